What follows belongs to an exercise in optimizing a design on an open flow for small area, a short achievable clock period and few clock cycles; a production flow would make more cautious choices.
Where RTL was checked, it was by simulation tests only, not by an equivalence proof against the original.
Runs are listed by start time; runs that overlapped did not see each other's results, and the first one shown may already differ from the original design.
Some runs may be left out. An edit can pass the tests and still lose a function that they never use.
The RTL of run 2 was laid out without a check of its function.
Power is estimated from default activity; no workload was simulated.

`flow/run.sh`:
```
#!/bin/bash
# synth_recipe.tcl (not shown) runs the flow's synth.tcl, then flattens the netlist and writes it again
# the make line also repeats each setting of config.mk as NAME=value (left out here)
make -C /OpenROAD-flow-scripts/flow DESIGN_CONFIG=/design/flow/config.mk WORK_HOME=/design/flow/orfs CLKGATE_MAP_FILE= SYNTH_SCRIPT=/design/flow/synth_recipe.tcl finish
```
`flow/config.mk`:
```
export PLATFORM = sky130hd
export DESIGN_NAME = riscx
export DESIGN_NICKNAME = riscx
export VERILOG_FILES = /design/flow/design.v
export SDC_FILE = /design/flow/constraint.sdc
export NUM_CORES = 4
export LEC_CHECK = 0
export CAP_MARGIN = 20
export CORE_MARGIN = 2
export CORE_UTILIZATION = 30
export PLACE_DENSITY = 0.5
export SLEW_MARGIN = 20
```
`flow/constraint.sdc`:
```
create_clock -name core_clock -period 10.0 [get_ports {clk}]
set_input_delay 2.0000 -clock core_clock [delete_from_list [all_inputs] [get_ports {clk}]]
set_output_delay 2.0000 -clock core_clock [all_outputs]
set_load 0.01 [all_outputs]
```
`flow/design.v`:
```
module dff
#(
    parameter DW        = 32,
    parameter RESET_VAL = 0
)
(
    input           clk,
    input           rst_n,
    input           wen,
    input  [DW-1:0] din,
    output [DW-1:0] qout
);
    reg [DW-1:0] qout_r;
    assign qout = qout_r;
    always @(posedge clk or negedge rst_n) begin
        if(~rst_n)
            qout_r <= RESET_VAL;
        else if(wen)
            qout_r <= din;
    end
endmodule
module pc_reg(
    input                  clk,
    input                  rst_n,
    input                  stall_i,
    input                  pipe_flush_i,
    input  [32-1:0] pipe_flush_pc_i,
    input  [32-1:0] pc_next_i,
    output [32-1:0] pc_o
);
    wire [32-1:0] pc_din = pipe_flush_i ? pipe_flush_pc_i : pc_next_i;
    wire wen = pipe_flush_i | ~stall_i;
    dff #(.DW(32), .RESET_VAL(0)) pc_dff(.clk(clk), .rst_n(rst_n), .wen(wen), .din(pc_din), .qout(pc_o));
endmodule
module fetch_mini_dec(
    input [32-1:0]    instr_i,
    output                      dec_bjp_o,  
    output                      dec_bxx_o,
    output                      dec_jal_o,
    output                      dec_jalr_o,
    output [5-1:0] dec_jalr_rs1_idx_o,
    output [32-1:0]          dec_bjp_imm_o
);
    wire [6:0] opcode = instr_i[6:0];
    assign dec_bxx_o  = (opcode == 7'b1100011);
    assign dec_jal_o  = (opcode == 7'b1101111);
    assign dec_jalr_o = (opcode == 7'b1100111);
    assign dec_bjp_o = dec_bxx_o | dec_jal_o | dec_jalr_o;
    assign dec_jalr_rs1_idx_o = instr_i[19:15];
    wire [32-1:0] bjp_imm_bxx  = { {19{instr_i[31]}}, instr_i[31],   instr_i[7],     instr_i[30:25], instr_i[11:8],  1'b0 };
    wire [32-1:0] bjp_imm_jal  = { {11{instr_i[31]}}, instr_i[31],   instr_i[19:12], instr_i[20],    instr_i[30:21], 1'b0};
    wire [32-1:0] bjp_imm_jalr = { {20{instr_i[31]}}, instr_i[31:20]};
    assign dec_bjp_imm_o = ({32{dec_bxx_o}}  & bjp_imm_bxx)
                         | ({32{dec_jal_o}}  & bjp_imm_jal)
                         | ({32{dec_jalr_o}} & bjp_imm_jalr);
endmodule
module ifu(
    input  [32-1:0]    pc_i,
    output [32-1:0]    if_pc_next_o,
    output [32-1:0]    imem_addr_o,
    input  [32-1:0] imem_rdata_i,
    output                    if_prdt_taken_o,
    output [32-1:0] if_instr_o,
    output [32-1:0]    if_pc_o
);
    wire [32-1:0] instr = imem_rdata_i;
    assign imem_addr_o = pc_i;
    assign if_pc_o     = pc_i;
    assign if_instr_o  = instr;
    wire                      dec_bjp;
    wire                      dec_bxx;
    wire                      dec_jal;
    wire                      dec_jalr;
    wire [5-1:0] dec_jalr_rs1_idx;
    wire [32-1:0]          dec_bjp_imm;
    fetch_mini_dec mini_dec_u(
        .instr_i            (instr),
        .dec_bjp_o          (dec_bjp),
        .dec_bxx_o          (dec_bxx),
        .dec_jal_o          (dec_jal),
        .dec_jalr_o         (dec_jalr),
        .dec_jalr_rs1_idx_o (dec_jalr_rs1_idx),
        .dec_bjp_imm_o      (dec_bjp_imm)
    );
    wire   prdt_taken = dec_jal | (dec_bxx & dec_bjp_imm[31]);
    assign if_prdt_taken_o = prdt_taken;
    wire [32-1:0] pc_add_op1 = pc_i;
    wire [32-1:0] pc_add_op2 = prdt_taken ? dec_bjp_imm : 32'd4;
    assign if_pc_next_o = pc_add_op1 + pc_add_op2;
endmodule
module if_id(
    input                     clk,
    input                     rst_n,
    input                     stall_i,  
    input                     flush_i,  
    input [32-1:0]     if_pc_i,
    input [32-1:0]  if_instr_i,
    input                     if_prdt_taken_i,
    output [32-1:0]    if_id_pc_o,
    output [32-1:0] if_id_instr_o,
    output                    if_id_prdt_taken_o
);
    wire wen = flush_i | ~stall_i;
    wire [32-1:0] instr_d      = flush_i ? 32'h00000013 : if_instr_i;
    wire                    prdt_taken_d = flush_i ? 1'b0       : if_prdt_taken_i;
    dff #(.DW(32),    .RESET_VAL(0))          pc_dff        (clk, rst_n, wen, if_pc_i,      if_id_pc_o);
    dff #(.DW(32), .RESET_VAL(32'h00000013)) instr_dff     (clk, rst_n, wen, instr_d,      if_id_instr_o);
    dff #(.DW(1),            .RESET_VAL(0))          prdt_taken_dff(clk, rst_n, wen, prdt_taken_d, if_id_prdt_taken_o);
endmodule
module id(
    input      [32-1:0]      pc_i,
    input      [32-1:0]   instr_i,
    output     [5-1:0] id_rs1_idx_o,
    output     [5-1:0] id_rs2_idx_o,
    output                          id_rs1_en_o,
    output                          id_rs2_en_o,
    input      [32-1:0]          rs1_rdata_i,
    input      [32-1:0]          rs2_rdata_i,
    input [5-1:0]      ex_rd_idx_i,
    input                           ex_rd_en_i,
    input [32-1:0]               ex_rd_wdata_i,
    input                           ex_ld_i,
    input [5-1:0]      ex_mem_ex_rd_idx_i,
    input                           ex_mem_ex_rd_en_i,
    input [32-1:0]               ex_mem_ex_rd_wdata_i,
    input [5-1:0]      mem_rd_idx_i,
    input                           mem_rd_en_i,
    input [32-1:0]               mem_rd_wdata_i,
    output     [32-1:0]          id_rs1_rdata_o,
    output     [32-1:0]          id_rs2_rdata_o,
    output     [32-1:0]          id_imm_o,
    output     [5-1:0] id_rd_idx_o,
    output                          id_rd_en_o,
    output                          id_stall_o
);
    wire [6:0] opcode = instr_i[6:0];
    wire [4:0] rd     = instr_i[11:7];
    wire [2:0] fun3   = instr_i[14:12];
    wire [4:0] rs1    = instr_i[19:15];
    wire [4:0] rs2    = instr_i[24:20];
    wire [6:0] fun7   = instr_i[31:25];
    assign id_rs1_idx_o = rs1;
    assign id_rs2_idx_o = rs2;
    assign id_rd_idx_o  = rd;
    wire rv32_op_imm = (opcode == 7'b00_100_11);
    wire rv32_op     = (opcode == 7'b01_100_11);
    wire rv32_branch = (opcode == 7'b11_000_11);
    wire rv32_jal    = (opcode == 7'b11_011_11);
    wire rv32_jalr   = (opcode == 7'b11_001_11);
    wire rv32_load   = (opcode == 7'b00_000_11);
    wire rv32_store  = (opcode == 7'b01_000_11);
    wire rv32_lui    = (opcode == 7'b01_101_11);
    wire rv32_auipc  = (opcode == 7'b00_101_11);
    wire rv32_system = (opcode == 7'b11_100_11);
    wire rv32_ecall  = rv32_system & (fun3 == 3'b000) & (instr_i[31:20] == 12'b0000_0000_0000);
    wire rv32_ebreak = rv32_system & (fun3 == 3'b000) & (instr_i[31:20] == 12'b0000_0000_0001);
    wire rv32_csrrwi = rv32_system & (fun3 == 3'b101);
    wire rv32_csrrsi = rv32_system & (fun3 == 3'b110);
    wire rv32_csrrci = rv32_system & (fun3 == 3'b111);
    wire rv32_need_rs1 = (~rv32_lui)    & (~rv32_auipc)  & (~rv32_jal)
                       & (~rv32_csrrwi) & (~rv32_csrrsi) & (~rv32_csrrci)
                       & (~rv32_ecall)  & (~rv32_ebreak);
    wire rv32_need_rs2 = rv32_op | rv32_branch | rv32_store;
    wire rv32_need_rd = (~rv32_ecall) & (~rv32_ebreak) & (~rv32_branch) & (~rv32_store);
    assign id_rs1_en_o = rv32_need_rs1;
    assign id_rs2_en_o = rv32_need_rs2;
    assign id_rd_en_o  = rv32_need_rd;
    wire [32-1:0] rv32_i_imm = { {20{instr_i[31]}}, instr_i[31:20] };
    wire [32-1:0] rv32_s_imm = { {20{instr_i[31]}}, instr_i[31:25], instr_i[11:7 ]};
    wire [32-1:0] rv32_b_imm = { {19{instr_i[31]}}, instr_i[31],    instr_i[7],     instr_i[30:25], instr_i[11:8 ], 1'b0 };
    wire [32-1:0] rv32_j_imm = { {11{instr_i[31]}}, instr_i[31],    instr_i[19:12], instr_i[20],    instr_i[30:21], 1'b0};
    wire [32-1:0] rv32_u_imm = { instr_i[31:12],    12'b0 };
    wire rv32_imm_sel_i = rv32_op_imm | rv32_load | rv32_jalr;
    wire rv32_imm_sel_s = rv32_store;
    wire rv32_imm_sel_b = rv32_branch;
    wire rv32_imm_sel_j = rv32_jal;
    wire rv32_imm_sel_u = rv32_lui | rv32_auipc;
    assign id_imm_o = ({32{rv32_imm_sel_i}} & rv32_i_imm)
                    | ({32{rv32_imm_sel_s}} & rv32_s_imm)
                    | ({32{rv32_imm_sel_b}} & rv32_b_imm)
                    | ({32{rv32_imm_sel_j}} & rv32_j_imm)
                    | ({32{rv32_imm_sel_u}} & rv32_u_imm);
    wire rs1_not_x0 = (rs1 != 5'd0);
    wire rs2_not_x0 = (rs2 != 5'd0);
    wire rs1_ex_fwd     = ((ex_rd_en_i        & rv32_need_rs1 & rs1_not_x0) & (rs1 == ex_rd_idx_i));
    wire rs1_mem_ex_fwd = ((ex_mem_ex_rd_en_i & rv32_need_rs1 & rs1_not_x0) & (rs1 == ex_mem_ex_rd_idx_i));
    wire rs1_mem_fwd    = ((mem_rd_en_i       & rv32_need_rs1 & rs1_not_x0) & (rs1 == mem_rd_idx_i));
    assign id_rs1_rdata_o = rs1_ex_fwd     ? ex_rd_wdata_i
                          : rs1_mem_ex_fwd ? ex_mem_ex_rd_wdata_i
                          : rs1_mem_fwd    ? mem_rd_wdata_i
                          : rs1_rdata_i;
    wire rs2_ex_fwd     = ((ex_rd_en_i        & rv32_need_rs2 & rs2_not_x0) & (rs2 == ex_rd_idx_i));
    wire rs2_mem_ex_fwd = ((ex_mem_ex_rd_en_i & rv32_need_rs2 & rs2_not_x0) & (rs2 == ex_mem_ex_rd_idx_i));
    wire rs2_mem_fwd    = ((mem_rd_en_i       & rv32_need_rs2 & rs2_not_x0) & (rs2 == mem_rd_idx_i));
    assign id_rs2_rdata_o = rs2_ex_fwd     ? ex_rd_wdata_i
                          : rs2_mem_ex_fwd ? ex_mem_ex_rd_wdata_i
                          : rs2_mem_fwd    ? mem_rd_wdata_i
                          : rs2_rdata_i;
    wire rs1_ld_use = ex_ld_i & rv32_need_rs1 & rs1_not_x0 & (rs1 == ex_rd_idx_i);
    wire rs2_ld_use = ex_ld_i & rv32_need_rs2 & rs2_not_x0 & (rs2 == ex_rd_idx_i);
    assign id_stall_o = rs1_ld_use | rs2_ld_use;
endmodule
module regfile
#(
    parameter reg_num = 32
)
(
    input                      clk,
    input                      rst_n,
    input                      wb_rd_en_i,
    input [5-1:0] wb_rd_idx_i,
    input [32-1:0]          wb_rd_wdata_i,
    input                      id_rs1_en_i,
    input                      id_rs2_en_i,
    input [5-1:0] id_rs1_idx_i,
    input [5-1:0] id_rs2_idx_i,
    output [32-1:0]         rf_rs1_rdata_o,
    output [32-1:0]         rf_rs2_rdata_o
);
    reg [32-1:0] reg_data [1:reg_num-1];
    integer i;
    always @(posedge clk or negedge rst_n) begin
        if(~rst_n) begin
            for(i = 1; i < reg_num; i = i + 1) begin
                reg_data[i] <= 32'b0;
            end
        end else if(wb_rd_en_i & (wb_rd_idx_i != 5'd0)) begin
            reg_data[wb_rd_idx_i] <= wb_rd_wdata_i;
        end
    end
    assign rf_rs1_rdata_o = ((id_rs1_idx_i == 5'd0) | ~id_rs1_en_i)   ? 32'b0
                          : ((id_rs1_idx_i == wb_rd_idx_i) & wb_rd_en_i) ? wb_rd_wdata_i
                          : reg_data[id_rs1_idx_i];
    assign rf_rs2_rdata_o = ((id_rs2_idx_i == 5'd0) | ~id_rs2_en_i)   ? 32'b0
                          : ((id_rs2_idx_i == wb_rd_idx_i) & wb_rd_en_i) ? wb_rd_wdata_i
                          : reg_data[id_rs2_idx_i];
endmodule
module id_ex(
    input                       clk,
    input                       rst_n,
    input                       flush_i,
    input  [32-1:0]      if_id_pc_i,
    input  [32-1:0]   if_id_instr_i,
    input                       if_id_prdt_taken_i,
    input  [32-1:0]          id_rs1_rdata_i,
    input  [32-1:0]          id_rs2_rdata_i,
    input  [32-1:0]          id_imm_i,
    input  [5-1:0] id_rd_idx_i,
    input                       id_rd_en_i,
    output [32-1:0]      id_ex_pc_o,
    output [32-1:0]   id_ex_instr_o,
    output                      id_ex_prdt_taken_o,
    output [32-1:0]          id_ex_rs1_rdata_o,
    output [32-1:0]          id_ex_rs2_rdata_o,
    output [32-1:0]          id_ex_imm_o,
    output [5-1:0] id_ex_rd_idx_o,
    output                      id_ex_rd_en_o
);
    wire wen = 1'b1;
    wire [32-1:0] instr_d      = flush_i ? 32'h00000013 : if_id_instr_i;
    wire                    prdt_taken_d = flush_i ? 1'b0       : if_id_prdt_taken_i;
    wire                    rd_en_d      = flush_i ? 1'b0       : id_rd_en_i;
    dff #(32     , 0)          pc_dff        (clk, rst_n, wen, if_id_pc_i,     id_ex_pc_o);
    dff #(32  , 32'h00000013) instr_dff     (clk, rst_n, wen, instr_d,        id_ex_instr_o);
    dff #(32         , 0)          alu_op1_dff   (clk, rst_n, wen, id_rs1_rdata_i, id_ex_rs1_rdata_o);
    dff #(32         , 0)          alu_op2_dff   (clk, rst_n, wen, id_rs2_rdata_i, id_ex_rs2_rdata_o);
    dff #(32         , 0)          alu_fun_dff   (clk, rst_n, wen, id_imm_i,       id_ex_imm_o);
    dff #(5, 0)          rd_idx_dff    (clk, rst_n, wen, id_rd_idx_i,    id_ex_rd_idx_o);
    dff #(1             , 0)          rd_en_dff     (clk, rst_n, wen, rd_en_d,        id_ex_rd_en_o);
    dff #(1             , 0)          prdt_taken_dff(clk, rst_n, wen, prdt_taken_d,   id_ex_prdt_taken_o);
endmodule
module ex(
    input  [32-1:0]      pc_i,
    input  [32-1:0]   instr_i,
    input                       prdt_taken,
    input  [5-1:0] rd_idx_i,
    input                       rd_en_i,
    input  [32-1:0]          rs1_rdata_i,
    input  [32-1:0]          rs2_rdata_i,
    input  [32-1:0]          imm_i,
    output [32-1:0]          ex_alu_res_o,  
    output                      ex_pipe_flush_o,
    output [32-1:0]      ex_pipe_flush_pc_o,
    output [5-1:0] ex_rd_idx_o,
    output                      ex_rd_en_o,
    output [32-1:0]          ex_rd_wdata_o,
    output                      ex_ld_o
);
    wire [6:0] opcode = instr_i[6:0];
    wire [4:0] rd     = instr_i[11:7];
    wire [2:0] fun3   = instr_i[14:12];
    wire [6:0] fun7   = instr_i[31:25];
    wire al    = (opcode == 7'b01_100_11);
    wire ali   = (opcode == 7'b00_100_11);
    wire ld    = (opcode == 7'b00_000_11);
    wire st    = (opcode == 7'b01_000_11);
    wire ld_st = ld | st;
    wire bxx   = (opcode == 7'b11_000_11);
    wire jal   = (opcode == 7'b11_011_11);
    wire jalr  = (opcode == 7'b11_001_11);
    wire lui   = (opcode == 7'b01_101_11);
    wire auipc = (opcode == 7'b00_101_11);
    wire al_ali = al | ali;
    assign ex_rd_idx_o   = rd;
    assign ex_rd_en_o    = (al_ali | lui | auipc | jal | jalr);
    assign ex_rd_wdata_o = ex_alu_res_o;
    assign ex_ld_o       = ld;
    wire fun_add     = (fun3 == 3'b000);
    wire fun_sll     = (fun3 == 3'b001);
    wire fun_slt     = (fun3 == 3'b010);
    wire fun_sltu    = (fun3 == 3'b011);
    wire fun_xor     = (fun3 == 3'b100);
    wire fun_srl     = (fun3 == 3'b101 & ~fun7[5]);
    wire fun_sra     = (fun3 == 3'b101 &  fun7[5]);
    wire fun_or      = (fun3 == 3'b110);
    wire fun_and     = (fun3 == 3'b111);
    wire op_sub  = (al      & fun_add & fun7[5]);
    wire op_add  = ((al_ali & fun_add & ~op_sub) | ld_st | lui | auipc | jal | jalr);
    wire op_sll  = (al_ali  & fun_sll);
    wire op_srl  = (al_ali  & fun_srl);
    wire op_sra  = (al_ali  & fun_sra);
    wire op_and  = (al_ali  & fun_and);
    wire op_or   = (al_ali  & fun_or);
    wire op_xor  = (al_ali  & fun_xor);
    wire op_slt  = (al_ali  & fun_slt);
    wire op_sltu = (al_ali  & fun_sltu);
    wire [32-1:0] alu_op1;
    wire [32-1:0] alu_op2;
    assign alu_op1 = lui                  ? 32'b0
                   : (auipc | jal | jalr) ? pc_i
                   : rs1_rdata_i;
    assign alu_op2 = (al | bxx)   ? rs2_rdata_i
                   : (jal | jalr) ? 32'd4
                   : imm_i;
    wire [32-1:0] add_res = alu_op1 + alu_op2;
    wire [32:0]   sub_full = {1'b0, alu_op1} + {1'b0, ~alu_op2} + 1'b1;
    wire [32-1:0] sub_res  = sub_full[32-1:0];
    wire [4:0]       shamt   = alu_op2[4:0];
    wire [32-1:0] sll_res = alu_op1 << shamt;
    wire [32-1:0] srl_res = alu_op1 >> shamt;
    wire [32-1:0] sra_res = $signed(alu_op1) >>> shamt;
    wire [32-1:0] and_res = alu_op1 & alu_op2;
    wire [32-1:0] or_res  = alu_op1 | alu_op2;
    wire [32-1:0] xor_res = alu_op1 ^ alu_op2;
    wire ltu = ~sub_full[32];
    wire lt  = (alu_op1[32-1] ^ alu_op2[32-1]) ? alu_op1[32-1] : sub_res[32-1];
    wire [32-1:0] slt_res  = { {(32-1){1'b0}}, lt  };
    wire [32-1:0] sltu_res = { {(32-1){1'b0}}, ltu };
    assign ex_alu_res_o = ({32{op_add}}  & add_res)
                        | ({32{op_sub}}  & sub_res)
                        | ({32{op_sll}}  & sll_res)
                        | ({32{op_srl}}  & srl_res)
                        | ({32{op_sra}}  & sra_res)
                        | ({32{op_and}}  & and_res)
                        | ({32{op_or}}   & or_res)
                        | ({32{op_xor}}  & xor_res)
                        | ({32{op_slt}}  & slt_res)
                        | ({32{op_sltu}} & sltu_res);
    wire beq  = bxx & (fun3 == 3'b000);
    wire bne  = bxx & (fun3 == 3'b001);
    wire blt  = bxx & (fun3 == 3'b100);
    wire bge  = bxx & (fun3 == 3'b101);
    wire bltu = bxx & (fun3 == 3'b110);
    wire bgeu = bxx & (fun3 == 3'b111);
    wire neq = (|xor_res);
    wire branch_res = (beq  & ~neq)
                    | (bne  &  neq)
                    | (blt  &  lt )
                    | (bge  & ~lt )
                    | (bltu &  ltu)
                    | (bgeu & ~ltu);
    assign ex_pipe_flush_o = (bxx & (branch_res ^ prdt_taken)) | jalr;
    wire [32-1:0] pipe_flush_pc_op1 = jalr ? rs1_rdata_i : pc_i;
    wire [32-1:0] pipe_flush_pc_op2 = jalr ? imm_i
                                           : prdt_taken ? 32'd4 : imm_i;
    wire [32-1:0] pipe_flush_pc_sum = pipe_flush_pc_op1 + pipe_flush_pc_op2;
    assign ex_pipe_flush_pc_o = {pipe_flush_pc_sum[32-1:1], pipe_flush_pc_sum[0] & ~jalr};
endmodule
module ex_mem(
    input                       clk,
    input                       rst_n,
    input  [32-1:0]      id_ex_pc_i,
    input  [32-1:0]   id_ex_instr_i,
    input  [32-1:0]          id_ex_rs2_rdata_i,
    input  [32-1:0]          ex_alu_res_i,
    input  [5-1:0] ex_rd_idx_i,
    input                       ex_rd_en_i,
    input  [32-1:0]          ex_rd_wdata_i,
    output [32-1:0]      ex_mem_pc_o,
    output [32-1:0]   ex_mem_instr_o,
    output [32-1:0]          ex_mem_rs2_rdata_o,
    output [32-1:0]          ex_mem_alu_res_o,
    output [5-1:0] ex_mem_ex_rd_idx_o,
    output                      ex_mem_ex_rd_en_o,
    output [32-1:0]          ex_mem_ex_rd_wdata_o
);
    wire wen = 1'b1;
    dff #(.DW(32),      .RESET_VAL(0))          pc_dff         (clk, rst_n, wen, id_ex_pc_i,        ex_mem_pc_o);
    dff #(.DW(32),   .RESET_VAL(32'h00000013)) instr_dff      (clk, rst_n, wen, id_ex_instr_i,     ex_mem_instr_o);
    dff #(.DW(32),          .RESET_VAL(0))          rs2_rdata_dff  (clk, rst_n, wen, id_ex_rs2_rdata_i, ex_mem_rs2_rdata_o);
    dff #(.DW(32),          .RESET_VAL(0))          alu_res_dff    (clk, rst_n, wen, ex_alu_res_i,      ex_mem_alu_res_o);
    dff #(.DW(5), .RESET_VAL(0))          ex_rd_idx_dff  (clk, rst_n, wen, ex_rd_idx_i,       ex_mem_ex_rd_idx_o);
    dff #(.DW(1),              .RESET_VAL(0))          ex_rd_en_dff   (clk, rst_n, wen, ex_rd_en_i,        ex_mem_ex_rd_en_o);
    dff #(.DW(32),          .RESET_VAL(0))          ex_rd_wdata_dff(clk, rst_n, wen, ex_rd_wdata_i,     ex_mem_ex_rd_wdata_o);
endmodule
module mem(
    input  [32-1:0]   ex_mem_instr_i,
    input  [32-1:0]          ex_mem_rs2_rdata_i,
    input  [32-1:0]          ex_mem_alu_res_i,
    output [32-1:0]          dmem_addr_o,
    output                      dmem_wen_o,
    output [3:0]                dmem_wstrb_o,
    output [32-1:0]          dmem_wdata_o,
    input  [32-1:0]          dmem_rdata_i,
    output [5-1:0] mem_rd_idx_o,
    output                      mem_rd_en_o,
    output [32-1:0]          mem_rd_wdata_o
);
    wire [6:0] opcode = ex_mem_instr_i[6:0];
    wire [2:0] fun3   = ex_mem_instr_i[14:12];
    assign mem_rd_idx_o = ex_mem_instr_i[11:7];
    wire ld = (opcode == 7'b00_000_11);
    wire st = (opcode == 7'b01_000_11);
    assign mem_rd_en_o = ld;
    wire [32-1:0] mem_addr = ex_mem_alu_res_i;
    wire [1:0]       byte_off = mem_addr[1:0];
    assign dmem_addr_o = mem_addr;
    assign dmem_wen_o  = st;
    wire sb = (fun3[1:0] == 2'b00);
    wire sh = (fun3[1:0] == 2'b01);
    assign dmem_wstrb_o = sb ? (4'b0001 << byte_off)
                        : sh ? (byte_off[1] ? 4'b1100 : 4'b0011)
                        : 4'b1111;
    assign dmem_wdata_o = sb ? {4{ex_mem_rs2_rdata_i[7:0]}}
                        : sh ? {2{ex_mem_rs2_rdata_i[15:0]}}
                        : ex_mem_rs2_rdata_i;
    wire [32-1:0] ld_shift = dmem_rdata_i >> {byte_off, 3'b000};
    wire             ld_uns   = fun3[2];
    wire [32-1:0] ld_data = sb ? { {24{~ld_uns & ld_shift[7]}},  ld_shift[7:0] }
                             : sh ? { {16{~ld_uns & ld_shift[15]}}, ld_shift[15:0] }
                             : dmem_rdata_i;
    assign mem_rd_wdata_o = mem_rd_en_o ? ld_data : 32'b0;
endmodule
module mem_wb(
    input                       clk,
    input                       rst_n,
    input [5-1:0]  ex_mem_ex_rd_idx_i,
    input                       ex_mem_ex_rd_en_i,
    input [32-1:0]           ex_mem_ex_rd_wdata_i,
    input [5-1:0]  mem_rd_idx_i,
    input                       mem_rd_en_i,
    input [32-1:0]           mem_rd_wdata_i,
    output [5-1:0] mem_wb_ex_rd_idx_o,
    output                      mem_wb_ex_rd_en_o,
    output [32-1:0]          mem_wb_ex_rd_wdata_o,
    output [5-1:0] mem_wb_mem_rd_idx_o,
    output                      mem_wb_mem_rd_en_o,
    output [32-1:0]          mem_wb_mem_rd_wdata_o
);
    wire wen = 1'b1;
    dff #(.DW(5), .RESET_VAL(0)) ex_rd_idx_dff  (clk, rst_n, wen, ex_mem_ex_rd_idx_i,   mem_wb_ex_rd_idx_o);
    dff #(.DW(1),              .RESET_VAL(0)) ex_rd_en_dff   (clk, rst_n, wen, ex_mem_ex_rd_en_i,    mem_wb_ex_rd_en_o);
    dff #(.DW(32),          .RESET_VAL(0)) ex_rd_wdata_dff(clk, rst_n, wen, ex_mem_ex_rd_wdata_i, mem_wb_ex_rd_wdata_o);
    dff #(.DW(5), .RESET_VAL(0)) mem_rd_idx_dff  (clk, rst_n, wen, mem_rd_idx_i,   mem_wb_mem_rd_idx_o);
    dff #(.DW(1),              .RESET_VAL(0)) mem_rd_en_dff   (clk, rst_n, wen, mem_rd_en_i,    mem_wb_mem_rd_en_o);
    dff #(.DW(32),          .RESET_VAL(0)) mem_rd_wdata_dff(clk, rst_n, wen, mem_rd_wdata_i, mem_wb_mem_rd_wdata_o);
endmodule
module wb(
    input [5-1:0]  mem_wb_ex_rd_idx_i,
    input                       mem_wb_ex_rd_en_i,
    input [32-1:0]           mem_wb_ex_rd_wdata_i,
    input [5-1:0]  mem_wb_mem_rd_idx_i,
    input                       mem_wb_mem_rd_en_i,
    input [32-1:0]           mem_wb_mem_rd_wdata_i,
    output                      wb_rd_en_o,
    output [5-1:0] wb_rd_idx_o,
    output [32-1:0]          wb_rd_wdata_o
);
    assign wb_rd_en_o = mem_wb_ex_rd_en_i | mem_wb_mem_rd_en_i;
    assign wb_rd_idx_o = ({5{mem_wb_ex_rd_en_i}}  & mem_wb_ex_rd_idx_i)
                       | ({5{mem_wb_mem_rd_en_i}} & mem_wb_mem_rd_idx_i);
    assign wb_rd_wdata_o = ({32{mem_wb_ex_rd_en_i}}  & mem_wb_ex_rd_wdata_i)
                         | ({32{mem_wb_mem_rd_en_i}} & mem_wb_mem_rd_wdata_i);
endmodule
module riscx(
    input                      clk,
    input                      rst_n,
    output [32-1:0]     imem_addr,
    input  [32-1:0]  imem_rdata,
    output [32-1:0]         dmem_addr,
    output                     dmem_wen,
    output [3:0]               dmem_wstrb,
    output [32-1:0]         dmem_wdata,
    input  [32-1:0]         dmem_rdata
);
    wire [32-1:0]    if_pc_next;
    wire [32-1:0]    pr_pc;
    wire [32-1:0]    if_pc;
    wire [32-1:0] if_instr;
    wire                    if_prdt_taken;
    wire [32-1:0]    if_id_pc;
    wire [32-1:0] if_id_instr;
    wire                    if_id_prdt_taken;
    wire                      id_rs1_en;
    wire                      id_rs2_en;
    wire [5-1:0] id_rs1_idx;
    wire [5-1:0] id_rs2_idx;
    wire [32-1:0]          rf_rs1_rdata;
    wire [32-1:0]          rf_rs2_rdata;
    wire [32-1:0]          id_rs1_rdata;
    wire [32-1:0]          id_rs2_rdata;
    wire [32-1:0]          id_imm;
    wire [5-1:0] id_rd_idx;
    wire                      id_rd_en;
    wire                      id_stall;
    wire [32-1:0]      id_ex_pc;
    wire [32-1:0]   id_ex_instr;
    wire                      id_ex_prdt_taken;
    wire [32-1:0]          id_ex_rs1_rdata;
    wire [32-1:0]          id_ex_rs2_rdata;
    wire [32-1:0]          id_ex_imm;
    wire [5-1:0] id_ex_rd_idx;
    wire                      id_ex_rd_en;
    wire                      ex_pipe_flush;
    wire [32-1:0]      ex_pipe_flush_pc;
    wire [32-1:0]          ex_alu_res;
    wire [5-1:0] ex_rd_idx;
    wire                      ex_rd_en;
    wire [32-1:0]          ex_rd_wdata;
    wire                      ex_ld;
    wire [32-1:0]      ex_mem_pc;
    wire [32-1:0]   ex_mem_instr;
    wire [32-1:0]          ex_mem_rs2_rdata;
    wire [32-1:0]          ex_mem_alu_res;
    wire [5-1:0] ex_mem_ex_rd_idx;
    wire                      ex_mem_ex_rd_en;
    wire [32-1:0]          ex_mem_ex_rd_wdata;
    wire [5-1:0] mem_rd_idx;
    wire                      mem_rd_en;
    wire [32-1:0]          mem_rd_wdata;
    wire [5-1:0] mem_wb_ex_rd_idx;
    wire                      mem_wb_ex_rd_en;
    wire [32-1:0]          mem_wb_ex_rd_wdata;
    wire [5-1:0] mem_wb_mem_rd_idx;
    wire                      mem_wb_mem_rd_en;
    wire [32-1:0]          mem_wb_mem_rd_wdata;
    wire [5-1:0] wb_rd_idx;
    wire                      wb_rd_en;
    wire [32-1:0]          wb_rd_wdata;
    pc_reg pc_reg_u(
        .clk             (clk),
        .rst_n           (rst_n),
        .stall_i         (id_stall),
        .pipe_flush_i    (ex_pipe_flush),
        .pipe_flush_pc_i (ex_pipe_flush_pc),
        .pc_next_i       (if_pc_next),
        .pc_o            (pr_pc)
    );
    ifu if_u(
        .pc_i               (pr_pc),
        .if_pc_next_o       (if_pc_next),
        .imem_addr_o        (imem_addr),
        .imem_rdata_i       (imem_rdata),
        .if_prdt_taken_o    (if_prdt_taken),
        .if_instr_o         (if_instr),
        .if_pc_o            (if_pc)
    );
    if_id if_id_u(
        .clk                (clk),
        .rst_n              (rst_n),
        .stall_i            (id_stall),
        .flush_i            (ex_pipe_flush),
        .if_pc_i            (if_pc),
        .if_instr_i         (if_instr),
        .if_prdt_taken_i    (if_prdt_taken),
        .if_id_pc_o         (if_id_pc),
        .if_id_instr_o      (if_id_instr),
        .if_id_prdt_taken_o (if_id_prdt_taken)
    );
    id id_u(
        .pc_i                 (if_id_pc),
        .instr_i              (if_id_instr),
        .id_rs1_idx_o         (id_rs1_idx),
        .id_rs2_idx_o         (id_rs2_idx),
        .id_rs1_en_o          (id_rs1_en),
        .id_rs2_en_o          (id_rs2_en),
        .rs1_rdata_i          (rf_rs1_rdata),
        .rs2_rdata_i          (rf_rs2_rdata),
        .ex_rd_idx_i          (ex_rd_idx),
        .ex_rd_en_i           (ex_rd_en),
        .ex_rd_wdata_i        (ex_rd_wdata),
        .ex_ld_i              (ex_ld),
        .ex_mem_ex_rd_idx_i   (ex_mem_ex_rd_idx),
        .ex_mem_ex_rd_en_i    (ex_mem_ex_rd_en),
        .ex_mem_ex_rd_wdata_i (ex_mem_ex_rd_wdata),
        .mem_rd_idx_i         (mem_rd_idx),
        .mem_rd_en_i          (mem_rd_en),
        .mem_rd_wdata_i       (mem_rd_wdata),
        .id_rs1_rdata_o       (id_rs1_rdata),
        .id_rs2_rdata_o       (id_rs2_rdata),
        .id_imm_o             (id_imm),
        .id_rd_idx_o          (id_rd_idx),
        .id_rd_en_o           (id_rd_en),
        .id_stall_o           (id_stall)
    );
    regfile regfile_u(
        .clk               (clk),
        .rst_n             (rst_n),
        .wb_rd_en_i        (wb_rd_en),
        .wb_rd_idx_i       (wb_rd_idx),
        .wb_rd_wdata_i     (wb_rd_wdata),
        .id_rs1_en_i       (id_rs1_en),
        .id_rs2_en_i       (id_rs2_en),
        .id_rs1_idx_i      (id_rs1_idx),
        .id_rs2_idx_i      (id_rs2_idx),
        .rf_rs1_rdata_o    (rf_rs1_rdata),
        .rf_rs2_rdata_o    (rf_rs2_rdata)
    );
    id_ex id_ex_u(
        .clk                (clk),
        .rst_n              (rst_n),
        .flush_i            (ex_pipe_flush | id_stall),
        .if_id_pc_i         (if_id_pc),
        .if_id_instr_i      (if_id_instr),
        .if_id_prdt_taken_i (if_id_prdt_taken),
        .id_rs1_rdata_i     (id_rs1_rdata),
        .id_rs2_rdata_i     (id_rs2_rdata),
        .id_imm_i           (id_imm),
        .id_rd_idx_i        (id_rd_idx),
        .id_rd_en_i         (id_rd_en),
        .id_ex_pc_o         (id_ex_pc),
        .id_ex_instr_o      (id_ex_instr),
        .id_ex_prdt_taken_o (id_ex_prdt_taken),
        .id_ex_rs1_rdata_o  (id_ex_rs1_rdata),
        .id_ex_rs2_rdata_o  (id_ex_rs2_rdata),
        .id_ex_imm_o        (id_ex_imm),
        .id_ex_rd_idx_o     (id_ex_rd_idx),
        .id_ex_rd_en_o      (id_ex_rd_en)
    );
    ex ex_u(
        .pc_i               (id_ex_pc),
        .instr_i            (id_ex_instr),
        .prdt_taken         (id_ex_prdt_taken),
        .rd_idx_i           (id_ex_rd_idx),
        .rd_en_i            (id_ex_rd_en),
        .rs1_rdata_i        (id_ex_rs1_rdata),
        .rs2_rdata_i        (id_ex_rs2_rdata),
        .imm_i              (id_ex_imm),
        .ex_alu_res_o       (ex_alu_res),
        .ex_pipe_flush_o    (ex_pipe_flush),
        .ex_pipe_flush_pc_o (ex_pipe_flush_pc),
        .ex_rd_idx_o        (ex_rd_idx),
        .ex_rd_en_o         (ex_rd_en),
        .ex_rd_wdata_o      (ex_rd_wdata),
        .ex_ld_o            (ex_ld)
    );
    ex_mem ex_mem_u(
        .clk                  (clk),
        .rst_n                (rst_n),
        .id_ex_pc_i           (id_ex_pc),
        .id_ex_instr_i        (id_ex_instr),
        .id_ex_rs2_rdata_i    (id_ex_rs2_rdata),
        .ex_alu_res_i         (ex_alu_res),
        .ex_rd_idx_i          (ex_rd_idx),
        .ex_rd_en_i           (ex_rd_en),
        .ex_rd_wdata_i        (ex_rd_wdata),
        .ex_mem_pc_o          (ex_mem_pc),
        .ex_mem_instr_o       (ex_mem_instr),
        .ex_mem_rs2_rdata_o   (ex_mem_rs2_rdata),
        .ex_mem_alu_res_o     (ex_mem_alu_res),
        .ex_mem_ex_rd_idx_o   (ex_mem_ex_rd_idx),
        .ex_mem_ex_rd_en_o    (ex_mem_ex_rd_en),
        .ex_mem_ex_rd_wdata_o (ex_mem_ex_rd_wdata)
    );
    mem mem_u(
        .ex_mem_instr_i     (ex_mem_instr),
        .ex_mem_rs2_rdata_i (ex_mem_rs2_rdata),
        .ex_mem_alu_res_i   (ex_mem_alu_res),
        .dmem_addr_o        (dmem_addr),
        .dmem_wen_o         (dmem_wen),
        .dmem_wstrb_o       (dmem_wstrb),
        .dmem_wdata_o       (dmem_wdata),
        .dmem_rdata_i       (dmem_rdata),
        .mem_rd_idx_o       (mem_rd_idx),
        .mem_rd_en_o        (mem_rd_en),
        .mem_rd_wdata_o     (mem_rd_wdata)
    );
    mem_wb mem_wb_u(
        .clk                   (clk),
        .rst_n                 (rst_n),
        .ex_mem_ex_rd_idx_i    (ex_mem_ex_rd_idx),
        .ex_mem_ex_rd_en_i     (ex_mem_ex_rd_en),
        .ex_mem_ex_rd_wdata_i  (ex_mem_ex_rd_wdata),
        .mem_rd_idx_i          (mem_rd_idx),
        .mem_rd_en_i           (mem_rd_en),
        .mem_rd_wdata_i        (mem_rd_wdata),
        .mem_wb_ex_rd_idx_o    (mem_wb_ex_rd_idx),
        .mem_wb_ex_rd_en_o     (mem_wb_ex_rd_en),
        .mem_wb_ex_rd_wdata_o  (mem_wb_ex_rd_wdata),
        .mem_wb_mem_rd_idx_o   (mem_wb_mem_rd_idx),
        .mem_wb_mem_rd_en_o    (mem_wb_mem_rd_en),
        .mem_wb_mem_rd_wdata_o (mem_wb_mem_rd_wdata)
    );
    wb wb_u(
        .mem_wb_ex_rd_idx_i    (mem_wb_ex_rd_idx),
        .mem_wb_ex_rd_en_i     (mem_wb_ex_rd_en),
        .mem_wb_ex_rd_wdata_i  (mem_wb_ex_rd_wdata),
        .mem_wb_mem_rd_idx_i   (mem_wb_mem_rd_idx),
        .mem_wb_mem_rd_en_i    (mem_wb_mem_rd_en),
        .mem_wb_mem_rd_wdata_i (mem_wb_mem_rd_wdata),
        .wb_rd_en_o            (wb_rd_en),
        .wb_rd_idx_o           (wb_rd_idx),
        .wb_rd_wdata_o         (wb_rd_wdata)
    );
endmodule
```
==> flow_summary_export.csv, run 1 <==
group,metric,value,unit
timing,tightestPinTransition,1380,ps
drt,dr.first_iter.drc_count,14081,
floorplan,ioPinCount,167,
drt,routedWlPerCell,36.9,um
worst_setup_path,cp_top_family,"compound AO/OA/AOI/OAI gates",
drt,drc,0,
grt,grt_pass1_vias,74019,
worst_setup_path,cp_num_cells,26,
drt,vias_per_cell,6.37,
clock_tree,clock_path_buffers,3,
yosys,ys_ff_latch,1417,
floorplan,die_h,512,um
grt,grt_antenna_before_repair,51,
yosys,async_flop_share,97.7,%
run,cap_violations,0,
floorplan,core-area,257000,um^2
worst_setup_path,slowest_delay,750,ps
worst_setup_path,crit_arrival,9270,ps
drt,wirelength,457000,um
power,peakVddDrop,0.212,mV
drt,vias,79010,
yosys,synth_area_leaders,"dfrtp_1, a22oi_1, a21oi_1, nand2_1, nor2_1",
worst_hold_path,hold_depth,0,
power,leakagePower,40.0,nW
clock_tree,h-tree-depth,4,
worst_setup_path,cpMaxStageDelayCell,"a2111oi_0",
cells_and_area,area_growth,15.5,%
grt,grt_usage,33.7,%
timing,period_share,85.2,%
timing,relSlewSlack,8.12,%
clock_tree,clock-root-buffer,"clkbuf_16",
timing,setup_viol,0,
cells_and_area,drive_gt1_share,8.84,%
cells_and_area,multi_input_area,39300,um^2
cells_and_area,fillers,26505,
placement,dp.cells,12062,
yosys,synth_area_per_cell,8.62,um^2
power,power.density,181,nW/um^2
worst_setup_path,worstSetupStartpointType,"flop",
yosys,synthCells,8983,
worst_setup_path,ff2ff_path_depth,26,
worst_setup_path,cp_data_required_time,10760,ps
worst_hold_path,hold_class,"flop to flop",
timing,rsz0062_at_grt,"no",
clock_tree,ctsResizeCount,0,
status,status,"timing/DRC/antenna clean",
yosys,syn_area,77500,um^2
placement,numPortBuffers,166,
worst_setup_path,crit_path_max_fanout,29,
cells_and_area,fin_util,34.8,%
floorplan,placement_rows,186,
grt,grt_pass1_wl,621000,um
placement,hpwlAfterDp,294000,um
cells_and_area,instances_no_fill,12402,
grt,grt_overflow,0,
timing,skew,63.0,ps
clock_tree,postCtsSetupBuffers,0,
timing,final_max_slew_viol_count,0,
floorplan,dieArea,262000,um^2
worst_setup_path,cp-end-kind,"flop",
timing,layout_min_cycle_time,8520,ps
cells_and_area,finalNetCount,9072,
cells_and_area,seq_area,35600,um^2
yosys,synth_area_leader_cell,"dfrtp_1",
yosys,synth_edf_count,32,
yosys,synth_top_flop_cell,"dfrtp_1",
clock_tree,cts_hold_buffers,0,
worst_setup_path,critPathBufInv,2,
timing,tns,0,ps
worst_setup_path,critical_path_class,"flop to flop",
timing,finalHoldViolCount,0,
yosys,yosysSeqAreaShare,46.0,%
timing,setup_ws,1480,ps
drt,ant_nets,0,
yosys,yosysWarnings,6,
placement,place_ws,1830,ps
floorplan,fp.dieW,512,um
grt,grt_max_degree,158,
placement,place_congestion,1.02,
yosys,yosysUniqueCellTypes,100,
yosys,synth_top_area_share,44.5,%
clock_tree,cts_made_buffers,161,
drt,drtPass1Iterations,9,
clock_tree,clk_pin_slew,60,ps
timing,timing.fmax,0.117,GHz
clock_tree,cts_num_sinks,1417,
clock_tree,cts_tree,"built",
floorplan,initial_utilization,30.1,%
clock_tree,insertion_delay,860,ps
[cells in the final DEF, fill, tap and decap left out, types with 47 or more instances in the layout]
cell / n
ha_1: 159
nor3_1: 111
nand4_1: 85
dfrtp_1: 1372
xnor2_1: 55
nor2_4: 83
nand3_1: 86
nor2b_1: 48
a221oi_1: 54
nor4_1: 59
clkbuf_16: 167
o221ai_1: 61
buf_4: 253
a22o_1: 47
o21ai_0: 594
a211oi_1: 66
a21oi_1: 1088
nand2_1: 1140
nor2_1: 983
a22oi_1: 890
inv_1: 194
and2_1: 65
o211ai_1: 89
and3_1: 60
clkdlybuf4s50_1: 165
mux2i_1: 79
a21o_1: 93
[logic make-up after synthesis]
family | synth area share (%)
other | 0.00484
and+or+nand+nor | 15.7
muxes | 1.91
buffers and inverters | 4.79
DFF | 46.0
xor gates and xnor gates | 1.14
adders and majority gates | 2.70
AOI/OAI and AO/OA | 27.8
[power breakdown]
group	switching, W	leakage [nW]	internal (W)
registers	0.000732	19.0	0.00623
logic	0.00177	18.1	0.000934
clock network	0.00270	2.81	0.00383
[registers in the layout (all words and copies together) (netlist names)]
register,flops
id_ex_u.alu_op2_dff.qout_r,32
mem_wb_u.ex_rd_en_dff.qout_r,1
id_ex_u.pc_dff.qout_r,32
mem_wb_u.mem_rd_wdata_dff.qout_r,32
mem_wb_u.ex_rd_idx_dff.qout_r,5
id_ex_u.alu_fun_dff.qout_r,32
mem_wb_u.ex_rd_wdata_dff.qout_r,32
id_ex_u.instr_dff.qout_r,16
if_id_u.prdt_taken_dff.qout_r,1
pc_reg_u.pc_dff.qout_r,32
ex_mem_u.rs2_rdata_dff.qout_r,32
id_ex_u.prdt_taken_dff.qout_r,1
ex_mem_u.ex_rd_wdata_dff.qout_r,32
id_ex_u.alu_op1_dff.qout_r,32
mem_wb_u.mem_rd_en_dff.qout_r,1
if_id_u.instr_dff.qout_r,32
ex_mem_u.ex_rd_en_dff.qout_r,1
ex_mem_u.instr_dff.qout_r,15
if_id_u.pc_dff.qout_r,32
regfile_u.reg_data,1024
[through the flow]
step / hold slack, ps / power [W] / instance area, um^2
floorplan: 349 / 0.00811 / 77600
global placement: 361 / 0.00963 / 83600
detailed placement: 362 / 0.00964 / 83600
CTS: 376 / 0.0161 / 89400
global route: 392 / 0.0167 / 89400
finish: 375 / 0.0162 / 89500
[cells in the mapped netlist (all sizes together), types with 23 or more instances]
library cell,count
nand4,85
a21o,93
buf,94
a22oi,924
edfxtp,32
nor3,113
clkbuf,669
and2,68
o21bai,30
nand2,1151
ha,159
nor4,63
o221ai,61
o21a,32
a22o,47
dfrtp,1376
nand2b,31
a221o,23
xnor2,55
o22ai,30
a211oi,69
inv,197
nor2b,48
a21oi,1092
a222oi,41
and3,61
a221oi,55
nand3,90
a31oi,24
xor2,46
nor2,1069
mux2i,80
mux2,42
o21ai,612
o211ai,89
[area by class of cell]
class                   instances  area share (%)
diodes                         39           0.109
flip-flops and latches       1417            39.8
repair buffers                427            4.18
inverters                     197           0.829
well taps                    3384            4.73
multi-input cells            6638            43.9
clock buffers                 234            5.32
clock inverters                66            1.13
[per-layer routing]
layer | vias to the layer above | wire length (um) | GRT usage [%]
li1 | 32220 | - | -
met1 | 39261 | 187000 | 46.0
met2 | 6056 | 182000 | 46.2
met3 | 1435 | 57100 | 10.9
met4 | 38 | 30300 | 19.5
met5 | - | 303 | 0.183
[path summary, 6_finish.rpt]
| kind | start | to | slack (ps) |
|---|---|---|---|
| min in group asynchronous | rst_n | regfile_u.reg_data[10][30] | 1030 |
| max in group asynchronous | rst_n | mem_wb_u.ex_rd_wdata_dff.qout_r[18] | 6600 |
| setup / recovery | id_ex_u.instr_dff.qout_r[4] | pc_reg_u.pc_dff.qout_r[24] | 1480 |
| setup reg to reg | id_ex_u.instr_dff.qout_r[4] | pc_reg_u.pc_dff.qout_r[24] | 1480 |
| hold / removal | if_id_u.pc_dff.qout_r[29] | id_ex_u.pc_dff.qout_r[29] | 370 |
| hold reg to reg | if_id_u.pc_dff.qout_r[29] | id_ex_u.pc_dff.qout_r[29] | 370 |
[worst register-to-register path, stage by stage (launching register included)]
cell	delay, ps
dfstp_2	610
nor2b_1	510
nand2_1	190
o21ai_2	460
buf_4	440
a22o_1	330
ha_1	440
a21o_1	250
a21o_1	180
a21oi_1	230
nor3_1	80
a2111oi_0	750
o31ai_1	240
a21o_1	270
a21oi_1	170
o21bai_1	80
a21oi_1	150
o21bai_1	100
fa_1	600
o21ai_0	280
o21ai_0	120
nor3_1	390
buf_4	230
xnor2_1	290
a21o_1	520
mux2_2	390
a21oi_1	140
==> run 2, diff against run 1 <==
==> flow/design.v (replaced) <==
module regfile(
    input             clk,
    input             we,
    input      [4:0]  waddr,
    input      [31:0] wdata,
    input      [4:0]  raddr1,
    input      [4:0]  raddr2,
    output     [31:0] rdata1,
    output     [31:0] rdata2
);
    reg [31:0] rf [1:31];
    always @(posedge clk)
        if (we && waddr != 5'd0)
            rf[waddr] <= wdata;
    assign rdata1 = (raddr1 == 5'd0) ? 32'd0 : rf[raddr1];
    assign rdata2 = (raddr2 == 5'd0) ? 32'd0 : rf[raddr2];
endmodule
module riscx(
    input                      clk,
    input                      rst_n,
    output [32-1:0]     imem_addr,
    input  [32-1:0]  imem_rdata,
    output [32-1:0]         dmem_addr,
    output                     dmem_wen,
    output [3:0]               dmem_wstrb,
    output [32-1:0]         dmem_wdata,
    input  [32-1:0]         dmem_rdata
);
    reg  [31:2] pc_f;
    reg         v_d;
    reg  [31:0] ir_d;
    reg  [31:2] pc_d;
    reg  [31:0] a_e, b_e, s_e;
    reg  [31:2] t_e;
    reg  [4:0]  rd_e;
    reg  [2:0]  f3_e, mf_e;
    reg         we_e, ld_e, st_e, br_e, jalr_e, alu_e, sub_e, sra_e;
    reg  [31:0] res_m, wdata_m;
    reg  [3:0]  wstrb_m;
    reg  [4:0]  rd_m;
    reg  [2:0]  f3_m;
    reg         we_m, ld_m, wen_m;
    assign dmem_addr  = res_m;
    assign dmem_wen   = wen_m;
    assign dmem_wstrb = wstrb_m;
    assign dmem_wdata = wdata_m;
    wire [15:0] ld_h = res_m[1] ? dmem_rdata[31:16] : dmem_rdata[15:0];
    wire [7:0]  ld_b = res_m[0] ? ld_h[15:8] : ld_h[7:0];
    wire [31:0] ld_val = (f3_m[1:0] == 2'b00) ? {{24{~f3_m[2] & ld_b[7]}}, ld_b}
                       : (f3_m[1:0] == 2'b01) ? {{16{~f3_m[2] & ld_h[15]}}, ld_h}
                       : dmem_rdata;
    wire [31:0] wb_m = ld_m ? ld_val : res_m;
    wire [31:0] b_inv = sub_e ? ~b_e : b_e;
    wire [32:0] sum_c = {1'b0, a_e} + {1'b0, b_inv} + {32'd0, sub_e};
    wire [31:0] sum   = sum_c[31:0];
    wire        ltu   = ~sum_c[32];
    wire        lt    = (a_e[31] ^ b_e[31]) ? a_e[31] : sum[31];
    wire        eq    = (a_e == b_e);
    wire        sh_left = ~f3_e[2];
    reg  [31:0] a_rev;
    integer k;
    always @(*) for (k = 0; k < 32; k = k + 1) a_rev[k] = a_e[31-k];
    wire [31:0] sh_in  = sh_left ? a_rev : a_e;
    wire [32:0] sh_ext = {sra_e & a_e[31], sh_in};
    wire [32:0] sh_out = $signed(sh_ext) >>> b_e[4:0];
    reg  [31:0] sh_rev;
    always @(*) for (k = 0; k < 32; k = k + 1) sh_rev[k] = sh_out[31-k];
    wire [31:0] sh_res = sh_left ? sh_rev : sh_out[31:0];
    reg  [31:0] alu_res;
    always @(*) begin
        case (f3_e)
            3'b000: alu_res = sum;
            3'b001: alu_res = sh_res;
            3'b010: alu_res = {31'd0, lt};
            3'b011: alu_res = {31'd0, ltu};
            3'b100: alu_res = a_e ^ b_e;
            3'b101: alu_res = sh_res;
            3'b110: alu_res = a_e | b_e;
            default: alu_res = a_e & b_e;
        endcase
    end
    wire [31:0] res_e = jalr_e ? {t_e, 2'b00} : alu_res;
    reg br_cond;
    always @(*) begin
        case (f3_e[2:1])
            2'b00:   br_cond = eq  ^ f3_e[0];
            2'b10:   br_cond = lt  ^ f3_e[0];
            2'b11:   br_cond = ltu ^ f3_e[0];
            default: br_cond = 1'b0;
        endcase
    end
    wire        redir_e = (br_e & br_cond) | jalr_e;
    wire [31:2] tgt_e   = jalr_e ? sum[31:2] : t_e;
    wire [31:0] st_data = (mf_e[1:0] == 2'b00) ? {4{s_e[7:0]}}
                        : (mf_e[1:0] == 2'b01) ? {2{s_e[15:0]}}
                        : s_e;
    wire [3:0]  st_strb = (mf_e[1:0] == 2'b00) ? (4'b0001 << sum[1:0])
                        : (mf_e[1:0] == 2'b01) ? (sum[1] ? 4'b1100 : 4'b0011)
                        : 4'b1111;
    wire [4:0] op  = ir_d[6:2];
    wire [4:0] rd  = ir_d[11:7];
    wire [2:0] f3  = ir_d[14:12];
    wire [4:0] rs1 = ir_d[19:15];
    wire [4:0] rs2 = ir_d[24:20];
    wire d_lui   = (op == 5'b01101);
    wire d_auipc = (op == 5'b00101);
    wire d_jal   = (op == 5'b11011);
    wire d_jalr  = (op == 5'b11001);
    wire d_br    = (op == 5'b11000);
    wire d_ld    = (op == 5'b00000);
    wire d_st    = (op == 5'b01000);
    wire d_opi   = (op == 5'b00100);
    wire d_op    = (op == 5'b01100);
    wire use1 = d_jalr | d_br | d_ld | d_st | d_opi | d_op;
    wire use2 = d_br | d_st | d_op;
    wire d_we = (d_lui | d_auipc | d_jal | d_jalr | d_ld | d_opi | d_op) & (rd != 5'd0);
    wire [31:0] imm_i = {{20{ir_d[31]}}, ir_d[31:20]};
    wire [31:0] imm_s = {{20{ir_d[31]}}, ir_d[31:25], ir_d[11:7]};
    wire [31:0] imm_b = {{19{ir_d[31]}}, ir_d[31], ir_d[7], ir_d[30:25], ir_d[11:8], 1'b0};
    wire [31:0] imm_j = {{11{ir_d[31]}}, ir_d[31], ir_d[19:12], ir_d[20], ir_d[30:21], 1'b0};
    wire [31:0] imm_u = {ir_d[31:12], 12'd0};
    wire [31:0] rf1, rf2;
    regfile rf_u(
        .clk    (clk),
        .we     (we_m),
        .waddr  (rd_m),
        .wdata  (wb_m),
        .raddr1 (rs1),
        .raddr2 (rs2),
        .rdata1 (rf1),
        .rdata2 (rf2)
    );
    wire fe1 = we_e & (rd_e == rs1);
    wire fe2 = we_e & (rd_e == rs2);
    wire fm1 = we_m & (rd_m == rs1);
    wire fm2 = we_m & (rd_m == rs2);
    wire [31:0] r1_mr = fm1 ? wb_m : rf1;
    wire [31:0] r2_mr = fm2 ? wb_m : rf2;
    wire stall = v_d & ld_e & ((use1 & fe1) | (use2 & fe2));
    wire        a_is_r = ~(d_lui | d_auipc | d_jal);
    wire [31:0] a_nf   = d_lui ? 32'd0 : (d_auipc | d_jal) ? {pc_d, 2'b00} : r1_mr;
    wire [31:0] a_d    = (a_is_r & fe1) ? res_e : a_nf;
    wire        b_is_r = d_op | d_br;
    wire [31:0] b_imm  = d_st ? imm_s : (d_lui | d_auipc) ? imm_u : d_jal ? 32'd4 : imm_i;
    wire [31:0] b_nf   = b_is_r ? r2_mr : b_imm;
    wire [31:0] b_d    = (b_is_r & fe2) ? res_e : b_nf;
    wire [31:0] s_d    = fe2 ? res_e : r2_mr;
    wire [31:0] t_off  = d_jal ? imm_j : d_br ? imm_b : 32'd4;
    wire [31:2] t_d    = pc_d + t_off[31:2];
    wire redir_d = v_d & d_jal;
    wire [31:2] pc_next = redir_e ? tgt_e
                        : redir_d ? t_d
                        : stall   ? pc_f
                        : pc_f + 30'd1;
    assign imem_addr = {pc_f, 2'b00};
    wire kill_d = redir_e | ~v_d;           
    wire go_e   = ~kill_d & ~stall;
    always @(posedge clk or negedge rst_n) begin
        if (~rst_n) begin
            pc_f   <= 30'd0;
            v_d    <= 1'b0;
            we_e   <= 1'b0;
            ld_e   <= 1'b0;
            st_e   <= 1'b0;
            br_e   <= 1'b0;
            jalr_e <= 1'b0;
            we_m   <= 1'b0;
            wen_m  <= 1'b0;
        end else begin
            pc_f   <= pc_next;
            if (~stall)
                v_d <= ~(redir_e | redir_d);
            we_e   <= go_e & d_we;
            ld_e   <= go_e & d_ld;
            st_e   <= go_e & d_st;
            br_e   <= go_e & d_br;
            jalr_e <= go_e & d_jalr;
            we_m   <= we_e;
            wen_m  <= st_e;
        end
    end
    always @(posedge clk) begin
        if (~stall) begin
            ir_d <= imem_rdata;
            pc_d <= pc_f;
        end
        a_e    <= a_d;
        b_e    <= b_d;
        s_e    <= s_d;
        t_e    <= t_d;
        rd_e   <= rd;
        f3_e   <= (d_op | d_opi | d_br) ? f3 : 3'b000;
        mf_e   <= f3;
        alu_e  <= d_op | d_opi;
        sub_e  <= (d_op & f3 == 3'b000 & ir_d[30]) | d_br | ((d_op | d_opi) & f3[2:1] == 2'b01);
        sra_e  <= ir_d[30];
        res_m   <= res_e;
        wdata_m <= st_data;
        wstrb_m <= st_strb;
        rd_m    <= rd_e;
        f3_m    <= mf_e;
        ld_m    <= ld_e;
    end
endmodule
==> flow_summary_export.csv, run 2 <==
group,metric,value,unit
grt,grt_pass1_vias,44682,
timing,rsz0062_at_grt,"no",
timing,timing.fmax,0.173,GHz
yosys,synth_top_area_share,46.7,%
placement,hpwlAfterDp,173000,um
power,p_seq_share,46.1,%
floorplan,initial_utilization,30.2,%
clock_tree,cts_num_sinks,1316,
yosys,yosysSeqAreaShare,54.8,%
yosys,ys_ff_latch,1316,
floorplan,fp.dieW,479,um
floorplan,core-area,224000,um^2
placement,place_area,73000,um^2
power,power.density,216,nW/um^2
clock_tree,cts_hold_buffers,0,
yosys,synth_edf_count,1052,
drt,routedWlPerCell,33.8,um
yosys,async_flop_share,2.89,%
run,cap_violations,0,
worst_setup_path,cp_data_required_time,10680,ps
cells_and_area,multi_input_area,29100,um^2
grt,grt_pass1_wl,366000,um
cells_and_area,area_growth,14.5,%
power,comb_power_share,22.9,%
yosys,syn_area,67700,um^2
yosys,synthCells,4672,
yosys,synth_area_per_cell,14.5,um^2
yosys,synth_most_common_cell,"edfxtp_1",
cells_and_area,layout_commonest_cell,"edfxtp_1",
worst_setup_path,cp_cell_sequence,"and3b_1 > and3_1 > o21ai_0 > inv_1 > ha_1 > a21o_1 > a21oi_1 > nand2_1 > nor4b_1 > nor2_1 > o311ai_0 > o21ai_0 > xor2_1 > o21ai_0 > o221ai_1",
timing,tns,0,ps
worst_hold_path,hold_class,"flop to flop",
clock_tree,insertion_delay,800,ps
grt,grt_overflow,0,
drt,vias,45570,
clock_tree,clock_path_buffers,3,
yosys,synthTopCellsByCount,"edfxtp_1, mux4_2, a21oi_1",
floorplan,die_h,479,um
clock_tree,postCtsSetupBuffers,0,
placement,dp.cells,7593,
drt,drc,0,
cells_and_area,drive_gt1_share,22.1,%
grt,grt_usage,22.7,%
yosys,synth_area_leaders,"edfxtp_1, mux4_2, dfxtp_1, mux2i_1, a21oi_1",
drt,ant_nets,0,
cells_and_area,largest_register,"rf_u.rf",
yosys,synth_top_flop_cell,"edfxtp_1",
grt,grt_max_degree,115,
clock_tree,ctsResizeCount,0,
power,leakagePower,26.3,nW
clock_tree,cts_tree,"built",
clock_tree,clock-root-buffer,"clkbuf_16",
drt,dr.first_iter.drc_count,5574,
drt,drtPass1Iterations,6,
grt,grt_antenna_before_repair,17,
timing,final_max_slew_viol_count,0,
placement,place_congestion,0.995,
timing,relSlewSlack,14.0,%
clock_tree,h-tree-depth,4,
worst_setup_path,critical_path_class,"flop to flop",
clock_tree,clk_pin_slew,60,ps
status,status,"timing/DRC/antenna clean",
drt,wirelength,265000,um
cells_and_area,finalNetCount,4938,
cells_and_area,stdcell_area,77500,um^2
drt,met2_length,119000,um
worst_setup_path,ff2ff_path_depth,15,
worst_setup_path,slowest_delay,700,ps
drt,wl_met1,109000,um
floorplan,ioPinCount,167,
timing,layout_min_cycle_time,5760,ps
clock_tree,cts_made_buffers,142,
worst_setup_path,r2r_slack,4240,ps
placement,numPortBuffers,162,
cells_and_area,instances_no_fill,7850,
yosys,synth_area_leader_cell,"edfxtp_1",
floorplan,placement_rows,174,
power,pwr-share-clk,31.0,%
power,power_switching,0.00568,W
worst_hold_path,hp-start,"mf_e[2]",
worst_hold_path,holdPathEnd,"f3_m[2]",
worst_setup_path,worstReg2RegEnd,"pc_f[29]",
power,p_int,0.0111,W
worst_hold_path,hold_depth,0,
worst_setup_path,worstSetupStartpointType,"flop",
worst_setup_path,cpMaxStageDelayCell,"o21ai_0",
drt,highest_layer,"met5",
worst_setup_path,cpMostUsedCell,"o21ai_0",
drt,dr_wl_met3,21500,um
yosys,yosysWarnings,2,
worst_setup_path,crit_path_max_fanout,11,
timing,skew,68.0,ps
timing,setup_viol,0,
cells_and_area,largest_register_ffs,992,
power,peakVddDrop,0.139,mV
worst_setup_path,cp-end-kind,"flop",
worst_setup_path,r2r_start,"ir_d[5]",
timing,tightestPinTransition,1290,ps
timing,finalHoldViolCount,0,
drt,vias_per_cell,5.81,
worst_setup_path,crit_arrival,6450,ps
cells_and_area,fillers,21564,
cells_and_area,final_cell_mix,"edfxtp_1, mux4_2, a21oi_1, nand2_1, nor2_1",
floorplan,dieArea,229000,um^2
cells_and_area,seq_area,37100,um^2
power,switching_share,33.9,%
timing,period_share,57.6,%
yosys,yosysUniqueCellTypes,92,
## run 2: final cells by class
| cell class | count | area share, % |
|---|---|---|
| antenna | 7 | 0.0226 |
| clock buffer | 179 | 4.97 |
| clock inverter | 71 | 0.883 |
| inverter | 143 | 0.694 |
| multi-input combinational | 2866 | 37.5 |
| sequential | 1316 | 47.9 |
| tap | 2992 | 4.83 |
| timing repair buffer | 276 | 3.25 |
## run 2: power by group through the flow
stage / Sequential [W] / Clock, W / Combinational [W]
floorplan: 0.00728 / 0 / 0.00211
global placement: 0.00781 / 0 / 0.00374
detailed placement: 0.00779 / 0 / 0.00377
CTS: 0.00769 / 0.00529 / 0.00379
global route: 0.00771 / 0.00550 / 0.00408
finish: 0.00772 / 0.00519 / 0.00384
## run 2: kinds of logic after synthesis
kind of cell / Yosys count / share of synthesized area [%]
DFF: 1316 / 54.8
AOI/OAI and AO/OA: 979 / 9.38
muxes: 844 / 23.7
and+or+nand+nor: 790 / 5.30
buffers and inverters: 491 / 2.90
adders and majority gates: 127 / 2.37
xor gates and xnor gates: 124 / 1.60
other: 1 / 0.00554
## run 2: how the worst max path moves through the flow
| stage | from | end | cells after the start |
|---|---|---|---|
| 2_1_floorplan | dmem_rdata[31] | a_e[22] | 10 |
| 3_3_place_gp | dmem_rdata[31] | rf_u.rf[26][20] | 9 |
| 3_5_place_dp | dmem_rdata[31] | rf_u.rf[25][20] | 9 |
| 4_1_cts | ir_d[5] | pc_f[29] | 15 |
| 5_1_grt | ir_d[5] | pc_f[29] | 15 |
| 6_report | ir_d[5] | pc_f[29] | 15 |
## run 2: worst max-delay path: cells and delay by family, from the launching register on
kind                       cells  cell delay [ps]
xor gates and xnor gates       1              410
adders and majority gates      1              480
AOI/OAI and AO/OA              7             2420
and+or+nand+nor                5             1360
DFF                            1              540
buffers and inverters          1              440
## run 2: through the flow
step	hold slack [ps]	total power [W]	utilization [%]	setup WS, ps
floorplan	310	0.00938	-	5310
global placement	316	0.0115	32.5	3970
detailed placement	313	0.0116	32.5	3900
CTS	330	0.0168	34.5	4240
global route	340	0.0173	34.5	3550
finish	331	0.0168	34.5	4240
## run 2: metal layers
layer | global-route usage [%] | up-vias
met3 | 4.90 | 478
met5 | 0 | -
li1 | - | 18868
met2 | 34.6 | 2197
met1 | 30.5 | 24009
met4 | 11.5 | 18
==> run 3, diff against run 2 <==
==> flow/design.v (replaced) <==
module regfile(
    input             clk,
    input             we,
    input      [4:0]  waddr,
    input      [31:0] wdata,
    input      [4:0]  raddr1,
    input      [4:0]  raddr2,
    output reg [31:0] rdata1,
    output reg [31:0] rdata2
);
    reg [31:0] rf [1:31];
    always @(posedge clk)
        if (we && waddr != 5'd0)
            rf[waddr] <= wdata;
    integer i;
    always @(*) begin
        rdata1 = 32'd0;
        rdata2 = 32'd0;
        for (i = 1; i < 32; i = i + 1) begin
            rdata1 = rdata1 | (rf[i] & {32{raddr1 == i}});
            rdata2 = rdata2 | (rf[i] & {32{raddr2 == i}});
        end
    end
endmodule
module riscx(
    input                      clk,
    input                      rst_n,
    output [32-1:0]     imem_addr,
    input  [32-1:0]  imem_rdata,
    output [32-1:0]         dmem_addr,
    output                     dmem_wen,
    output [3:0]               dmem_wstrb,
    output [32-1:0]         dmem_wdata,
    input  [32-1:0]         dmem_rdata
);
    reg  [31:2] pc_f;
    reg         v_d;
    reg  [31:0] ir_d;
    reg  [31:0] a_e, b_e;
    reg  [31:0] t_e;    
    reg  [4:0]  rd_e;
    reg  [2:0]  f3_e, mf_e;
    reg         we_e, ld_e, st_e, br_e, jalr_e, link_e, alu_e, sub_e, sra_e;
    reg         dead_e, sgn_e, is_sum_e;
    reg  [4:0]  sh_e;
    reg  [31:0] res_m, wdata_m;
    reg  [3:0]  wstrb_m;
    reg  [4:0]  rd_m;
    reg  [2:0]  f3_m;
    reg         we_m, ld_m, wen_m;
    assign dmem_addr  = res_m;
    assign dmem_wen   = wen_m;
    assign dmem_wstrb = wstrb_m;
    assign dmem_wdata = wdata_m;
    wire [15:0] ld_h = res_m[1] ? dmem_rdata[31:16] : dmem_rdata[15:0];
    wire [7:0]  ld_b = res_m[0] ? ld_h[15:8] : ld_h[7:0];
    wire [31:0] ld_val = (f3_m[1:0] == 2'b00) ? {{24{~f3_m[2] & ld_b[7]}}, ld_b}
                       : (f3_m[1:0] == 2'b01) ? {{16{~f3_m[2] & ld_h[15]}}, ld_h}
                       : dmem_rdata;
    wire [31:0] wb_m = ld_m ? ld_val : res_m;
    wire        ok_e  = ~dead_e;
    wire [31:0] b_inv = sub_e ? ~b_e : b_e;
    wire [31:0] sum   = a_e + b_inv + {31'd0, sub_e};
    wire        ltx   = {a_e[31] ^ sgn_e, a_e[30:0]} < {b_e[31] ^ sgn_e, b_e[30:0]};
    wire        eq    = (a_e == b_e);
    wire        sh_left = ~f3_e[2];
    reg  [31:0] a_rev;
    integer k;
    always @(*) for (k = 0; k < 32; k = k + 1) a_rev[k] = a_e[31-k];
    wire [31:0] sh_in  = sh_left ? a_rev : a_e;
    wire [32:0] sh_ext = {sra_e & a_e[31], sh_in};
    wire [32:0] sh_out = $signed(sh_ext) >>> sh_e;
    reg  [31:0] sh_rev;
    always @(*) for (k = 0; k < 32; k = k + 1) sh_rev[k] = sh_out[31-k];
    wire [31:0] sh_res = sh_left ? sh_rev : sh_out[31:0];
    reg  [31:0] oth_res;
    always @(*) begin
        case (f3_e)
            3'b001: oth_res = sh_res;
            3'b010: oth_res = {31'd0, ltx};
            3'b011: oth_res = {31'd0, ltx};
            3'b100: oth_res = a_e ^ b_e;
            3'b101: oth_res = sh_res;
            3'b110: oth_res = a_e | b_e;
            3'b111: oth_res = a_e & b_e;
            default: oth_res = t_e;
        endcase
    end
    wire [31:0] res_e = is_sum_e ? sum : oth_res;
    wire br_cond = (f3_e[2] ? ltx : eq) ^ f3_e[0];
    wire redir_e = ok_e & ((br_e & br_cond) | jalr_e);
    wire [31:2] tgt_e   = jalr_e ? sum[31:2] : t_e[31:2];
    wire [31:0] st_data = (mf_e[1:0] == 2'b00) ? {4{t_e[7:0]}}
                        : (mf_e[1:0] == 2'b01) ? {2{t_e[15:0]}}
                        : t_e;
    wire [3:0]  st_strb = (mf_e[1:0] == 2'b00) ? (4'b0001 << sum[1:0])
                        : (mf_e[1:0] == 2'b01) ? (sum[1] ? 4'b1100 : 4'b0011)
                        : 4'b1111;
    wire [4:0] op  = ir_d[6:2];
    wire [4:0] rd  = ir_d[11:7];
    wire [2:0] f3  = ir_d[14:12];
    wire [4:0] rs1 = ir_d[19:15];
    wire [4:0] rs2 = ir_d[24:20];
    wire d_lui   = (op == 5'b01101);
    wire d_auipc = (op == 5'b00101);
    wire d_jal   = (op == 5'b11011);
    wire d_jalr  = (op == 5'b11001);
    wire d_br    = (op == 5'b11000);
    wire d_ld    = (op == 5'b00000);
    wire d_st    = (op == 5'b01000);
    wire d_opi   = (op == 5'b00100);
    wire d_op    = (op == 5'b01100);
    wire use1 = d_jalr | d_br | d_ld | d_st | d_opi | d_op;
    wire use2 = d_br | d_st | d_op;
    wire d_we = (d_lui | d_auipc | d_jal | d_jalr | d_ld | d_opi | d_op) & (rd != 5'd0);
    wire [31:0] imm_i = {{20{ir_d[31]}}, ir_d[31:20]};
    wire [31:0] imm_s = {{20{ir_d[31]}}, ir_d[31:25], ir_d[11:7]};
    wire [31:0] imm_b = {{19{ir_d[31]}}, ir_d[31], ir_d[7], ir_d[30:25], ir_d[11:8], 1'b0};
    wire [31:0] imm_j = {{11{ir_d[31]}}, ir_d[31], ir_d[19:12], ir_d[20], ir_d[30:21], 1'b0};
    wire [31:0] imm_u = {ir_d[31:12], 12'd0};
    wire [19:0] imm_u_hi_m1 = ir_d[31:12] - 20'd1;
    wire [31:0] imm_u_m4 = {imm_u_hi_m1, 12'hffc};
    wire [31:0] rf1, rf2;
    regfile rf_u(
        .clk    (clk),
        .we     (we_m),
        .waddr  (rd_m),
        .wdata  (wb_m),
        .raddr1 (rs1),
        .raddr2 (rs2),
        .rdata1 (rf1),
        .rdata2 (rf2)
    );
    wire fe1 = we_e & ok_e & (rd_e == rs1);
    wire fe2 = we_e & ok_e & (rd_e == rs2);
    wire fm1 = we_m & (rd_m == rs1);
    wire fm2 = we_m & (rd_m == rs2);
    wire [31:0] r1_mr = fm1 ? wb_m : rf1;
    wire [31:0] r2_mr = fm2 ? wb_m : rf2;
    wire stall = v_d & ld_e & ((use1 & fe1) | (use2 & fe2));
    wire        a_is_r = ~(d_lui | d_auipc);
    wire [31:0] a_nf   = d_lui ? 32'd0 : d_auipc ? {pc_f, 2'b00} : r1_mr;
    wire [31:0] a_d    = (a_is_r & fe1) ? res_e : a_nf;
    wire        b_is_r = d_op | d_br;
    wire [31:0] b_imm  = d_st ? imm_s : d_lui ? imm_u : d_auipc ? imm_u_m4 : imm_i;
    wire [31:0] b_nf   = b_is_r ? r2_mr : b_imm;
    wire [31:0] b_d    = (b_is_r & fe2) ? res_e : b_nf;
    wire [31:0] s_d    = fe2 ? res_e : r2_mr;
    wire [31:0] t_off  = ir_d[3] ? imm_j : imm_b;
    wire [31:2] t_s    = ~(pc_f ^ t_off[31:2]);
    wire [31:2] t_c    = pc_f | t_off[31:2];
    wire [31:2] t_d    = t_s + {t_c[30:2], 1'b0};
    wire [31:0] t_de   = d_st ? s_d : d_br ? {t_d, 2'b00} : {pc_f, 2'b00};
    wire redir_d = v_d & d_jal;
    wire [31:2] pc_next = redir_e ? tgt_e
                        : redir_d ? t_d
                        : stall   ? pc_f
                        : pc_f + 30'd1;
    assign imem_addr = {pc_f, 2'b00};
    wire go_e   = v_d & ~stall;
    always @(posedge clk or negedge rst_n) begin
        if (~rst_n) begin
            pc_f   <= 30'd0;
            v_d    <= 1'b0;
            we_e   <= 1'b0;
            ld_e   <= 1'b0;
            st_e   <= 1'b0;
            br_e   <= 1'b0;
            jalr_e <= 1'b0;
            dead_e <= 1'b0;
            we_m   <= 1'b0;
            wen_m  <= 1'b0;
        end else begin
            pc_f   <= pc_next;
            if (~stall)
                v_d <= ~(redir_e | redir_d);
            we_e   <= go_e & d_we;
            ld_e   <= go_e & d_ld;
            st_e   <= go_e & d_st;
            br_e   <= go_e & d_br;
            jalr_e <= go_e & d_jalr;
            dead_e <= redir_e;
            we_m   <= we_e & ok_e;
            wen_m  <= st_e & ok_e;
        end
    end
    always @(posedge clk) begin
        if (~stall) begin
            ir_d <= imem_rdata;
        end
        a_e    <= a_d;
        b_e    <= b_d;
        t_e    <= t_de;
        rd_e   <= rd;
        f3_e   <= (d_op | d_opi | d_br) ? f3 : 3'b000;
        sgn_e  <= d_br ? ~f3[1] : ~f3[0];
        is_sum_e <= ~(d_op | d_opi | d_jal | d_jalr) | ((d_op | d_opi) & f3 == 3'b000);
        sh_e   <= b_d[4:0];
        mf_e   <= f3;
        alu_e  <= d_op | d_opi;
        sub_e  <= d_op & f3 == 3'b000 & ir_d[30];
        sra_e  <= ir_d[30];
        link_e <= d_jal | d_jalr;
        res_m   <= res_e;
        wdata_m <= st_data;
        wstrb_m <= st_strb;
        rd_m    <= rd_e;
        f3_m    <= mf_e;
        ld_m    <= ld_e;
    end
endmodule
--- a/flow/config.mk
+++ b/flow/config.mk
@@ -7,6 +7,7 @@
 export LEC_CHECK = 0
 export CAP_MARGIN = 20
 export CORE_MARGIN = 2
-export CORE_UTILIZATION = 30
-export PLACE_DENSITY = 0.5
+export CORE_UTILIZATION = 40
+export PLACE_DENSITY = 0.6
+export SETUP_SLACK_MARGIN = 5
 export SLEW_MARGIN = 20
==> flow_summary_export.csv, run 3 <==
group,metric,value,unit
power,peakVddDrop,0.233,mV
power,switching_share,36.6,%
worst_setup_path,cpMostUsedCell,"nand2_1",
timing,skew,77.4,ps
worst_setup_path,r2r_slack,4740,ps
cells_and_area,layout_commonest_cell,"edfxtp_1",
yosys,synth_area_leaders,"edfxtp_1, a22oi_1, dfxtp_1, ha_1, nand2_1",
power,leakagePower,26.2,nW
power,pwr-share-clk,29.5,%
yosys,synthSimpleGateAreaFrac,10.1,%
timing,rsz0062_at_grt,"yes",
drt,dr.first_iter.drc_count,13352,
yosys,yosysSeqAreaShare,55.4,%
clock_tree,h-tree-depth,4,
clock_tree,cts_num_sinks,1249,
timing,period_share,52.6,%
cells_and_area,largest_register,"rf_u.rf",
drt,vias_per_cell,7.40,
timing,timing.fmax,0.190,GHz
yosys,synth-compound-area-share,21.7,%
grt,grt_usage,40.2,%
yosys,synth_top_area_share,48.0,%
yosys,synth_top_flop_cell,"edfxtp_1",
drt,wirelength,339000,um
worst_setup_path,cp_cell_sequence,"nand2_1 > nor2_4 > buf_4 > a22oi_1 > nand2_1 > nor4_1 > a31oi_1 > o21ai_0 > o211a_1 > a221oi_1",
grt,grt_antenna_before_repair,21,
floorplan,core-area,159000,um^2
timing,final_max_slew_viol_count,0,
power,power_switching,0.00637,W
power,power.density,236,nW/um^2
drt,drtPass1Iterations,9,
cells_and_area,largest_register_ffs,992,
worst_setup_path,critical_path_class,"flop to flop",
yosys,synthCells,5699,
timing,relSlewSlack,12.1,%
timing,tightestPinTransition,1320,ps
yosys,yosysUniqueCellTypes,91,
worst_hold_path,hold_class,"flop to flop",
timing,setup_viol,0,
floorplan,ioPinCount,167,
worst_hold_path,hold_depth,0,
placement,hpwlAfterDp,201000,um
floorplan,dieArea,163000,um^2
clock_tree,clock_path_buffers,3,
grt,grt_overflow,0,
drt,vias,59208,
cells_and_area,fin_util,46.4,%
clock_tree,insertion_delay,830,ps
clock_tree,clock-root-buffer,"clkbuf_16",
power,comb_power_share,28.9,%
cells_and_area,area_growth,15.1,%
cells_and_area,fillers,14492,
cells_and_area,drive_gt1_share,11.6,%
grt,grt_pass1_vias,53963,
worst_setup_path,crit_arrival,5930,ps
worst_setup_path,crit_path_max_fanout,23,
yosys,synth_edf_count,1022,
timing,layout_min_cycle_time,5260,ps
yosys,synth_area_leader_cell,"edfxtp_1",
cells_and_area,finalNetCount,6062,
floorplan,fp.dieW,404,um
floorplan,die_h,404,um
yosys,yosysWarnings,2,
cells_and_area,final_cell_mix,"edfxtp_1, a22oi_1, nand2_1, nor2_1, o21ai_0",
grt,grt_pass1_wl,451000,um
drt,routedWlPerCell,42.4,um
worst_setup_path,ff2ff_path_depth,10,
grt,grt_max_degree,72,
worst_setup_path,cpMaxStageDelayCell,"edfxtp_1",
worst_setup_path,worstSetupStartpointType,"flop",
clock_tree,cts_tree,"built",
yosys,synth_fa_ha_area_share,3.68,%
power,p_int,0.0110,W
yosys,synthMuxAreaShare,3.66,%
clock_tree,clk_pin_slew,60,ps
yosys,async_flop_share,3.12,%
timing,tns,0,ps
placement,place_congestion,1.03,
yosys,syn_area,64000,um^2
yosys,synthTopCellsByCount,"edfxtp_1, a22oi_1, nand2_1",
clock_tree,cts_made_buffers,133,
worst_setup_path,slowest_delay,890,ps
worst_setup_path,cp_data_required_time,10670,ps
run,cap_violations,0,
floorplan,initial_utilization,40.3,%
timing,finalHoldViolCount,0,
worst_setup_path,cp-end-kind,"flop",
yosys,synth_area_per_cell,11.2,um^2
power,total_power,0.0174,W
drt,ant_nets,0,
placement,numPortBuffers,162,
drt,drc,0,
yosys,synth_top_family_by_area,"compound AO/OA/AOI/OAI gates",
yosys,ys_ff_latch,1249,
floorplan,placement_rows,146,
status,status,"timing/DRC/antenna clean",
yosys,synth_most_common_cell,"edfxtp_1",
clock_tree,cts_hold_buffers,0,
power,p_seq_share,41.6,%
yosys,synth-xor-area-share,1.56,%
[run 3: layout make-up]
class | instances | area [um^2] | share of cell area (%)
Sequential cell | 1249 | 35400 | 48.1
Multi-Input combinational cell | 3815 | 26900 | 36.6
Clock buffer | 162 | 3510 | 4.77
Timing Repair Buffer | 378 | 3290 | 4.47
Tap cell | 2072 | 2590 | 3.52
Clock inverter | 83 | 925 | 1.26
Inverter | 230 | 875 | 1.19
Antenna cell | 7 | 17.5 | 0.0238
Timing Repair inverter | 2 | 10.0 | 0.0136
[run 3: path summary, 6_finish.rpt]
path                          start  endpoint
hold / removal              mf_e[2]   f3_m[2]
max in group asynchronous     rst_n  pc_f[29]
setup reg to reg           ir_d[20]   t_e[21]
min in group asynchronous     rst_n  pc_f[17]
hold reg to reg             mf_e[2]   f3_m[2]
setup / recovery           ir_d[20]   t_e[21]
[run 3: logic make-up after synthesis]
group                      count (synthesis)
adders and majority gates                187
AOI/OAI and AO/OA                       1951
other                                      1
xor gates and xnor gates                 114
and+or+nand+nor                         1401
DFF                                     1249
buffers and inverters                    636
muxes                                    160
[run 3: critical path, delay by kind of cell (launching register included)]
kind / cells / cell delay [ps]
compound gates: 5 / 1770
flops: 1 / 890
simple gates: 4 / 1690
buf+inv: 1 / 750
[run 3: power groups by stage]
stage | Clock (W) | Combinational [W] | Sequential, W
final | 0.00512 | 0.00503 | 0.00724
after detailed placement | 0 | 0.00471 | 0.00729
after floorplan | 0 | 0.00258 | 0.00693
after CTS | 0.00509 | 0.00474 | 0.00718
after global placement | 0 | 0.00467 | 0.00729
after global routing | 0.00531 | 0.00524 | 0.00720
[run 3: metrics by stage]
step | area [um^2] | setup slack [ps] | hold WS [ps] | cells
after global placement | 68800 | 3950 | 312 | 7724
after CTS | 73300 | 5030 | 360 | 7969
after floorplan | 64000 | 5270 | 310 | 5700
final | 73600 | 4740 | 355 | 7998
after global routing | 73600 | 5000 | 358 | 7991
after detailed placement | 68800 | 3970 | 327 | 7724
[run 3: routing by layer]
layer / share of wire [%] / wire (um) / track usage (%)
met1: 33 / 112000 / 48.5
met2: 41 / 138000 / 57.4
met3: 17 / 57800 / 17.4
met4: 9.2 / 31100 / 28.4
met5: 0.067 / 226 / 0.0892
[run 3: repair_timing]
| item | CTS | global route |
|---|---|---|
| setup endpoints to repair | 4 | 61 |
| pin swaps | 0 | 5 |
| cloned | 0 | 2 |
| resized for setup | 2 | 13 |
| setup buffers | 0 | 16 |
Testbench counts for the RTL of run 3, summed over its fixed seeds: cycles 158,247.
==> run 4, diff against run 3 <==
--- a/flow/design.v
+++ b/flow/design.v
@@ -42,7 +42,7 @@
     reg  [2:0]  f3_e, mf_e;
     reg         we_e, ld_e, st_e, br_e, jalr_e, link_e, alu_e, sub_e, sra_e;
     reg         dead_e, sgn_e, is_sum_e;
-    reg  [4:0]  sh_e;
+    reg  [4:0]  shl_e, shr_e;
     reg  [31:0] res_m, wdata_m;
     reg  [3:0]  wstrb_m;
     reg  [4:0]  rd_m;
@@ -63,24 +63,18 @@
     wire [31:0] sum   = a_e + b_inv + {31'd0, sub_e};
     wire        ltx   = {a_e[31] ^ sgn_e, a_e[30:0]} < {b_e[31] ^ sgn_e, b_e[30:0]};
     wire        eq    = (a_e == b_e);
-    wire        sh_left = ~f3_e[2];
-    reg  [31:0] a_rev;
-    integer k;
-    always @(*) for (k = 0; k < 32; k = k + 1) a_rev[k] = a_e[31-k];
-    wire [31:0] sh_in  = sh_left ? a_rev : a_e;
-    wire [32:0] sh_ext = {sra_e & a_e[31], sh_in};
-    wire [32:0] sh_out = $signed(sh_ext) >>> sh_e;
-    reg  [31:0] sh_rev;
-    always @(*) for (k = 0; k < 32; k = k + 1) sh_rev[k] = sh_out[31-k];
-    wire [31:0] sh_res = sh_left ? sh_rev : sh_out[31:0];
+    wire [31:0] sll_res = a_e << shl_e;
+    wire [32:0] sr_ext  = {sra_e & a_e[31], a_e};
+    wire [32:0] sr_out  = $signed(sr_ext) >>> shr_e;
+    wire [31:0] sr_res  = sr_out[31:0];
     reg  [31:0] oth_res;
     always @(*) begin
         case (f3_e)
-            3'b001: oth_res = sh_res;
+            3'b001: oth_res = sll_res;
             3'b010: oth_res = {31'd0, ltx};
             3'b011: oth_res = {31'd0, ltx};
             3'b100: oth_res = a_e ^ b_e;
-            3'b101: oth_res = sh_res;
+            3'b101: oth_res = sr_res;
             3'b110: oth_res = a_e | b_e;
             3'b111: oth_res = a_e & b_e;
             default: oth_res = t_e;
@@ -146,16 +140,18 @@
     wire [31:0] b_nf   = b_is_r ? r2_mr : b_imm;
     wire [31:0] b_d    = (b_is_r & fe2) ? res_e : b_nf;
     wire [31:0] s_d    = fe2 ? res_e : r2_mr;
-    wire [31:0] t_off  = ir_d[3] ? imm_j : imm_b;
-    wire [31:2] t_s    = ~(pc_f ^ t_off[31:2]);
-    wire [31:2] t_c    = pc_f | t_off[31:2];
-    wire [31:2] t_d    = t_s + {t_c[30:2], 1'b0};
-    wire [31:0] t_de   = d_st ? s_d : d_br ? {t_d, 2'b00} : {pc_f, 2'b00};
+    wire [31:2] tj_s   = ~(pc_f ^ imm_j[31:2]);
+    wire [31:2] tj_c   = pc_f | imm_j[31:2];
+    wire [31:2] t_j    = tj_s + {tj_c[30:2], 1'b0};
+    wire [31:2] tb_s   = ~(pc_f ^ imm_b[31:2]);
+    wire [31:2] tb_c   = pc_f | imm_b[31:2];
+    wire [31:2] t_b    = tb_s + {tb_c[30:2], 1'b0};
+    wire [31:0] t_oth  = d_st ? s_d : {pc_f, 2'b00};
+    wire [31:0] t_de   = d_br ? {t_b, 2'b00} : t_oth;
     wire redir_d = v_d & d_jal;
-    wire [31:2] pc_next = redir_e ? tgt_e
-                        : redir_d ? t_d
-                        : stall   ? pc_f
-                        : pc_f + 30'd1;
+    wire [31:2] pc_seq  = stall ? pc_f : pc_f + 30'd1;
+    wire [31:2] pc_nd   = redir_d ? t_j : pc_seq;
+    wire [31:2] pc_next = redir_e ? tgt_e : pc_nd;
     assign imem_addr = {pc_f, 2'b00};
     wire go_e   = v_d & ~stall;
     always @(posedge clk or negedge rst_n) begin
@@ -195,7 +191,8 @@
         f3_e   <= (d_op | d_opi | d_br) ? f3 : 3'b000;
         sgn_e  <= d_br ? ~f3[1] : ~f3[0];
         is_sum_e <= ~(d_op | d_opi | d_jal | d_jalr) | ((d_op | d_opi) & f3 == 3'b000);
-        sh_e   <= b_d[4:0];
+        shl_e  <= b_d[4:0];
+        shr_e  <= b_d[4:0];
         mf_e   <= f3;
         alu_e  <= d_op | d_opi;
         sub_e  <= d_op & f3 == 3'b000 & ir_d[30];
==> flow/flow/run.sh (new file) <==
#!/bin/bash
set -euo pipefail
bash standard.sh SETUP_SLACK_MARGIN=6.5 "BUFFER_PORTS_ARGS=-buffer_cell sky130_fd_sc_hd__buf_4" finish > standard_flow.log 2>&1
==> flow/standard.sh (new file) <==
#!/bin/bash
# synth_recipe.tcl (not shown) runs the flow's synth.tcl, then flattens the netlist and writes it again
# the make line also repeats each setting of config.mk as NAME=value (left out here)
make -C /OpenROAD-flow-scripts/flow DESIGN_CONFIG=/design/flow/config.mk WORK_HOME=/design/flow/orfs CLKGATE_MAP_FILE= SYNTH_SCRIPT=/design/flow/synth_recipe.tcl "${@:-finish}"
--- a/flow/config.mk
+++ b/flow/config.mk
@@ -7,7 +7,6 @@
 export LEC_CHECK = 0
 export CAP_MARGIN = 20
 export CORE_MARGIN = 2
-export CORE_UTILIZATION = 40
-export PLACE_DENSITY = 0.6
-export SETUP_SLACK_MARGIN = 5
+export CORE_UTILIZATION = 30
+export PLACE_DENSITY = 0.5
 export SLEW_MARGIN = 20
removed: flow/run.sh
==> flow_summary_export.csv, run 4 <==
group,metric,value,unit
clock_tree,insertion_delay,830,ps
drt,vias,61771,
drt,ant_nets,0,
worst_hold_path,hold_class,"flop to flop",
placement,numPortBuffers,162,
timing,skew,66.4,ps
floorplan,ioPinCount,167,
worst_setup_path,cp_data_required_time,10510,ps
floorplan,initial_utilization,30.1,%
yosys,synth_top_flop_cell,"edfxtp_1",
clock_tree,clk_pin_slew,80,ps
clock_tree,cts_num_sinks,1249,
floorplan,dieArea,219000,um^2
yosys,yosysUniqueCellTypes,103,
grt,grt_max_degree,72,
yosys,synth_most_common_cell,"edfxtp_1",
cells_and_area,area_growth,26.1,%
cells_and_area,drive_gt1_share,25.6,%
power,power_switching,0.00762,W
timing,rsz0062_at_grt,"yes",
cells_and_area,largest_register,"rf_u.rf",
timing,layout_min_cycle_time,3730,ps
cells_and_area,instances_no_fill,9070,
power,comb_power_share,36.8,%
yosys,synth_top_area_share,47.5,%
timing,relSlewSlack,6.83,%
floorplan,core-area,214000,um^2
timing,hold_ws,298,ps
timing,timing.fmax,0.268,GHz
yosys,syn_area,64600,um^2
clock_tree,clock-root-buffer,"clkbuf_16",
drt,drtPass1Iterations,11,
yosys,synth_edf_count,1022,
grt,grt_overflow,0,
cells_and_area,fin_util,38.0,%
power,power.density,243,nW/um^2
yosys,yosysSeqAreaShare,54.8,%
drt,vias_per_cell,6.81,
grt,grt_pass1_wl,503000,um
power,p_int,0.0122,W
floorplan,fp.dieW,468,um
power,peakVddDrop,0.128,mV
power,total_power,0.0198,W
floorplan,placement_rows,170,
run,cap_violations,0,
yosys,synth_area_per_cell,11.5,um^2
worst_setup_path,r2r_slack,6310,ps
cells_and_area,layout_commonest_cell,"edfxtp_1",
yosys,synth_area_leader_cell,"edfxtp_1",
placement,place_congestion,0.983,
power,switching_share,38.5,%
yosys,ys_ff_latch,1249,
floorplan,die_h,468,um
yosys,yosysWarnings,2,
worst_setup_path,crit_arrival,4240,ps
timing,finalHoldViolCount,0,
yosys,async_flop_share,3.12,%
placement,hpwlAfterDp,225000,um
drt,routedWlPerCell,42.3,um
clock_tree,cts_hold_buffers,0,
yosys,synthTopCellsByCount,"edfxtp_1, a22oi_1, nor2_1",
grt,grt_antenna_before_repair,20,
power,leakagePower,29.0,nW
drt,drc,0,
yosys,synth_area_leaders,"edfxtp_1, a22oi_1, dfxtp_1, ha_1, a221oi_1",
worst_setup_path,critical_path_class,"input pin to flop",
timing,tns,0,ps
worst_setup_path,cp-end-kind,"flop",
grt,grt_pass1_vias,56711,
power,p_seq_share,36.9,%
clock_tree,clock_path_buffers,3,
power,pwr-share-clk,26.3,%
timing,period_share,37.3,%
timing,tightestPinTransition,1390,ps
cells_and_area,largest_register_ffs,992,
cells_and_area,finalNetCount,6389,
grt,grt_usage,33.6,%
status,status,"timing/DRC/antenna clean",
placement,dp.cells,8453,
clock_tree,h-tree-depth,4,
clock_tree,cts_made_buffers,135,
timing,final_max_slew_viol_count,0,
cells_and_area,fillers,20713,
timing,setup_viol,0,
drt,dr.first_iter.drc_count,13205,
clock_tree,cts_tree,"built",
yosys,synthCells,5637,
drt,wirelength,383000,um
cells_and_area,final_cell_mix,"edfxtp_1, buf_4, a22oi_1, nand2_1, nor2_1",
worst_setup_path,crit_path_max_fanout,16,
worst_setup_path,worstSetupStartpointType,"input pin",
==> run 4: cell types whose count changed in the layout (fill, tap and decap cells not counted), sizes merged, moves of 40 or more <==
cell / delta
nand2: -130
nor2: +42
a22oi: -278
inv: +45
clkdlybuf4s50: -161
buf: +478
a221oi: +155
a22o: +151
nand4: +41
a31oi: -40
==> run 4: final cells by class <==
type | count | area (um^2) | area share, %
antenna | 16 | 40.0 | 0.0491
inverter | 280 | 1110 | 1.36
multi-input combinational | 3734 | 30200 | 37.1
sequential | 1249 | 35600 | 43.7
tap | 2838 | 3550 | 4.36
timing repair inverter | 2 | 12.5 | 0.0154
timing repair buffer | 707 | 6440 | 7.91
clock buffer | 174 | 3670 | 4.50
clock inverter | 70 | 757 | 0.929
==> run 4: logic make-up (layout without fill, tap and decap cells) <==
| kind of cell | Yosys count | count (layout) | share of synthesized area (%) |
|---|---|---|---|
| adders and majority gates | 214 | 214 | 4.18 |
| other | 1 | 18 | 0.00580 |
| DFF | 1249 | 1249 | 54.8 |
| buffers and inverters | 674 | 1233 | 4.22 |
| AOI/OAI and AO/OA | 1931 | 1947 | 21.8 |
| and+or+nand+nor | 1259 | 1262 | 9.03 |
| muxes | 169 | 169 | 4.02 |
| xor gates and xnor gates | 140 | 140 | 1.90 |
==> run 4: worst max-delay path: stages <==
cell	delay, ps
buf_4	110
mux2i_4	80
o21ai_4	550
nand2_4	660
o2bb2ai_2	810
==> run 4: through the flow <==
| step | worst slack, ps | area (um^2) |
|---|---|---|
| 2_1_floorplan | 6210 | 65100 |
| 3_3_place_gp | 4950 | 70500 |
| 3_5_place_dp | 4940 | 70500 |
| 4_1_cts | 6280 | 79400 |
| 5_1_grt | 6260 | 81400 |
| 6_report | 6270 | 81500 |
==> run 4: final timing paths <==
check,end,depth (start not counted),from
min reg2reg,f3_m[2],0,mf_e[2]
min in group asynchronous,pc_f[24],1,rst_n
max reg2reg,t_e[22],15,ir_d[26]
max,rf_u.rf[13][17],5,dmem_rdata[31]
max in group asynchronous,pc_f[9],1,rst_n
min,f3_m[2],0,mf_e[2]
==> run 4: routing by layer <==
metal	part of all wire, %	track usage, %	wire, um	up-vias
li1	-	-	-	23324
met1	35	41.0	135000	30596
met2	41	47.6	155000	6228
met3	16	15.3	62000	1597
met4	8.0	21.4	30700	26
met5	0.092	0.812	353	-
==> run 4: repair_timing <==
| action | 4_1_cts | 5_1_grt |
|---|---|---|
| setup endpoints to repair | 240 | 519 |
| cloned | 30 | 3 |
| pin swaps | 98 | 78 |
| resized for setup | 456 | 248 |
| buffers inserted | 231 | 92 |
==> run 4: power by group through the flow <==
stage                     sequential (W)  combinational [W]  clock (W)
after detailed placement         0.00743            0.00520          0
after CTS                        0.00725            0.00641    0.00518
after global placement           0.00743            0.00520          0
after floorplan                  0.00697            0.00305          0
after global routing             0.00727            0.00750    0.00539
final                            0.00730            0.00728    0.00520
Testbench counts for the RTL of run 4, summed over its fixed seeds: cycles 158,247.

[afterwards: timing with drivers on the ports]
The results above use ideal ports. As a check the final layouts listed here were re-extracted and re-timed, cells and wires unchanged.
Step 1 (the two cells are an assumption about what drives the block):
set clk [get_ports {clk}]
set_driving_cell -lib_cell sky130_fd_sc_hd__clkbuf_16 $clk
set_driving_cell -lib_cell sky130_fd_sc_hd__buf_2 [delete_from_list [all_inputs] $clk]
Step 2 moves the port delays by t, midway between the first and last clock arrival at a register: inputs arrive t later, outputs are due t later. That takes back most of the time a late clock gives input paths.
Slacks: no drivers / after step 1 / after step 2; pairs: no drivers / after step 1.
run | t (ns) | slack for setup (ns) | worst setup path at the end
run 1 | 0.924 | 1.484 / 1.484 / 1.484 | register to register
run 2 | 0.861 | 4.236 / 4.236 / 3.810 | input to register
run 3 | 0.871 | 4.742 / 4.742 / 4.039 | input to register
run 4 | 0.892 | 6.272 / 6.297 / 5.405 | input to register
After both steps every run listed still meets setup and hold. For run 4, which loses most, drivers alone change the setup slack by +0.025 ns; drivers and shift together by -0.867 ns.
